Background: an optimization exercise with open tools, aiming at small area. Do not read the settings as production practice. Function was checked by simulation only, so behaviour that the tests miss may differ from the original. The runs stand in the order in which they began. Some may have run side by side, so a run need not build on the results above it, and the first need not be the original design. Not every run is shown, and edits may drop behaviour that the tests do not exercise. The clock port is modelled as an ideal driver; clocking choices that lean on that would not hold on a real chip. Power is estimated from default activity; no workload was simulated.

File: design.v
`timescale 1ns / 1ps
module debounce(input pb_1,clk,reset,output pb_out);
	wire slow_clk_en;
	wire Q1,Q2,Q2_bar,Q0;
	clock_enable u1(clk,reset,slow_clk_en);
	my_dff_en d0(clk,reset,slow_clk_en,pb_1,Q0);
	my_dff_en d1(clk,reset,slow_clk_en,Q0,Q1);
	my_dff_en d2(clk,reset,slow_clk_en,Q1,Q2);
	assign Q2_bar = ~Q2;
	assign pb_out = Q1 & Q2_bar & slow_clk_en;
endmodule
module clock_enable(input Clk_100M,reset,output slow_clk_en);
    reg [26:0]counter;
		 always @(posedge Clk_100M)
		 begin
			 if (reset)
				 counter <= 0;
			 else
				 counter <= (counter>=249999)?0:counter+1;
		 end
    assign slow_clk_en = (counter == 249999)?1'b1:1'b0;
endmodule
module my_dff_en(input DFF_CLOCK, reset, clock_enable,D, output reg Q);
    always @ (posedge DFF_CLOCK) begin
			if (reset)
				Q <= 0;
			else if(clock_enable==1) 
				Q <= D;
    end
endmodule 
`timescale 1ns / 1ps
module division(input [3:0] sw, input clk, btn, reset, output reg [7:0] led);
  reg [7:0] dividend;
  reg [7:0] divisor;
  reg [7:0] quotient;
  reg [7:0] remainder;
  reg [3:0] btn_counter;
  localparam integer n = 8;
  integer counter;
  wire pb_out;
  debounce db (.pb_1(btn), .clk(clk), .reset(reset), .pb_out(pb_out));
	always @(posedge clk) begin
	if (reset) begin
		btn_counter <= 0;
		dividend <= 0;
		divisor <= 0;
	end
   if (pb_out) begin
      if (btn_counter == 0) begin
        dividend[7:4] <= sw[3:0];
      end else if (btn_counter == 1) begin
        dividend[3:0] <= sw[3:0];
      end else if (btn_counter == 2) begin
        divisor[7:4] <= sw[3:0];
      end else if (btn_counter == 3) begin
        divisor[3:0] <= sw[3:0];
      end
      btn_counter <= btn_counter + 1;
    end
  end
  always @(posedge clk) begin
  	if (reset) begin
		counter = 7;
		led <= 0;
		quotient = 0;
		remainder = 0;
	end
    if (btn_counter > 3) begin
      if (divisor > dividend) begin
        quotient = 8'b0;
        remainder = dividend;
      end
      else begin
        if ((counter >= 0) && (counter < n)) begin
          remainder = (remainder << 1) | ((dividend >> counter) & 1);
          quotient = quotient << 1;
          if (remainder >= divisor) begin
            remainder = remainder - divisor;
            quotient = quotient | 1;
          end
          counter = counter - 1;
        end
      end
      if (btn_counter == 4) begin
        led <= quotient;
      end
      else if (btn_counter > 4) begin
        led <= remainder;
      end
    end
  end
endmodule
File: run.sh
#!/bin/bash
# synth_recipe.tcl (not shown) runs the flow's synth.tcl, then flattens the netlist and writes it again
# the make line also repeats each setting of config.mk as NAME=value (left out here)
make -C /OpenROAD-flow-scripts/flow DESIGN_CONFIG=/design/flow/config.mk WORK_HOME=/design/flow/orfs CLKGATE_MAP_FILE= SYNTH_SCRIPT=/design/flow/synth_recipe.tcl finish
File: config.mk
export PLATFORM = sky130hd
export DESIGN_NAME = division
export DESIGN_NICKNAME = division
export VERILOG_FILES = /design/flow/design.v
export SDC_FILE = /design/flow/constraint.sdc
export NUM_CORES = 4
export LEC_CHECK = 0
export CAP_MARGIN = 20
export CORE_MARGIN = 2
export CORE_UTILIZATION = 40
export SLEW_MARGIN = 20
File: constraint.sdc
create_clock -name core_clock -period 10.0 [get_ports {clk}]
set_input_delay 2.0000 -clock core_clock [delete_from_list [all_inputs] [get_ports {clk}]]
set_output_delay 2.0000 -clock core_clock [all_outputs]
set_load 0.01 [all_outputs]
==> results.sh, run 1 <==
export IMPL_clk_pin_slew_ns=0.07
export IMPL_coreArea_mm2=0.0121
export IMPL_die_area_mm2=0.0133
export IMPL_cts_htree_levels=3
export IMPL_finClkSkew_ns=0.00633
export IMPL_root_buffer="clkbuf_16"
export IMPL_cp_top_family="compound AO/OA/AOI/OAI gates"
export IMPL_critPathArrivalTime_ns=6.04
export IMPL_start_util_pct=41.2
export IMPL_fin_tns_setup_ns=0
export IMPL_critical_path_buf_inv_count=4
export IMPL_synth_top_area_share_pct=41.1
export IMPL_placed_area_mm2=0.00528
export IMPL_cp_max_fo=66
export IMPL_first_pass_iters=4
export IMPL_ios=15
export IMPL_end_kind="register"
export IMPL_die_w_um=115
export IMPL_avgSynthCellArea_um2=8.59
export IMPL_finalCritPeriodShare_pct=58.2
export IMPL_reg2reg_depth=14
export IMPL_hold_end="db.u1.counter[0]$_SDFF_PP0_"
export IMPL_drt_total_wl_um=11000
export IMPL_synth_edff_count=4
export IMPL_fin_cells=766
export IMPL_cts_sinks=106
export IMPL_top_layer_used="met4"
export IMPL_grt_usage_pct=17.6
export IMPL_gr_total_overflow=0
export IMPL_cts_tree="built"
export IMPL_holdCritStartpoint="db.u1.counter[0]$_SDFF_PP0_"
export IMPL_io_buffers=14
export IMPL_synthArstFlopShare_pct=0
export IMPL_yosysUniqueCellTypes=62
export IMPL_m1WireLength_um=5260
export IMPL_synthTopCellsByCount="102 x dfxtp_1, 65 x nor2_1, 57 x inv_1, 51 x o21ai_0, 44 x nand2_1"
export IMPL_regToRegSetupSlack_ns=6.10
export IMPL_max_slew_margin_rel_pct=38.2
export IMPL_min_period_ns=5.82
export IMPL_post_cts_resized=0
export IMPL_r2r_end="led[0]$_DFF_P_"
export IMPL_syn_area_mm2=0.00496
export IMPL_synth_xor_area_share_pct=4.23
export IMPL_r2r_start="counter[0]$_DFF_P_"
export IMPL_vdd_ir_drop_worst_mv=0.110
export IMPL_p_total_mw=1.13
export IMPL_synthFlopType="dfxtp_1"
export IMPL_crit_slowest_cell="buf_4"
export IMPL_die_y_um=115
export IMPL_fin_nets=623
export IMPL_crit_path_start_kind="input port"
export IMPL_yosysSeqAreaShare_pct=43.6
export IMPL_syn_inst=578
export IMPL_slowest_delay_ns=0.50
export IMPL_power_leakage_nw=2.15
export IMPL_worstMarginPinSlew_ns=0.919
export IMPL_route_met3_wl_um=399
export IMPL_worstPathCellList="buf_2, buf_4, nor2_1, a211o_1, a32o_1, a22oi_1, ha_1, inv_1, fa_1, a211oi_1, o21ai_0, a311oi_1, buf_4, nor2_1, o21bai_1, a222oi_1, o21ai_0"
export IMPL_p_per_area_mw_per_mm2=203
export IMPL_setup_viol=0
export IMPL_gp_congestion=0.863
export IMPL_tritoncts_num_buffers=9
export IMPL_ys_warn_count=3
export IMPL_clk_latency_ns=0.34
export IMPL_outcome="finished clean"
export IMPL_setup_slack_ns=4.18
export IMPL_synthSimpleGateAreaFrac_pct=19.3
export IMPL_dp_slack_ns=3.87
export IMPL_wl_per_cell_um=14.3
export IMPL_hold_viol_final=0
export IMPL_vias=3991
export IMPL_required_ns=10.22
export IMPL_ys_ff_latch=106
export IMPL_hpwl_um=7870
export IMPL_synth_area_top_cells="dfxtp_1 41%, ha_1 5.5%, o21ai_0 5.1%"
export IMPL_drive_gt1_share_pct=6.02
export IMPL_vias_per_cell=5.21
export IMPL_whs_path_depth=1
export IMPL_dp_cells=749
export IMPL_fin_area_mm2=0.00558
export IMPL_grt_pass1_wl_um=18500
export IMPL_wl_met2_um=5180
export IMPL_hold_buffers=0
export IMPL_post_cts_repair_setup_buffers=0
export IMPL_synthAdderAreaFrac_pct=5.95
export IMPL_rows=40
export IMPL_post_synth_top_count_cell="dfxtp_1"
export IMPL_clock_fmax_mhz=172
export IMPL_drv_cap=0
export IMPL_grt_max_degree=67
export IMPL_antenna_found_initial=0
export IMPL_grt_pass1_vias=3853
export IMPL_synth_compound_area_share_pct=17.5
export IMPL_post_route_util_pct=46.3
export IMPL_yosys_area_top_type="dfxtp_1"
export IMPL_hold_class="reg -> reg"
export IMPL_drc=0
export IMPL_antenna_cells=0
export IMPL_ant_nets=0
export IMPL_rsz0062_at_grt="no"
export IMPL_critical_path_class="in -> reg"
export IMPL_hold_worst_slack_ns=0.451
export IMPL_synth_top_family_by_area="simple AND/OR/NAND/NOR gates"
export IMPL_areaGrowthSynthToFinish_pct=12.5
export IMPL_dr_first_iter_drc_count=275
export IMPL_cts_buffer_depth=2
export IMPL_yosys_mux_area_fraction_pct=2.95
export IMPL_slew_viol_final=0
worst register-to-register path, stage by stage (launching register included):
cell	delay [ns]
dfxtp_1	0.42
mux4_2	0.52
a32o_1	0.23
a22oi_1	0.28
ha_1	0.23
inv_1	0.05
fa_1	0.42
a211oi_1	0.29
o21ai_0	0.14
a311oi_1	0.28
buf_4	0.23
nor2_1	0.11
o21bai_1	0.20
a222oi_1	0.26
o21ai_0	0.13
final cells by class:
cell class              count  area [um^2]
clock buffers               9          225
inverters                  57          214
well taps                 168          210
repair buffers             19          176
multi-input cells         400         2540
flip-flops and latches    106         2160
clock inverters             7         55.1
fillers                  1198         6480
layer usage:
layer	up-vias	GRT usage (%)
li1	2011	-
met1	1896	22.7
met2	70	29.3
met3	14	4.06
met4	0	5.14
met5	-	0
power by group:
group | switching (mW) | total [mW] | internal [mW] | leakage [nW]
logic | 0.169 | 0.304 | 0.135 | 1.15
registers | 0.0276 | 0.497 | 0.470 | 0.869
clock network | 0.160 | 0.330 | 0.171 | 0.127
total | 0.356 | 1.13 | 0.776 | 2.15
flip-flops by register name (all words and copies together), names as in the netlist:
register / flops
db.d1.Q: 1
divisor: 8
db.u1.counter: 27
dividend: 8
quotient: 8
btn_counter: 4
remainder: 8
db.d0.Q: 1
db.d2.Q: 1
counter: 32
led: 8
cells in the final DEF, fill, tap and decap left out, types with 7 or more instances in the layout:
master / Yosys / final
xnor2_1: 12 / 12
a21o_1: 13 / 13
clkbuf_16: 0 / 9
mux2i_1: 9 / 9
nand2b_1: 8 / 8
nand3_1: 18 / 18
dfxtp_1: 102 / 102
nand2_1: 44 / 44
a21oi_1: 22 / 22
conb_1: 1 / 9
nor2_1: 65 / 65
nor3_1: 15 / 15
inv_1: 57 / 57
xor2_1: 12 / 12
o211ai_1: 7 / 7
ha_1: 22 / 22
clkdlybuf4s50_1: 0 / 13
a22oi_1: 8 / 8
nor4_1: 9 / 9
o21ai_0: 51 / 51
how the worst max path moves through the flow:
stage	startpoint	endpoint	slack, ns	cells after the start
3_5_place_dp	reset	led[0]$_DFF_P_	3.87	17
5_1_grt	reset	led[0]$_DFF_P_	3.80	17
6_report	reset	led[0]$_DFF_P_	4.18	17
3_3_place_gp	reset	led[0]$_DFF_P_	3.97	17
4_1_cts	reset	led[0]$_DFF_P_	4.20	17
2_1_floorplan	reset	remainder[2]$_DFF_P_	4.66	15
cell families after synthesis:
| kind of cell | Yosys count |
|---|---|
| xor+xnor | 24 |
| mux | 13 |
| compound gates | 137 |
| buf+inv | 80 |
| other cells | 1 |
| fa+ha+maj | 23 |
| simple gates | 194 |
| flops | 106 |
==> inputs of run 2 (changes only) <==
==> design.v (replaced) <==
module debounce(input pb_1, clk, reset, output pb_out, output slow_clk_en);
  reg [17:0] cnt;
  reg q0, q1, q2;
  assign slow_clk_en = (cnt[17:12] == 6'h00) && (cnt[10:0] == 11'h321);
  wire clr = reset | slow_clk_en;
  always @(posedge clk) begin
    if (clr)
      cnt <= 18'd0;
    else
      cnt <= {~cnt[16:0], cnt[17] ^ cnt[6]};
  end
  always @(posedge clk) begin
    if (reset) begin
      q0 <= 1'b0;
      q1 <= 1'b0;
      q2 <= 1'b0;
    end else if (slow_clk_en) begin
      q0 <= pb_1;
      q1 <= q0;
      q2 <= q1;
    end
  end
  assign pb_out = q1 & ~q2 & slow_clk_en;
endmodule
module division(input [3:0] sw, input clk, btn, reset, output [7:0] led);
  reg [7:0] dividend;
  reg [7:0] divisor;
  reg [7:0] quotient;
  reg [7:0] remainder;
  reg [3:0] btn_counter;
  reg [3:0] k;         
  reg       show_q;
  wire pb_out, strobe;
  debounce db (.pb_1(btn), .clk(clk), .reset(reset), .pb_out(pb_out), .slow_clk_en(strobe));
  always @(posedge clk) begin
    if (reset) begin
      btn_counter <= 4'd0;
      dividend <= 8'd0;
      divisor <= 8'd0;
    end
    if (pb_out) begin
      case (btn_counter)
        4'd0: dividend[7:4] <= sw;
        4'd1: dividend[3:0] <= sw;
        4'd2: divisor[7:4] <= sw;
        4'd3: divisor[3:0] <= sw;
        default: ;
      endcase
      btn_counter <= btn_counter + 4'd1;
    end
  end
  wire       run = btn_counter[3] | btn_counter[2];
  wire [3:0] k0  = reset ? 4'd7 : k;
  wire [7:0] q0  = reset ? 8'd0 : quotient;
  wire [7:0] r0  = reset ? 8'd0 : remainder;
  wire [7:0] r2   = {r0[6:0], dividend[k0[2:0]]};
  wire [8:0] diff = {1'b0, r2} - {1'b0, divisor};
  wire       ge   = ~diff[8];
  always @(posedge clk) begin
    if (run) begin
      if (divisor > dividend) begin
        quotient <= 8'd0;
        remainder <= dividend;
        k <= k0;
      end else if (!k0[3]) begin
        quotient <= {q0[6:0], ge};
        remainder <= ge ? diff[7:0] : r2;
        k <= k0 - 4'd1;
      end else begin
        quotient <= q0;
        remainder <= r0;
        k <= k0;
      end
      show_q <= (btn_counter == 4'd4);
    end else begin
      quotient <= q0;
      remainder <= r0;
      k <= k0;
      if (reset)
        show_q <= 1'b0;
    end
  end
  assign led = show_q ? quotient : remainder;
endmodule
==> run 2 against run 1 <==
  * Fmax grew 18%
  * Highest routed layer unchanged
  * Still clean
  * Hold slack lost 0.061 ns
  * Via count shrank 42%
  * Clock skew grew 0.0035 ns
  * Sequential share of layout area shrank 3.7 points
  * Power shrank 43%
  * Routed wire length shrank 42%
  * Largest power group unchanged
  * Global-route usage shrank 1.3 points
  * Register-to-register slack gained 0.84 ns
  * Non-clock buffer count shrank 4
  * Final area shrank 34%
  * Critical path depth shrank 4
==> results.sh, run 2 <==
export IMPL_cts_tree="built"
export IMPL_drv_cap=0
export IMPL_hold_viol_final=0
export IMPL_slowest_delay_ns=0.45
export IMPL_yosys_area_top_type="dfxtp_1"
export IMPL_synth_area_top_cells="dfxtp_1 35%, ha_1 8.1%, mux2_4 7.4%"
export IMPL_outcome="finished clean"
export IMPL_worstMarginPinSlew_ns=0.808
export IMPL_areaGrowthSynthToFinish_pct=13.2
export IMPL_hold_buffers=0
export IMPL_yosysSeqAreaShare_pct=39.7
export IMPL_regToRegSetupSlack_ns=6.94
export IMPL_cts_buffer_depth=2
export IMPL_cts_htree_levels=3
export IMPL_rsz0062_at_grt="no"
export IMPL_die_w_um=94.2
export IMPL_grt_usage_pct=16.3
export IMPL_grt_max_degree=42
export IMPL_wl_per_cell_um=13.9
export IMPL_finalCritPeriodShare_pct=49.4
export IMPL_ant_nets=0
export IMPL_final_common_cell="nor2_1"
export IMPL_critical_path_class="in -> reg"
export IMPL_top_register="db.cnt"
export IMPL_die_area_mm2=0.00887
export IMPL_vdd_ir_drop_worst_mv=0.0775
export IMPL_max_slew_margin_rel_pct=46.1
export IMPL_p_clk_share_pct=36.7
export IMPL_vias_per_cell=5.08
export IMPL_switching_share_pct=28.9
export IMPL_coreArea_mm2=0.00781
export IMPL_ios=15
export IMPL_power_leakage_nw=1.53
export IMPL_fin_cells=457
export IMPL_ys_ff_latch=62
export IMPL_synth_top_area_share_pct=35.1
export IMPL_hpwl_um=4690
export IMPL_drc=0
export IMPL_die_y_um=94.2
export IMPL_synthFlopType="dfxtp_1"
export IMPL_fin_tns_setup_ns=0
export IMPL_cp_max_fo=41
export IMPL_antenna_found_initial=0
export IMPL_clock_fmax_mhz=202
export IMPL_vias=2321
export IMPL_p_int_mw=0.455
export IMPL_syn_area_mm2=0.00325
export IMPL_dr_first_iter_drc_count=104
export IMPL_gr_total_overflow=0
export IMPL_io_buffers=14
export IMPL_post_synth_top_count_cell="nor2_1"
export IMPL_pwr_share_comb_pct=19.1
export IMPL_root_buffer="clkbuf_8"
export IMPL_grt_pass1_vias=2208
export IMPL_critPathArrivalTime_ns=5.18
export IMPL_hold_class="reg -> reg"
export IMPL_post_cts_repair_setup_buffers=0
export IMPL_min_period_ns=4.94
export IMPL_drive_gt1_share_pct=16.6
export IMPL_share_seq_of_total_power_pct=44.2
export IMPL_grt_pass1_wl_um=10900
export IMPL_crit_path_start_kind="input port"
export IMPL_clk_pin_slew_ns=0.08
export IMPL_ys_warn_count=2
export IMPL_cts_sinks=62
export IMPL_synthTopCellsByCount="58 x nor2_1, 57 x dfxtp_1, 24 x inv_1, 22 x nand2_1, 21 x ha_1"
export IMPL_p_sw_mw=0.185
export IMPL_tritoncts_num_buffers=9
export IMPL_crit_slowest_cell="clkdlybuf4s50_1"
export IMPL_avgSynthCellArea_um2=9.68
export IMPL_synthArstFlopShare_pct=0
export IMPL_antenna_cells=0
export IMPL_finClkSkew_ns=0.00981
export IMPL_gp_congestion=0.803
export IMPL_largest_reg_flops=18
export IMPL_drt_total_wl_um=6340
export IMPL_fin_nets=379
export IMPL_worstPathCellList="clkdlybuf4s50_1, buf_4, a21oi_1, o32ai_1, o32ai_1, ha_1, fa_1, nand2b_1, a21oi_1, a21o_1, mux2i_1, nor2_1, a221o_1"
export IMPL_synth_edff_count=5
export IMPL_start_util_pct=41.7
export IMPL_syn_inst=336
export IMPL_setup_viol=0
export IMPL_yosysUniqueCellTypes=52
export IMPL_end_kind="register"
export IMPL_required_ns=10.24
export IMPL_first_pass_iters=4
export IMPL_final_cell_mix="58 x nor2_1, 57 x dfxtp_1, 24 x inv_1"
export IMPL_post_cts_resized=0
export IMPL_slew_viol_final=0
export IMPL_clk_latency_ns=0.36
export IMPL_dp_cells=441
export IMPL_rows=32
export IMPL_p_per_area_mw_per_mm2=174
==> run 2: critical path: cells and delay by family <==
family	cells	cell delay (ns)
multiplexers	1	0.24
adder cells (fa/ha/maj)	2	0.64
AND/OR/NAND/NOR	2	0.23
AO/OA/AOI/OAI	6	1.24
buffers and inverters	2	0.81
==> run 2: per-stage QoR <==
step	area, um^2	setup slack (ns)	hold WS, ns	power (mW)	util [%]
after floorplan	3250	5.72	0.368	0.378	-
after global placement	3470	4.74	0.374	0.410	44.4
after detailed placement	3470	4.68	0.382	0.411	44.4
after CTS	3680	5.03	0.393	0.648	47.2
after global routing	3680	4.78	0.409	0.674	47.2
final	3680	5.06	0.390	0.640	47.2
==> run 2: power groups by stage <==
stage | Combinational, mW | Sequential (mW) | Clock, mW
2_1_floorplan | 0.0956 | 0.283 | 0
3_3_place_gp | 0.121 | 0.288 | 0
3_5_place_dp | 0.122 | 0.288 | 0
4_1_cts | 0.123 | 0.283 | 0.242
5_1_grt | 0.137 | 0.285 | 0.252
6_report | 0.122 | 0.282 | 0.235
==> run 2: routing by layer <==
metal	routed length, um	global-route usage [%]	part of all wire [%]	vias up
li1	-	-	-	1191
met1	3240	22.1	51	1087
met2	2720	24.1	43	33
met3	243	3.61	3.8	10
met4	143	8.33	2.3	0
met5	0	0	0	-
==> run 2: cell type report <==
type / count / area [um^2]
clock buffers: 11 / 174
clock inverters: 5 / 42.5
fillers: 752 / 4130
inverters: 24 / 90.1
multi-input cells: 238 / 1810
flip-flops and latches: 62 / 1290
well taps: 102 / 128
repair buffers: 15 / 148
==> run 2: final timing paths <==
path                            cells after the start             startpoint               endpoint
worst max register to register                     11           k[0]$_DFF_P_   remainder[4]$_DFF_P_
worst min-delay path                                1  db.cnt[11]$_SDFF_PP0_  db.cnt[12]$_SDFF_PP0_
worst min register to register                      1  db.cnt[11]$_SDFF_PP0_  db.cnt[12]$_SDFF_PP0_
worst max-delay path                               13                  reset   remainder[4]$_DFF_P_
==> run 2: cells by family after synthesis <==
kind of cell,count (synthesis),synth area share (%)
muxes,36,14.3
xor gates and xnor gates,10,2.69
DFF,62,39.7
buffers and inverters,36,4.69
AOI/OAI and AO/OA,46,10.2
and+or+nand+nor,124,19.8
adders and majority gates,22,8.69
==> inputs of run 3 (changes only) <==
==> flow/run.sh (new file) <==
#!/bin/bash
# Own layout flow: the standard synthesis, then its combinational logic mapped
# again by ABC for area (registers, their names and cell types kept as the
# standard synthesis made them), then the standard layout steps, with clock
# tree synthesis run without dummy loads.
set -euo pipefail
W=$(pwd)
YOSYS=$FLOW_HOME/../tools/install/yosys/bin/yosys
[ -x "$YOSYS" ] || YOSYS=yosys
R=$W/orfs/results/$FLOW_PLATFORM/division/base

bash standard.sh synth > $W/log_synth.txt 2>&1
cp $R/1_2_yosys.v $W/synth_std.v

# cells the platform marks don't-use
DU=$(sed -n '/^export DONT_USE_CELLS/,/^$/p' $FLOW_HOME/platforms/$FLOW_PLATFORM/config.mk \
      | grep -o 'sky130_fd_sc_hd__[A-Za-z0-9_]*' | tr '\n' ' ')
export REMAP_DONT_USE="$DU"
export REMAP_IN=$W/synth_std.v
export REMAP_OUT=$W/synth_remap.v
export REMAP_LIB=$FLOW_HOME/platforms/$FLOW_PLATFORM/lib/sky130_fd_sc_hd__tt_025C_1v80.lib
export REMAP_SCRIPT=$W/flow/area.abc
regs() { grep -oE '^\s*sky130_fd_sc_hd__(e?dfx|df|sdf|dl)[a-z0-9_]* +\S+' "$1" | sed -E 's/_[0-9]+ +/ /' | sort; }
if $YOSYS -c $W/flow/remap.tcl > $W/log_remap.txt 2>&1 \
   && [ -n "$(regs $W/synth_std.v)" ] \
   && [ "$(regs $W/synth_std.v)" == "$(regs $W/synth_remap.v)" ]; then
  cp $W/synth_remap.v $R/1_2_yosys.v
  touch $R/1_2_yosys.v
  rm -f $R/1_synth.odb
fi

bash standard.sh \
  "CTS_ARGS=-sink_clustering_enable -repair_clock_nets -dont_use_dummy_load" \
  finish > $W/log_layout.txt 2>&1
==> flow/area.abc (new file) <==
strash
&get -n
&deepsyn -T 20
&put
dch -f
amap
==> flow/remap.tcl (new file) <==
# Map the standard synthesis's combinational logic again for area. Every
# sequential and tie cell stays as it is (blackboxed), so the registers keep
# their instance names and cell types.
yosys -import
set lib $::env(REMAP_LIB)
read_liberty -ignore_miss_func $lib
read_verilog $::env(REMAP_IN)
hierarchy -top division
blackbox sky130_fd_sc_hd__df* sky130_fd_sc_hd__edf* sky130_fd_sc_hd__sdf* sky130_fd_sc_hd__dl* sky130_fd_sc_hd__conb_1
flatten
hierarchy -top division
opt_clean
set du {}
foreach c $::env(REMAP_DONT_USE) { lappend du -dont_use $c }
abc -liberty $lib {*}$du -script $::env(REMAP_SCRIPT)
opt_clean -purge
hilomap -singleton -hicell sky130_fd_sc_hd__conb_1 HI -locell sky130_fd_sc_hd__conb_1 LO
insbuf -buf sky130_fd_sc_hd__buf_4 A X
opt_clean -purge
tee -o $::env(REMAP_OUT).stat stat -liberty $lib
write_verilog -noattr -nohex -nodec $::env(REMAP_OUT)
==> standard.sh (new file) <==
#!/bin/bash
# synth_recipe.tcl (not shown) runs the flow's synth.tcl, then flattens the netlist and writes it again
# the make line also repeats each setting of config.mk as NAME=value (left out here)
make -C /OpenROAD-flow-scripts/flow DESIGN_CONFIG=/design/flow/config.mk WORK_HOME=/design/flow/orfs CLKGATE_MAP_FILE= SYNTH_SCRIPT=/design/flow/synth_recipe.tcl "${@:-finish}"
removed: run.sh
==> run 3 against run 2 <==
  * Routed wire length down 11%
  * Still clean
  * Clock power down 32%
  * Synthesized cell count down 9.5%
==> results.sh, run 3 <==
export IMPL_coreArea_mm2=0.00596
export IMPL_critPathArrivalTime_ns=6.90
export IMPL_cts_sinks=62
export IMPL_die_w_um=82.9
export IMPL_root_buffer="clkbuf_8"
export IMPL_reg2reg_depth=23
export IMPL_ant_nets=0
export IMPL_crit_path_start_kind="input port"
export IMPL_drt_total_wl_um=5640
export IMPL_power_leakage_nw=0.984
export IMPL_end_kind="register"
export IMPL_areaGrowthSynthToFinish_pct=14.4
export IMPL_drc=0
export IMPL_ys_warn_count=2
export IMPL_cts_buffer_depth=2
export IMPL_vias_per_cell=5.44
export IMPL_fin_cells=402
export IMPL_grt_usage_pct=17.2
export IMPL_vdd_ir_drop_worst_mv=0.0901
export IMPL_post_cts_resized=0
export IMPL_antenna_found_initial=0
export IMPL_fin_nets=336
export IMPL_tritoncts_num_buffers=9
export IMPL_max_slew_margin_rel_pct=57.9
export IMPL_outcome="finished clean"
export IMPL_avgSynthCellArea_um2=8.19
export IMPL_ios=15
export IMPL_final_cell_mix="57 x dfxtp_1, 52 x clkinv_1, 47 x nor2_1"
export IMPL_top_register="db.cnt"
export IMPL_hpwl_um=4210
export IMPL_holdCritStartpoint="db.cnt[11]$_SDFF_PP0_"
export IMPL_rsz0062_at_grt="no"
export IMPL_hold_class="reg -> reg"
export IMPL_grt_pass1_vias=1976
export IMPL_rows=28
export IMPL_r2r_end="remainder[5]$_DFF_P_"
export IMPL_grt_pass1_wl_um=9360
export IMPL_min_period_ns=6.73
export IMPL_largest_reg_flops=18
export IMPL_wl_per_cell_um=14.0
export IMPL_first_pass_iters=4
export IMPL_vias=2186
export IMPL_cts_tree="built"
export IMPL_p_per_area_mw_per_mm2=161
export IMPL_final_common_cell="dfxtp_1"
export IMPL_required_ns=10.17
export IMPL_grt_max_degree=20
export IMPL_post_cts_repair_setup_buffers=0
export IMPL_slew_viol_final=0
export IMPL_syn_inst=304
export IMPL_finalCritPeriodShare_pct=67.3
export IMPL_hold_viol_final=0
export IMPL_gp_congestion=0.871
export IMPL_cp_max_fo=11
export IMPL_regToRegSetupSlack_ns=5.28
export IMPL_hold_buffers=0
export IMPL_syn_area_mm2=0.00249
export IMPL_clk_pin_slew_ns=0.07
export IMPL_die_y_um=82.9
export IMPL_clock_fmax_mhz=149
export IMPL_start_util_pct=41.8
export IMPL_finClkSkew_ns=0.0189
export IMPL_io_buffers=14
export IMPL_gr_total_overflow=0
export IMPL_post_route_util_pct=47.8
export IMPL_dp_cells=393
export IMPL_drive_gt1_share_pct=2.75
export IMPL_fin_tns_setup_ns=0
export IMPL_cp_startpoint="reset"
export IMPL_clk_latency_ns=0.34
export IMPL_cts_htree_levels=3
export IMPL_setup_viol=0
export IMPL_dr_first_iter_drc_count=96
export IMPL_r2r_start="k[0]$_DFF_P_"
export IMPL_die_area_mm2=0.00687
export IMPL_drv_cap=0
export IMPL_cp_endpoint="remainder[5]$_DFF_P_"
export IMPL_antenna_cells=0
export IMPL_worstMarginPinSlew_ns=0.630
export IMPL_critical_path_class="in -> reg"
[run 3: worst min path at each step]
stage                     cells past startpoint  slack, ns               endpoint
after floorplan                               1       0.37  db.cnt[12]$_SDFF_PP0_
after global placement                        1       0.37  db.cnt[12]$_SDFF_PP0_
after detailed placement                      1       0.37  db.cnt[12]$_SDFF_PP0_
after CTS                                     1       0.38  db.cnt[12]$_SDFF_PP0_
after global routing                          1       0.40  db.cnt[12]$_SDFF_PP0_
final                                         1       0.38  db.cnt[12]$_SDFF_PP0_
[run 3: worst max-delay path, stage by stage]
cell	delay (ns)
clkdlybuf4s50_1	0.74
nor2_1	0.14
nand3_1	0.11
nand2_1	0.05
o32ai_1	0.35
nor2b_1	0.26
nand2_1	0.07
a31oi_1	0.23
nor2b_1	0.21
o22ai_1	0.12
nor2_1	0.14
o21ai_0	0.14
nor2_1	0.17
o21ai_0	0.14
nor2_1	0.15
o21ai_0	0.11
nor2b_1	0.16
a221oi_1	0.34
nor2b_1	0.21
nor2_1	0.07
nor2_1	0.49
a211oi_1	0.15
o211ai_1	0.19
o221ai_1	0.13
[run 3: layout make-up]
| class | instances | area (um^2) |
|---|---|---|
| flip-flops and latches | 62 | 1290 |
| repair buffers | 14 | 140 |
| clock buffers | 9 | 124 |
| fillers | 609 | 3110 |
| inverters | 52 | 195 |
| well taps | 75 | 93.8 |
| multi-input cells | 190 | 1000 |
[run 3: layer usage]
| metal | up-vias | routed length [um] | track usage (%) |
|---|---|---|---|
| met2 | 52 | 2350 | 25.4 |
| met4 | 0 | 110 | 9.54 |
| met3 | 11 | 292 | 3.78 |
| met1 | 986 | 2890 | 23.3 |
| met5 | - | 0 | 0 |
| li1 | 1137 | - | - |
[run 3: power breakdown]
group	total (mW)	switching, mW	internal [mW]
sequential	0.267	0.00694	0.260
combinational	0.0313	0.0186	0.0128
clock	0.160	0.0806	0.0797
total	0.459	0.106	0.353
[run 3: metrics by stage]
stage          hold slack (ns)  setup slack (ns)  cell area [um^2]  power (mW)
6_report                 0.382              3.27              2850       0.459
5_1_grt                  0.398              2.80              2850       0.477
4_1_cts                  0.384              3.41              2850       0.463
3_5_place_dp             0.373              3.09              2720       0.304
3_3_place_gp             0.372              3.32              2720       0.303
2_1_floorplan            0.368              4.44              2490       0.290
==> inputs of run 4 (changes only) <==
--- a/flow/run.sh
+++ b/flow/run.sh
@@ -4,3 +4,4 @@
 # standard synthesis made them), then the standard layout steps, with clock
-# tree synthesis run without dummy loads.
+# tree synthesis run without dummy loads and with clkbuf_4 only, and the
+# port buffers made of buf_1.
 set -euo pipefail
@@ -32,3 +33,4 @@
 bash standard.sh \
-  "CTS_ARGS=-sink_clustering_enable -repair_clock_nets -dont_use_dummy_load" \
+  "CTS_ARGS=-sink_clustering_enable -repair_clock_nets -dont_use_dummy_load -buf_list sky130_fd_sc_hd__clkbuf_4" \
+  "BUFFER_PORTS_ARGS=-buffer_cell sky130_fd_sc_hd__buf_1" \
   finish > $W/log_layout.txt 2>&1
==> run 4 against run 3 <==
  * Sequential share of layout area increased by 2.4 points
  * Via count down 1.5%
  * Final cell count unchanged
  * Clock skew increased by 0.013 ns
  * Fmax rose by 5.5%
  * Sequential cell count is the same
  * Worst setup slack gained 0.35 ns
  * Critical endpoint is now remainder[4]$_DFF_P_
  * Highest routed layer unchanged
==> results.sh, run 4 <==
export IMPL_clk_latency_ns=0.40
export IMPL_hold_worst_slack_ns=0.391
export IMPL_die_y_um=82.9
export IMPL_ant_nets=0
export IMPL_p_total_mw=0.411
export IMPL_ios=15
export IMPL_final_common_cell="dfxtp_1"
export IMPL_crit_slowest_cell="nor2_1"
export IMPL_setup_slack_ns=3.62
export IMPL_coreArea_mm2=0.00596
export IMPL_cts_htree_levels=3
export IMPL_clock_fmax_mhz=157
export IMPL_rows=28
export IMPL_finalCritPeriodShare_pct=63.8
export IMPL_regArea_mm2=0.00129
export IMPL_cp_max_fo=11
export IMPL_vias=2153
export IMPL_antenna_cells=0
export IMPL_largest_reg_flops=18
export IMPL_cts_sinks=62
export IMPL_slowest_delay_ns=0.47
export IMPL_hold_viol_final=0
export IMPL_cts_buffer_depth=2
export IMPL_start_util_pct=41.8
export IMPL_grt_max_degree=20
export IMPL_finClkSkew_ns=0.0315
export IMPL_setup_viol=0
export IMPL_reg2reg_depth=25
export IMPL_areaGrowthSynthToFinish_pct=8.59
export IMPL_post_route_util_pct=45.4
export IMPL_ys_warn_count=2
export IMPL_gp_congestion=0.850
export IMPL_crit_path_start_kind="input port"
export IMPL_die_w_um=82.9
export IMPL_grt_use_met2_pct=24.9
export IMPL_hold_buffers=0
export IMPL_min_period_ns=6.38
export IMPL_regToRegSetupSlack_ns=5.27
export IMPL_post_cts_resized=0
export IMPL_grt_pass1_vias=1978
export IMPL_drive_gt1_share_pct=2.75
export IMPL_antenna_found_initial=0
export IMPL_post_cts_repair_setup_buffers=0
export IMPL_end_kind="register"
export IMPL_vdd_ir_drop_worst_mv=0.0810
export IMPL_worstMarginPinSlew_ns=0.614
export IMPL_critPathArrivalTime_ns=6.62
export IMPL_drc=0
export IMPL_top_register="db.cnt"
export IMPL_met1_usage_pct=23.6
export IMPL_num_fill_cells=626
export IMPL_fin_tns_setup_ns=0
export IMPL_wl_per_cell_um=13.7
export IMPL_grt_usage_pct=17.2
export IMPL_power_leakage_nw=0.926
export IMPL_hpwl_um=4170
export IMPL_max_slew_margin_rel_pct=58.9
export IMPL_clk_pin_slew_ns=0.09
export IMPL_cp_common_cell="nor2_1"
export IMPL_hold_class="reg -> reg"
export IMPL_slew_viol_final=0
export IMPL_grt_use_met3_pct=4.57
export IMPL_root_buffer="clkbuf_4"
export IMPL_grt_pass1_wl_um=9380
export IMPL_whs_path_depth=1
export IMPL_rsz0062_at_grt="no"
export IMPL_critical_path_class="in -> reg"
export IMPL_first_pass_iters=4
export IMPL_dp_slack_ns=3.33
export IMPL_dr_first_iter_drc_count=149
export IMPL_vias_per_cell=5.36
export IMPL_die_area_mm2=0.00687
export IMPL_io_buffers=14
export IMPL_final_cell_mix="57 x dfxtp_1, 52 x clkinv_1, 47 x nor2_1"
export IMPL_syn_area_mm2=0.00249
export IMPL_avgSynthCellArea_um2=8.19
export IMPL_p_per_area_mw_per_mm2=152
export IMPL_drt_total_wl_um=5510
export IMPL_tritoncts_num_buffers=9
export IMPL_required_ns=10.24
export IMPL_gr_total_overflow=0
export IMPL_syn_inst=304
export IMPL_cts_tree="built"
export IMPL_fin_nets=336
export IMPL_multiInputGateArea_mm2=0.00100
export IMPL_grt_busiest_layer="met2"
export IMPL_outcome="finished clean"
export IMPL_drv_cap=0
## run 4: critical path, delay by kind of cell
family                 cells  cell delay [ns]
AOI/OAI and AO/OA         11             1.88
and+or+nand+nor           14             2.28
buffers and inverters      1             0.42
## run 4: metrics by stage
stage	instance area (um^2)	instances
floorplan	2490	304
global placement	2640	393
detailed placement	2640	393
CTS	2700	402
global route	2700	402
finish	2700	402
## run 4: layer usage
layer	vias up	part of all wire [%]
met5	-	0
met3	13	5.3
met4	0	2.7
met1	966	50
met2	47	42
li1	1127	-
## run 4: path summary, 6_finish.rpt
kind / from / endpoint
hold / removal: db.cnt[11]$_SDFF_PP0_ / db.cnt[12]$_SDFF_PP0_
setup reg to reg: k[0]$_DFF_P_ / remainder[4]$_DFF_P_
setup / recovery: reset / remainder[4]$_DFF_P_
hold reg to reg: db.cnt[11]$_SDFF_PP0_ / db.cnt[12]$_SDFF_PP0_
## run 4: power by group
group	total, mW	leakage (nW)	internal (mW)	switching, mW
sequential	0.267	0.520	0.260	0.00717
combinational	0.0272	0.365	0.00906	0.0182
clock	0.117	0.0414	0.0417	0.0754
total	0.411	0.926	0.310	0.101
## run 4: area by class of cell
cell class                      instances  share of cell area (%)
Clock buffer                            9                    2.50
Sequential cell                        62                    47.8
Timing Repair Buffer                   14                    1.94
Tap cell                               75                    3.47
Inverter                               52                    7.22
Multi-Input combinational cell        190                    37.1
==> inputs of run 5 (changes only) <==
--- a/design.v
+++ b/design.v
@@ -36,3 +36,2 @@
     if (reset) begin
-      btn_counter <= 4'd0;
       dividend <= 8'd0;
@@ -48,4 +47,4 @@
       endcase
-      btn_counter <= btn_counter + 4'd1;
     end
+    btn_counter <= (btn_counter & {4{~reset | pb_out}}) + {3'd0, pb_out};
   end
==> flow/area.abc (replaced) <==
strash
&get -n
&deepsyn -J 50 -T 60
&put
dch -f
amap
==> run 5 against run 4 <==
  * Still clean on timing, DRC and antenna
  * Fmax grew 7.7%
  * First-iteration DRC count shrank 18%
  * Final area shrank 1.2%
  * Routed wire length grew 1.2%
  * Power shrank 0.88%
  * Hold slack lost 0.020 ns
  * Die area shrank 1.3%
  * Non-clock buffer count is the same
  * Clock power is essentially flat
  * Via count grew 0.46%
  * Core utilization shrank 0.30 points
  * Worst setup slack gained 0.46 ns
==> results.sh, run 5 <==
export IMPL_vdd_ir_drop_worst_mv=0.0948
export IMPL_tritoncts_num_buffers=9
export IMPL_clock_fmax_mhz=169
export IMPL_drv_cap=0
export IMPL_max_slew_margin_rel_pct=61.8
export IMPL_worstMarginPinSlew_ns=0.567
export IMPL_avgSynthCellArea_um2=8.16
export IMPL_post_cts_repair_setup_buffers=0
export IMPL_top_register="db.cnt"
export IMPL_fin_nets=333
export IMPL_gr_total_overflow=0
export IMPL_cp_common_cell="nor2_1"
export IMPL_cts_sinks=62
export IMPL_grt_pass1_wl_um=9230
export IMPL_finalCritPeriodShare_pct=59.2
export IMPL_antenna_found_initial=0
export IMPL_rows=28
export IMPL_vias=2163
export IMPL_ys_warn_count=2
export IMPL_ant_nets=0
export IMPL_power_leakage_nw=0.889
export IMPL_setup_viol=0
export IMPL_wl_per_cell_um=14.0
export IMPL_cts_htree_levels=3
export IMPL_p_per_area_mw_per_mm2=153
export IMPL_cts_buffer_depth=2
export IMPL_coreArea_mm2=0.00592
export IMPL_grt_use_met2_pct=25.9
export IMPL_grt_busiest_layer="met2"
export IMPL_clk_pin_slew_ns=0.11
export IMPL_drt_total_wl_um=5570
export IMPL_worstPathCellList="buf_1, nor2_1, nor3_1, o32ai_1, nor2_1, nand2_1, a31oi_1, nand2_1, a31oi_1, nor2b_1, nor2_1, o22ai_1, nand2_1, a31oi_1, nor2b_1, o22ai_1, nor2_1, nor2_1, nor2_1, nor3_1, a21oi_1, nor2_1, a21oi_1, o22ai_1"
export IMPL_grt_pass1_vias=1980
export IMPL_drc=0
export IMPL_drive_gt1_share_pct=2.78
export IMPL_min_period_ns=5.92
export IMPL_largest_reg_flops=18
export IMPL_cp_max_fo=11
export IMPL_final_common_cell="dfxtp_1"
export IMPL_end_kind="register"
export IMPL_die_w_um=82.4
export IMPL_rsz0062_at_grt="no"
export IMPL_hold_viol_final=0
export IMPL_grt_use_met3_pct=5.54
export IMPL_critical_path_class="in -> reg"
export IMPL_root_buffer="clkbuf_4"
export IMPL_post_route_util_pct=45.1
export IMPL_start_util_pct=41.5
export IMPL_die_y_um=82.4
export IMPL_slowest_delay_ns=0.44
export IMPL_areaGrowthSynthToFinish_pct=8.71
export IMPL_ios=15
export IMPL_outcome="finished clean"
export IMPL_critPathArrivalTime_ns=6.18
export IMPL_dp_cells=390
export IMPL_syn_inst=301
export IMPL_grt_max_degree=19
export IMPL_post_cts_resized=0
export IMPL_gp_congestion=0.806
export IMPL_slew_viol_final=0
export IMPL_dr_first_iter_drc_count=122
export IMPL_syn_area_mm2=0.00246
export IMPL_final_cell_mix="61 x dfxtp_1, 54 x clkinv_1, 48 x nor2_1"
export IMPL_hold_buffers=0
export IMPL_hpwl_um=4150
export IMPL_first_pass_iters=4
export IMPL_cts_tree="built"
export IMPL_crit_path_start_kind="input port"
export IMPL_vias_per_cell=5.42
export IMPL_grt_usage_pct=18.4
export IMPL_crit_slowest_cell="buf_1"
export IMPL_io_buffers=14
export IMPL_clk_latency_ns=0.41
export IMPL_fin_cells=399
export IMPL_required_ns=10.26
export IMPL_antenna_cells=0
export IMPL_die_area_mm2=0.00678
export IMPL_met1_usage_pct=25.6
export IMPL_hold_class="reg -> reg"
export IMPL_finClkSkew_ns=0.0351
export IMPL_num_fill_cells=612
export IMPL_fin_tns_setup_ns=0
## run 5: stage by stage
stage          hold slack, ns  cell area (um^2)  setup WS [ns]  total power, mW
2_1_floorplan           0.368              2460           4.75            0.285
3_3_place_gp            0.378              2600           3.96            0.294
3_5_place_dp            0.378              2600           3.76            0.295
4_1_cts                 0.365              2670           4.14            0.411
5_1_grt                 0.385              2670           3.58            0.426
6_report                0.371              2670           4.08            0.408
## run 5: where the power goes
| part | internal, mW | total (mW) | switching (mW) |
|---|---|---|---|
| registers | 0.256 | 0.263 | 0.00635 |
| clock network | 0.0418 | 0.119 | 0.0769 |
| logic | 0.00836 | 0.0263 | 0.0180 |
| total | 0.306 | 0.408 | 0.101 |
## run 5: worst max-delay path, delay by kind of cell
family / cells / cell delay [ns]
and+or+nand+nor: 14 / 2.18
AOI/OAI and AO/OA: 9 / 1.55
buffers and inverters: 1 / 0.44
## run 5: worst paths after layout
path	startpoint	end	slack, ns	depth (start not counted)
max	reset	remainder[6]$_DFF_P_	4.08	24
min	db.cnt[11]$_SDFF_PP0_	db.cnt[12]$_SDFF_PP0_	0.37	1
max reg2reg	k[1]$_DFF_P_	remainder[6]$_DFF_P_	5.73	23
min reg2reg	db.cnt[11]$_SDFF_PP0_	db.cnt[12]$_SDFF_PP0_	0.37	1
## run 5: per-layer routing
metal | up-vias | share of wire [%]
met3 | 15 | 5.3
met1 | 959 | 52
li1 | 1130 | -
met2 | 59 | 40
met5 | - | 0
met4 | 0 | 2.9
## run 5: area by class of cell
| type | instances | area [um^2] | area share [%] |
|---|---|---|---|
| flip-flops and latches | 62 | 1250 | 46.9 |
| multi-input cells | 185 | 1000 | 37.5 |
| inverters | 54 | 203 | 7.59 |
| well taps | 75 | 93.8 | 3.51 |
| clock buffers | 9 | 67.6 | 2.53 |
| repair buffers | 14 | 52.6 | 1.97 |
==> inputs of run 6 (changes only) <==
--- a/flow/run.sh
+++ b/flow/run.sh
@@ -2,3 +2,3 @@
 # Own layout flow: the standard synthesis, then its combinational logic mapped
-# again by ABC for area (registers, their names and cell types kept as the
+# again by ABC for area, best of several runs (registers, their names and cell types kept as the
 # standard synthesis made them), then the standard layout steps, with clock
@@ -20,10 +20,28 @@
 export REMAP_IN=$W/synth_std.v
-export REMAP_OUT=$W/synth_remap.v
 export REMAP_LIB=$FLOW_HOME/platforms/$FLOW_PLATFORM/lib/sky130_fd_sc_hd__tt_025C_1v80.lib
-export REMAP_SCRIPT=$W/flow/area.abc
 regs() { grep -oE '^\s*sky130_fd_sc_hd__(e?dfx|df|sdf|dl)[a-z0-9_]* +\S+' "$1" | sed -E 's/_[0-9]+ +/ /' | sort; }
-if $YOSYS -c $W/flow/remap.tcl > $W/log_remap.txt 2>&1 \
-   && [ -n "$(regs $W/synth_std.v)" ] \
-   && [ "$(regs $W/synth_std.v)" == "$(regs $W/synth_remap.v)" ]; then
-  cp $W/synth_remap.v $R/1_2_yosys.v
+# several ABC runs (one per deepsyn seed); the smallest netlist that
+# keeps the standard synthesis's registers is used
+remap() {  # remap NAME SCRIPT-TEXT
+  printf "$2" > $W/remap_$1.abc
+  REMAP_OUT=$W/remap_$1.v REMAP_SCRIPT=$W/remap_$1.abc \
+    timeout 600 $YOSYS -c $W/flow/remap.tcl > $W/log_remap_$1.txt 2>&1 || true
+}
+i=0
+for S in 0 1 2 3 4 5 6 7; do
+  remap s$S "strash\n&get -n\n&deepsyn -J 100 -T 120 -S $S\n&put\ndch -f\namap\n" &
+  i=$((i+1)); if [ $((i % 4)) -eq 0 ]; then wait; fi
+done
+wait
+best=""; besta=""
+for f in $W/remap_s*.v; do
+  [ -f "$f.stat" ] || continue
+  a=$(awk '/Chip area/ {print $NF}' "$f.stat")
+  [ -n "$a" ] || continue
+  [ -n "$(regs $W/synth_std.v)" ] && [ "$(regs $W/synth_std.v)" == "$(regs $f)" ] || continue
+  if [ -z "$besta" ] || awk -v a=$a -v b=$besta 'BEGIN{exit !(a<b)}'; then best=$f; besta=$a; fi
+done
+echo "remap picked: $best $besta" > $W/log_remap_pick.txt
+if [ -n "$best" ]; then
+  cp $best $R/1_2_yosys.v
   touch $R/1_2_yosys.v
--- a/flow/remap.tcl
+++ b/flow/remap.tcl
@@ -5,8 +5,9 @@
 set lib $::env(REMAP_LIB)
+set top [expr {[info exists ::env(FLOW_TOP)] ? $::env(FLOW_TOP) : "division"}]
 read_liberty -ignore_miss_func $lib
 read_verilog $::env(REMAP_IN)
-hierarchy -top division
+hierarchy -top $top
 blackbox sky130_fd_sc_hd__df* sky130_fd_sc_hd__edf* sky130_fd_sc_hd__sdf* sky130_fd_sc_hd__dl* sky130_fd_sc_hd__conb_1
 flatten
-hierarchy -top division
+hierarchy -top $top
 opt_clean
removed: flow/area.abc
==> run 6 against run 5 <==
  * Still clean
  * Power fell by 0.52%
  * Register-to-register slack lost 0.36 ns
  * Die area decreased by 0.58%
  * Sequential share of layout area grew 0.18 points
  * Worst setup slack lost 0.34 ns
  * Critical path type unchanged
  * Largest power group unchanged
==> results.sh, run 6 <==
export IMPL_outcome="finished clean"
export IMPL_min_period_ns=6.26
export IMPL_ys_warn_count=2
export IMPL_regToRegSetupSlack_ns=5.37
export IMPL_grt_max_degree=20
export IMPL_required_ns=10.32
export IMPL_hold_viol_final=0
export IMPL_die_area_mm2=0.00674
export IMPL_reg2reg_depth=20
export IMPL_post_cts_resized=0
export IMPL_num_fill_cells=600
export IMPL_cts_htree_levels=3
export IMPL_coreArea_mm2=0.00592
export IMPL_tritoncts_num_buffers=9
export IMPL_syn_area_mm2=0.00244
export IMPL_die_y_um=82.1
export IMPL_final_cell_mix="61 x dfxtp_1, 52 x clkinv_1, 39 x o22ai_1"
export IMPL_finalCritPeriodShare_pct=62.6
export IMPL_cp_startpoint="reset"
export IMPL_drc=0
export IMPL_final_common_cell="dfxtp_1"
export IMPL_vias=2192
export IMPL_die_w_um=82.1
export IMPL_setup_slack_ns=3.74
export IMPL_vdd_ir_drop_worst_mv=0.0808
export IMPL_vias_per_cell=5.59
export IMPL_gp_congestion=0.895
export IMPL_hpwl_um=4130
export IMPL_grt_pass1_wl_um=9180
export IMPL_r2r_end="remainder[4]$_DFF_P_"
export IMPL_antenna_found_initial=0
export IMPL_antenna_cells=0
export IMPL_r2r_start="dividend[7]$_DFF_P_"
export IMPL_cts_buffer_depth=2
export IMPL_rsz0062_at_grt="no"
export IMPL_crit_path_start_kind="input port"
export IMPL_whs_path_depth=1
export IMPL_areaGrowthSynthToFinish_pct=8.97
export IMPL_fin_tns_setup_ns=0
export IMPL_dr_first_iter_drc_count=157
export IMPL_fin_nets=326
export IMPL_largest_reg_flops=18
export IMPL_clk_latency_ns=0.41
export IMPL_drive_gt1_share_pct=3.15
export IMPL_ios=15
export IMPL_clock_fmax_mhz=160
export IMPL_hold_buffers=0
export IMPL_first_pass_iters=5
export IMPL_cts_tree="built"
export IMPL_placed_area_mm2=0.00259
export IMPL_slew_viol_final=0
export IMPL_max_slew_margin_rel_pct=46.2
export IMPL_dp_slack_ns=3.40
export IMPL_top_register="db.cnt"
export IMPL_fin_area_mm2=0.00266
export IMPL_hold_class="reg -> reg"
export IMPL_rows=28
export IMPL_wl_per_cell_um=14.1
export IMPL_worstMarginPinSlew_ns=0.801
export IMPL_cp_max_fo=12
export IMPL_drv_cap=0
export IMPL_grt_usage_pct=18.4
export IMPL_holdCritStartpoint="db.cnt[11]$_SDFF_PP0_"
export IMPL_drt_total_wl_um=5530
export IMPL_end_kind="register"
export IMPL_grt_pass1_vias=1894
export IMPL_cts_sinks=62
export IMPL_power_leakage_nw=0.889
export IMPL_io_buffers=14
export IMPL_finClkSkew_ns=0.0214
export IMPL_start_util_pct=41.2
export IMPL_ant_nets=0
export IMPL_avgSynthCellArea_um2=8.33
export IMPL_clk_pin_slew_ns=0.08
export IMPL_syn_inst=293
export IMPL_critical_path_class="in -> reg"
export IMPL_setup_viol=0
export IMPL_root_buffer="clkbuf_4"
export IMPL_gr_total_overflow=0
export IMPL_p_total_mw=0.405
export IMPL_post_cts_repair_setup_buffers=0
export IMPL_critPathArrivalTime_ns=6.57
export IMPL_hold_end="db.cnt[12]$_SDFF_PP0_"
export IMPL_p_per_area_mw_per_mm2=152
-- run 6: report_power, final --
group	internal, mW	switching, mW
Clock	0.0417	0.0771
Combinational	0.00761	0.0167
Sequential	0.256	0.00641
-- run 6: worst max-delay path, stage by stage --
cell,delay [ns]
buf_1,0.40
nor2_1,0.15
o41ai_1,0.67
nor2_1,0.12
o22ai_1,0.26
nor2_1,0.08
o21ai_0,0.26
nor2_1,0.09
o21ai_0,0.30
nor2_1,0.10
o21ai_0,0.30
nor2_1,0.09
o21ai_0,0.27
nor2_1,0.09
o21ai_0,0.22
nor2_1,0.09
o22a_1,0.32
a211oi_1,0.30
o21ai_0,0.14
o311a_1,0.15
o22ai_1,0.16
-- run 6: cell type report --
class                           instances  area [um^2]  share of cell area, %
Tap cell                               75         93.8                   3.53
Timing Repair Buffer                   15         57.6                   2.16
Inverter                               52          195                   7.34
Multi-Input combinational cell        179          995                   37.4
Clock buffer                            9         67.6                   2.54
Sequential cell                        62         1250                   47.0
-- run 6: routing by layer --
metal  vias up  track usage [%]  part of all wire [%]
met4         0             9.50                   1.9
met1       995             26.6                    52
li1       1127                -                     -
met2        60             25.4                    40
met3        10             4.24                   6.0
met5         -                0                     0
-- run 6: worst max-delay path by stage --
stage | to | slack [ns]
final | remainder[4]$_DFF_P_ | 3.74
after detailed placement | remainder[3]$_DFF_P_ | 3.40
after global routing | remainder[4]$_DFF_P_ | 3.14
after floorplan | remainder[5]$_DFF_P_ | 4.51
after global placement | remainder[2]$_DFF_P_ | 3.63
after CTS | remainder[4]$_DFF_P_ | 3.83
-- run 6: through the flow --
step	util, %	cells	hold WS [ns]
3_3_place_gp	43.7	382	0.371
2_1_floorplan	-	293	0.368
6_report	44.9	392	0.392
5_1_grt	44.9	392	0.408
3_5_place_dp	43.7	382	0.382
4_1_cts	44.8	391	0.390
==> inputs of run 7 (changes only) <==
--- a/design.v
+++ b/design.v
@@ -29,3 +29,3 @@
   reg [7:0] remainder;
-  reg [3:0] btn_counter;
+  reg [3:0] btn_counter;   
   reg [3:0] k;         
@@ -33,2 +33,4 @@
   wire pb_out, strobe;
+  wire [3:0] pc_next = {btn_counter[2:0],
+                        btn_counter[3] ^ btn_counter[2] ^ (btn_counter[2:0] == 3'b000)};
   debounce db (.pb_1(btn), .clk(clk), .reset(reset), .pb_out(pb_out), .slow_clk_en(strobe));
@@ -41,6 +43,6 @@
       case (btn_counter)
-        4'd0: dividend[7:4] <= sw;
-        4'd1: dividend[3:0] <= sw;
-        4'd2: divisor[7:4] <= sw;
-        4'd3: divisor[3:0] <= sw;
+        4'b0000: dividend[7:4] <= sw;
+        4'b0001: dividend[3:0] <= sw;
+        4'b0010: divisor[7:4] <= sw;
+        4'b0100: divisor[3:0] <= sw;
         default: ;
@@ -48,5 +50,6 @@
     end
-    btn_counter <= (btn_counter & {4{~reset | pb_out}}) + {3'd0, pb_out};
+    btn_counter <= ({4{pb_out}} & pc_next) | ({4{~pb_out & ~reset}} & btn_counter);
   end
-  wire       run = btn_counter[3] | btn_counter[2];
+  wire       run = !(btn_counter == 4'b0000 || btn_counter == 4'b0001 ||
+                     btn_counter == 4'b0010 || btn_counter == 4'b0100);
   wire [3:0] k0  = reset ? 4'd7 : k;
@@ -72,3 +75,3 @@
       end
-      show_q <= (btn_counter == 4'd4);
+      show_q <= (btn_counter == 4'b1001);
     end else begin
==> run 7 against run 6 <==
  * Synthesized cell count up 2.0%
  * Sequential share of layout area is essentially flat
  * Clock power about the same
  * Area after synthesis is 0.21% lower
  * Sequential power fell by 2%
  * Power is 5.1% lower
  * Via count is 1.4% lower
  * Highest routed layer unchanged
==> results.sh, run 7 <==
export IMPL_antenna_cells=0
export IMPL_drive_gt1_share_pct=3.10
export IMPL_io_buffers=14
export IMPL_avgSynthCellArea_um2=8.15
export IMPL_die_w_um=82.0
export IMPL_worstMarginPinSlew_ns=0.590
export IMPL_num_fill_cells=620
export IMPL_cp_common_cell="o21ai_0"
export IMPL_root_buffer="clkbuf_4"
export IMPL_cp_top_family="compound AO/OA/AOI/OAI gates"
export IMPL_power_leakage_nw=0.932
export IMPL_dp_cells=389
export IMPL_grt_pass1_wl_um=8930
export IMPL_dr_first_iter_drc_count=140
export IMPL_top_register="db.cnt"
export IMPL_drt_total_wl_um=5390
export IMPL_vdd_ir_drop_worst_mv=0.105
export IMPL_syn_area_mm2=0.00244
export IMPL_r2r_start="dividend[7]$_DFF_P_"
export IMPL_crit_slowest_cell="o21ai_0"
export IMPL_vias_per_cell=5.43
export IMPL_p_per_area_mw_per_mm2=145
export IMPL_setup_slack_ns=4.18
export IMPL_cts_tree="built"
export IMPL_outcome="finished clean"
export IMPL_drc=0
export IMPL_gr_total_overflow=0
export IMPL_die_y_um=82.0
export IMPL_critical_path_buf_inv_count=2
export IMPL_crit_path_start_kind="input port"
export IMPL_clock_fmax_mhz=172
export IMPL_share_seq_of_total_power_pct=66.5
export IMPL_fin_tns_setup_ns=0
export IMPL_p_clk_share_pct=30.6
export IMPL_antenna_found_initial=0
export IMPL_areaGrowthSynthToFinish_pct=9.09
export IMPL_post_cts_resized=0
export IMPL_hold_viol_final=0
export IMPL_final_cell_mix="61 x dfxtp_1, 57 x clkinv_1, 42 x o22ai_1"
export IMPL_p_total_mw=0.385
export IMPL_largest_reg_flops=18
export IMPL_syn_inst=299
export IMPL_rows=28
export IMPL_slowest_delay_ns=0.48
export IMPL_cp_max_fo=8
export IMPL_hold_class="reg -> reg"
export IMPL_die_area_mm2=0.00673
export IMPL_coreArea_mm2=0.00592
export IMPL_dp_slack_ns=3.92
export IMPL_cts_htree_levels=3
export IMPL_cp_startpoint="reset"
export IMPL_hold_worst_slack_ns=0.390
export IMPL_grt_usage_pct=18.3
export IMPL_ys_warn_count=2
export IMPL_drv_cap=0
export IMPL_finClkSkew_ns=0.0255
export IMPL_pwr_share_comb_pct=2.9
export IMPL_vias=2162
export IMPL_fin_cells=398
export IMPL_first_pass_iters=4
export IMPL_gp_congestion=0.806
export IMPL_required_ns=10.27
export IMPL_critical_path_class="in -> reg"
export IMPL_setup_viol=0
export IMPL_grt_max_degree=19
export IMPL_start_util_pct=41.1
export IMPL_clk_latency_ns=0.40
export IMPL_cts_sinks=62
export IMPL_max_slew_margin_rel_pct=60.6
export IMPL_cts_buffer_depth=2
export IMPL_hold_buffers=0
export IMPL_holdCritStartpoint="db.cnt[11]$_SDFF_PP0_"
export IMPL_post_cts_repair_setup_buffers=0
export IMPL_switching_share_pct=22.5
export IMPL_p_int_mw=0.298
export IMPL_critPathArrivalTime_ns=6.08
export IMPL_finalCritPeriodShare_pct=58.2
export IMPL_ios=15
export IMPL_rsz0062_at_grt="no"
export IMPL_worstPathCellList="buf_1, nor2_1, nand3_1, nand2_1, o32ai_1, clkinv_1, o21ai_0, o21ai_0, nor2_1, o21ai_0, nor2_1, o21ai_0, nor2_1, o21ai_0, nor2_1, o21ai_0, nor2_1, o21ai_0, o21ai_0, o21bai_1, or2_0, a211oi_1, nand2_1, o21ai_0"
export IMPL_grt_pass1_vias=1904
export IMPL_clk_pin_slew_ns=0.10
export IMPL_final_common_cell="dfxtp_1"
export IMPL_post_route_util_pct=44.9
export IMPL_p_sw_mw=0.0867
export IMPL_placed_area_mm2=0.00259
export IMPL_fin_area_mm2=0.00266
export IMPL_ant_nets=0
export IMPL_hpwl_um=4000
export IMPL_fin_nets=332
export IMPL_wl_per_cell_um=13.5
export IMPL_tritoncts_num_buffers=9
export IMPL_min_period_ns=5.82
export IMPL_slew_viol_final=0
export IMPL_end_kind="register"
## run 7: cell types whose count changed in the layout (fill, tap and decap cells not counted), moves of 4 or more
cell / change
clkinv_1: +5
a211oi_1: -5
nand3_1: +5
a21oi_1: -5
nand2_1: +4
## run 7: layer usage
metal  wire length, um  GRT usage, %  share of wire, %  vias up
li1                  -             -                 -     1117
met1              2720          23.3                50      982
met2              2310          27.6                43       59
met3               315          7.91               5.8        4
met4                43          6.33              0.80        0
met5                 0             0                 0        -
## run 7: area by class of cell
type	instances	area [um^2]	share of cell area, %
Multi-Input combinational cell	180	971	36.5
Sequential cell	62	1250	47.1
Tap cell	75	93.8	3.53
Clock buffer	9	67.6	2.54
Timing Repair Buffer	15	60.1	2.26
Inverter	57	214	8.05
## run 7: power groups by stage
| stage | clock [mW] | combinational [mW] | sequential, mW |
|---|---|---|---|
| after floorplan | 0 | 0.00729 | 0.261 |
| after global placement | 0 | 0.0112 | 0.262 |
| after detailed placement | 0 | 0.0114 | 0.262 |
| after CTS | 0.123 | 0.0114 | 0.256 |
| after global routing | 0.135 | 0.0127 | 0.257 |
| final | 0.118 | 0.0113 | 0.256 |
## run 7: path summary, 6_finish.rpt
| check | cells after the start | slack (ns) | end |
|---|---|---|---|
| max reg2reg | 23 | 5.68 | remainder[6]$_DFF_P_ |
| min reg2reg | 1 | 0.39 | db.cnt[12]$_SDFF_PP0_ |
| max | 24 | 4.18 | remainder[6]$_DFF_P_ |
| min | 1 | 0.39 | db.cnt[12]$_SDFF_PP0_ |
==> inputs of run 8 (changes only) <==
--- a/flow/run.sh
+++ b/flow/run.sh
@@ -1,7 +1,2 @@
 #!/bin/bash
-# Own layout flow: the standard synthesis, then its combinational logic mapped
-# again by ABC for area, best of several runs (registers, their names and cell types kept as the
-# standard synthesis made them), then the standard layout steps, with clock
-# tree synthesis run without dummy loads and with clkbuf_4 only, and the
-# port buffers made of buf_1.
 set -euo pipefail
@@ -30,3 +25,3 @@
 i=0
-for S in 0 1 2 3 4 5 6 7; do
+for S in 0 1 2 3 4 5 6 7 8 9 10 11 12 13 14 15; do
   remap s$S "strash\n&get -n\n&deepsyn -J 100 -T 120 -S $S\n&put\ndch -f\namap\n" &
@@ -50,5 +45,17 @@
 
-bash standard.sh \
-  "CTS_ARGS=-sink_clustering_enable -repair_clock_nets -dont_use_dummy_load -buf_list sky130_fd_sc_hd__clkbuf_4" \
-  "BUFFER_PORTS_ARGS=-buffer_cell sky130_fd_sc_hd__buf_1" \
-  finish > $W/log_layout.txt 2>&1
+layout() {  # layout CLOCK-BUFFER LOG
+  bash standard.sh \
+    "CTS_ARGS=-sink_clustering_enable -repair_clock_nets -dont_use_dummy_load -buf_list $1" \
+    "BUFFER_PORTS_ARGS=-buffer_cell sky130_fd_sc_hd__buf_1" \
+    finish > $2 2>&1
+}
+layout sky130_fd_sc_hd__clkbuf_4 $W/log_layout.txt
+
+RESULTS=$R openroad -no_init -exit $W/flow/clkslew.tcl > $W/log_clkslew.txt 2>&1 || true
+slew=$(awk '/^CLKSLEW_PS/ {print $2}' $W/log_clkslew.txt)
+if [ -z "$slew" ] || awk -v s="$slew" 'BEGIN{exit !(s > 118)}'; then
+  mkdir -p $W/first_layout
+  cp $R/6_final.odb $W/first_layout/ 2>/dev/null || true
+  rm -f $R/4_* $R/5_* $R/6_* $W/out/final.def
+  layout sky130_fd_sc_hd__clkbuf_8 $W/log_layout2.txt
+fi
==> flow/clkslew.tcl (new file) <==
# Prints the largest slew (ps) at a flip-flop clock pin of the final layout,
# with its extracted parasitics.
set R $::env(RESULTS)
read_liberty $::env(REMAP_LIB)
read_db $R/6_final.odb
read_sdc $R/6_final.sdc
read_spef $R/6_final.spef
set worst 0.0
foreach pin [get_pins -hierarchical */CLK] {
  foreach a {min max} {
    foreach e {rise fall} {
      set s [get_property $pin slew_${a}_$e]
      if {[string is double -strict $s]} {
        set ps [expr {[sta::time_ui_sta $s] * 1e12}]
        if {$ps > $worst} { set worst $ps }
      }
    }
  }
}
puts "CLKSLEW_PS $worst"
==> run 8 against run 7 <==
  * Highest routed layer unchanged
  * Fmax did not move
  * Count of clock-buffer cells in the layout is the same
  * Still clean
  * Power unchanged
  * Combinational power is essentially flat
  * Largest cell class unchanged
  * Die area stayed put
==> results.sh, run 8 <==
export IMPL_grt_max_degree=19
export IMPL_dp_cells=389
export IMPL_critPathArrivalTime_ns=6.08
export IMPL_fin_nets=332
export IMPL_end_kind="register"
export IMPL_ant_nets=0
export IMPL_avgSynthCellArea_um2=8.15
export IMPL_cts_tree="built"
export IMPL_fin_tns_setup_ns=0
export IMPL_post_cts_repair_setup_buffers=0
export IMPL_finalCritPeriodShare_pct=58.2
export IMPL_post_cts_resized=0
export IMPL_tritoncts_num_buffers=9
export IMPL_vdd_ir_drop_worst_mv=0.105
export IMPL_vias=2162
export IMPL_grt_usage_pct=18.3
export IMPL_vias_per_cell=5.43
export IMPL_slowest_delay_ns=0.48
export IMPL_regToRegSetupSlack_ns=5.68
export IMPL_root_buffer="clkbuf_4"
export IMPL_min_period_ns=5.82
export IMPL_cts_buffer_depth=2
export IMPL_cts_htree_levels=3
export IMPL_required_ns=10.27
export IMPL_clk_pin_slew_ns=0.10
export IMPL_ys_warn_count=2
export IMPL_p_per_area_mw_per_mm2=145
export IMPL_clock_fmax_mhz=172
export IMPL_drc=0
export IMPL_cp_max_fo=8
export IMPL_gp_congestion=0.806
export IMPL_grt_pass1_vias=1904
export IMPL_crit_slowest_cell="o21ai_0"
export IMPL_final_common_cell="dfxtp_1"
export IMPL_syn_area_mm2=0.00244
export IMPL_worstMarginPinSlew_ns=0.590
export IMPL_antenna_cells=0
export IMPL_syn_inst=299
export IMPL_drv_cap=0
export IMPL_areaGrowthSynthToFinish_pct=9.09
export IMPL_multiInputGateArea_um2=971
export IMPL_setup_viol=0
export IMPL_num_fill_cells=620
export IMPL_drt_total_wl_um=5390
export IMPL_rsz0062_at_grt="no"
export IMPL_gr_total_overflow=0
export IMPL_rows=28
export IMPL_grt_pass1_wl_um=8930
export IMPL_top_register="db.cnt"
export IMPL_max_slew_margin_rel_pct=60.6
export IMPL_hold_viol_final=0
export IMPL_coreArea_mm2=0.00592
export IMPL_die_y_um=82.0
export IMPL_antenna_found_initial=0
export IMPL_start_util_pct=41.1
export IMPL_dr_first_iter_drc_count=140
export IMPL_regArea_mm2=0.00125
export IMPL_clk_latency_ns=0.40
export IMPL_crit_path_start_kind="input port"
export IMPL_finClkSkew_ns=0.0255
export IMPL_critical_path_class="in -> reg"
export IMPL_hold_buffers=0
export IMPL_final_cell_mix="61 x dfxtp_1, 57 x clkinv_1, 42 x o22ai_1"
export IMPL_hold_class="reg -> reg"
export IMPL_drive_gt1_share_pct=3.10
export IMPL_cp_common_cell="o21ai_0"
export IMPL_ios=15
export IMPL_p_total_mw=0.385
export IMPL_io_buffers=14
export IMPL_worstPathCellList="buf_1, nor2_1, nand3_1, nand2_1, o32ai_1, clkinv_1, o21ai_0, o21ai_0, nor2_1, o21ai_0, nor2_1, o21ai_0, nor2_1, o21ai_0, nor2_1, o21ai_0, nor2_1, o21ai_0, o21ai_0, o21bai_1, or2_0, a211oi_1, nand2_1, o21ai_0"
export IMPL_hpwl_um=4000
export IMPL_wl_per_cell_um=13.5
export IMPL_cts_sinks=62
export IMPL_largest_reg_flops=18
export IMPL_slew_viol_final=0
export IMPL_first_pass_iters=4
export IMPL_power_leakage_nw=0.932
export IMPL_die_w_um=82.0
export IMPL_die_area_mm2=0.00673
export IMPL_fin_cells=398
export IMPL_outcome="finished clean"
## run 8: cell counts in the layout (fill, tap and decap cells not counted)
Identical to the previous run, type by type.
## run 8: per-layer routing
metal,vias to the layer above,routed length (um),global-route usage (%),part of all wire [%]
li1,1117,-,-,-
met3,4,315,7.91,5.8
met4,0,43,6.33,0.80
met1,982,2720,23.3,50
met2,59,2310,27.6,43
met5,-,0,0,0
## run 8: cell type report
cell class              count  share of cell area (%)
inverters                  57                    8.05
flip-flops and latches     62                    47.1
repair buffers             15                    2.26
clock buffers               9                    2.54
well taps                  75                    3.53
multi-input cells         180                    36.5
## run 8: critical path: cells and delay by family
family / cells / cell delay, ns
AO/OA/AOI/OAI: 12 / 2.32
AND/OR/NAND/NOR: 10 / 1.32
buffers and inverters: 2 / 0.43
## run 8: worst paths after layout
| path | from | to | depth (start not counted) |
|---|---|---|---|
| worst max-delay path | reset | remainder[6]$_DFF_P_ | 24 |
| worst min-delay path | db.cnt[11]$_SDFF_PP0_ | db.cnt[12]$_SDFF_PP0_ | 1 |
| worst max register to register | dividend[7]$_DFF_P_ | remainder[6]$_DFF_P_ | 23 |
| worst min register to register | db.cnt[11]$_SDFF_PP0_ | db.cnt[12]$_SDFF_PP0_ | 1 |
## run 8: through the flow
stage,hold slack (ns),util (%),worst slack (ns),instance area [um^2]
finish,0.390,44.9,4.18,2660
global route,0.412,44.9,3.55,2660
CTS,0.394,44.9,4.31,2660
global placement,0.369,43.7,4.09,2590
floorplan,0.368,-,4.70,2440
detailed placement,0.378,43.7,3.92,2590
## run 8: power by group
part | leakage [nW] | internal, mW | total (mW) | switching, mW
Clock | 0.0414 | 0.0417 | 0.118 | 0.0758
Sequential | 0.508 | 0.253 | 0.256 | 0.00299
Combinational | 0.383 | 0.00348 | 0.0113 | 0.00784
==> inputs of run 9 (changes only) <==
--- a/config.mk
+++ b/config.mk
@@ -9,3 +9,3 @@
 export CORE_MARGIN = 2
-export CORE_UTILIZATION = 40
+export CORE_UTILIZATION = 60
 export SLEW_MARGIN = 20
==> run 9 against run 8 <==
  * Critical path depth unchanged
  * Critical path type unchanged
  * Global-route usage rose by 7.3 points
  * Clock skew shrank 0.0041 ns
  * Still clean
  * Critical endpoint is now remainder[3]$_DFF_P_
==> results.sh, run 9 <==
export IMPL_outcome="finished clean"
export IMPL_antenna_found_initial=0
export IMPL_setup_viol=0
export IMPL_power_leakage_nw=0.932
export IMPL_final_cell_mix="61 x dfxtp_1, 57 x clkinv_1, 42 x o22ai_1"
export IMPL_post_cts_resized=0
export IMPL_antenna_cells=0
export IMPL_coreArea_mm2=0.00394
export IMPL_tritoncts_num_buffers=9
export IMPL_critical_path_buf_inv_count=2
export IMPL_wl_per_cell_um=14.0
export IMPL_cp_max_fo=8
export IMPL_whs_path_depth=1
export IMPL_finClkSkew_ns=0.0214
export IMPL_start_util_pct=61.8
export IMPL_critPathArrivalTime_ns=6.05
export IMPL_r2r_end="remainder[3]$_DFF_P_"
export IMPL_first_pass_iters=4
export IMPL_r2r_start="k[0]$_DFF_P_"
export IMPL_ant_nets=0
export IMPL_hold_buffers=0
export IMPL_crit_path_start_kind="input port"
export IMPL_gr_total_overflow=0
export IMPL_vias=2108
export IMPL_cts_buffer_depth=2
export IMPL_drt_total_wl_um=5220
export IMPL_finalCritPeriodShare_pct=57.9
export IMPL_vias_per_cell=5.65
export IMPL_slowest_delay_ns=0.50
export IMPL_dp_slack_ns=3.91
export IMPL_cp_top_family="compound AO/OA/AOI/OAI gates"
export IMPL_setup_slack_ns=4.21
export IMPL_clk_latency_ns=0.39
export IMPL_dr_first_iter_drc_count=142
export IMPL_regToRegSetupSlack_ns=5.69
export IMPL_hold_end="db.cnt[12]$_SDFF_PP0_"
export IMPL_num_fill_cells=336
export IMPL_areaGrowthSynthToFinish_pct=7.81
export IMPL_regArea_mm2=0.00125
export IMPL_multiInputGateArea_um2=971
export IMPL_cts_tree="built"
export IMPL_critical_path_class="in -> reg"
export IMPL_end_kind="register"
export IMPL_grt_pass1_wl_um=8390
export IMPL_min_period_ns=5.79
export IMPL_root_buffer="clkbuf_4"
export IMPL_grt_pass1_vias=1843
export IMPL_die_area_mm2=0.00459
export IMPL_reg2reg_depth=24
export IMPL_crit_slowest_cell="o21ai_0"
export IMPL_cp_startpoint="reset"
export IMPL_rsz0062_at_grt="no"
export IMPL_drive_gt1_share_pct=3.10
export IMPL_dp_cells=364
export IMPL_cp_common_cell="o21ai_0"
export IMPL_placed_area_mm2=0.00256
export IMPL_post_route_util_pct=66.6
export IMPL_hold_viol_final=0
export IMPL_die_w_um=67.7
export IMPL_io_buffers=14
export IMPL_fin_tns_setup_ns=0
export IMPL_syn_area_mm2=0.00244
export IMPL_clk_pin_slew_ns=0.09
export IMPL_final_common_cell="dfxtp_1"
export IMPL_largest_reg_flops=18
export IMPL_worstMarginPinSlew_ns=0.654
export IMPL_hold_class="reg -> reg"
export IMPL_clock_fmax_mhz=173
export IMPL_grt_usage_pct=25.6
export IMPL_fin_cells=373
export IMPL_die_y_um=67.7
export IMPL_ys_warn_count=2
export IMPL_post_cts_repair_setup_buffers=0
export IMPL_grt_max_degree=19
export IMPL_ios=15
export IMPL_max_slew_margin_rel_pct=56.2
export IMPL_rows=23
export IMPL_required_ns=10.26
export IMPL_holdCritStartpoint="db.cnt[11]$_SDFF_PP0_"
export IMPL_worstPathCellList="buf_1, nor2_1, nand3_1, nand2_1, o32ai_1, clkinv_1, o21ai_0, o21ai_0, nor2_1, o21ai_0, nor2_1, o21ai_0, nor2_1, o21ai_0, nor2_1, o21ai_0, nor2_1, o21ai_0, o21ai_0, o21bai_1, or2_0, a211oi_1, nand2_1, o21ai_0"
export IMPL_vdd_ir_drop_worst_mv=0.104
export IMPL_avgSynthCellArea_um2=8.15
export IMPL_p_per_area_mw_per_mm2=147
export IMPL_fin_area_mm2=0.00263
export IMPL_cts_htree_levels=3
export IMPL_syn_inst=299
export IMPL_gp_congestion=0.868
export IMPL_drv_cap=0
export IMPL_cts_sinks=62
export IMPL_drc=0
export IMPL_hpwl_um=3820
export IMPL_top_register="db.cnt"
export IMPL_slew_viol_final=0
export IMPL_fin_nets=332
==> run 9: cell counts in the layout (fill, tap and decap cells not counted) <==
Identical to the previous run, type by type.
==> run 9: through the flow <==
stage | power, mW | hold WS [ns]
finish | 0.385 | 0.386
global route | 0.399 | 0.394
detailed placement | 0.273 | 0.371
CTS | 0.387 | 0.386
floorplan | 0.268 | 0.368
global placement | 0.273 | 0.369
==> run 9: area by class of cell <==
| cell class | count | area share, % |
|---|---|---|
| clock buffer | 9 | 2.57 |
| inverter | 57 | 8.15 |
| multi-input combinational | 180 | 37.0 |
| sequential | 62 | 47.6 |
| tap | 50 | 2.38 |
| timing repair buffer | 15 | 2.29 |
==> run 9: worst max-delay path by stage <==
stage | slack, ns | end | depth (start not counted)
after floorplan | 4.70 | remainder[3]$_DFF_P_ | 24
after global placement | 4.08 | remainder[3]$_DFF_P_ | 24
after detailed placement | 3.91 | remainder[3]$_DFF_P_ | 24
after CTS | 4.32 | remainder[3]$_DFF_P_ | 24
after global routing | 3.66 | remainder[3]$_DFF_P_ | 26
final | 4.21 | remainder[3]$_DFF_P_ | 24
==> run 9: power by group <==
part | internal [mW] | leakage [nW] | switching (mW)
Clock | 0.0418 | 0.0414 | 0.0764
Combinational | 0.00348 | 0.383 | 0.00776
Sequential | 0.253 | 0.508 | 0.00301
==> run 9: routing by layer <==
metal,vias to the layer above,track usage (%),share of wire [%]
met4,0,13.8,2.4
met3,15,5.83,3.3
li1,1114,-,-
met1,945,31.9,48
met2,34,40.9,46
met5,-,0,0
==> inputs of run 10 (changes only) <==
--- a/flow/run.sh
+++ b/flow/run.sh
@@ -17,3 +17,4 @@
 regs() { grep -oE '^\s*sky130_fd_sc_hd__(e?dfx|df|sdf|dl)[a-z0-9_]* +\S+' "$1" | sed -E 's/_[0-9]+ +/ /' | sort; }
-# several ABC runs (one per deepsyn seed); the smallest netlist that
+# several ABC runs (deepsyn seeds, amap with and without choices); the
+# smallest netlist that
 # keeps the standard synthesis's registers is used
@@ -27,3 +28,4 @@
   remap s$S "strash\n&get -n\n&deepsyn -J 100 -T 120 -S $S\n&put\ndch -f\namap\n" &
-  i=$((i+1)); if [ $((i % 4)) -eq 0 ]; then wait; fi
+  remap sa$S "strash\n&get -n\n&deepsyn -J 100 -T 120 -S $S\n&put\namap\n" &
+  i=$((i+2)); if [ $((i % 4)) -eq 0 ]; then wait; fi
 done
--- a/config.mk
+++ b/config.mk
@@ -9,3 +9,3 @@
 export CORE_MARGIN = 2
-export CORE_UTILIZATION = 60
+export CORE_UTILIZATION = 40
 export SLEW_MARGIN = 20
==> run 10 against run 9 <==
  * Global-route usage shrank 7.6 points
  * Combinational power about the same
  * Worst setup slack lost 0.69 ns
  * Routed wire length increased by 3.9%
  * Highest routed layer unchanged
  * Register-to-register slack got worse by 0.55 ns
  * Largest cell class unchanged
  * Area after synthesis down 0.56%
  * Fmax shrank 11%
  * Non-clock buffer count is 1 lower
  * Hold slack got worse by 0.00060 ns
  * Sequential share of layout area is 1.2 points lower
  * Final area rose by 2.5%
==> results.sh, run 10 <==
export IMPL_outcome="finished clean"
export IMPL_rows=28
export IMPL_ios=15
export IMPL_setup_viol=0
export IMPL_grt_pass1_wl_um=8900
export IMPL_power_leakage_nw=0.925
export IMPL_min_period_ns=6.48
export IMPL_gp_congestion=0.863
export IMPL_max_slew_margin_rel_pct=63.4
export IMPL_root_buffer="clkbuf_8"
export IMPL_rsz0062_at_grt="no"
export IMPL_clock_fmax_mhz=154
export IMPL_cts_sinks=62
export IMPL_grt_pass1_vias=1852
export IMPL_io_buffers=14
export IMPL_dp_cells=382
export IMPL_final_common_cell="dfxtp_1"
export IMPL_post_route_util_pct=45.7
export IMPL_p_per_area_mw_per_mm2=159
export IMPL_critical_path_buf_inv_count=1
export IMPL_post_cts_resized=0
export IMPL_drt_total_wl_um=5420
export IMPL_clk_latency_ns=0.34
export IMPL_placed_area_mm2=0.00257
export IMPL_syn_inst=293
export IMPL_required_ns=10.19
export IMPL_slew_viol_final=0
export IMPL_cp_max_fo=8
export IMPL_coreArea_mm2=0.00589
export IMPL_areaGrowthSynthToFinish_pct=11.2
export IMPL_vdd_ir_drop_worst_mv=0.0914
export IMPL_first_pass_iters=4
export IMPL_avgSynthCellArea_um2=8.27
export IMPL_worstMarginPinSlew_ns=0.547
export IMPL_hold_class="reg -> reg"
export IMPL_die_y_um=81.8
export IMPL_regToRegSetupSlack_ns=5.14
export IMPL_drv_cap=0
export IMPL_hpwl_um=4020
export IMPL_antenna_cells=0
export IMPL_cts_tree="built"
export IMPL_cp_top_family="compound AO/OA/AOI/OAI gates"
export IMPL_setup_slack_ns=3.52
export IMPL_dr_first_iter_drc_count=197
export IMPL_fin_tns_setup_ns=0
export IMPL_largest_reg_flops=18
export IMPL_cts_htree_levels=3
export IMPL_crit_slowest_cell="o21ai_0"
export IMPL_fin_area_mm2=0.00269
export IMPL_vias_per_cell=5.45
export IMPL_wl_per_cell_um=13.9
export IMPL_end_kind="register"
export IMPL_die_area_mm2=0.00669
export IMPL_ant_nets=0
export IMPL_finalCritPeriodShare_pct=64.8
export IMPL_tritoncts_num_buffers=9
export IMPL_dp_slack_ns=3.23
export IMPL_gr_total_overflow=0
export IMPL_start_util_pct=41.2
export IMPL_die_w_um=81.8
export IMPL_fin_cells=391
export IMPL_drc=0
export IMPL_top_register="db.cnt"
export IMPL_cts_buffer_depth=2
export IMPL_ys_warn_count=2
export IMPL_critical_path_class="in -> reg"
export IMPL_syn_area_mm2=0.00242
export IMPL_cp_startpoint="reset"
export IMPL_critPathArrivalTime_ns=6.67
export IMPL_antenna_found_initial=0
export IMPL_hold_buffers=0
export IMPL_r2r_start="dividend[7]$_DFF_P_"
export IMPL_grt_max_degree=19
export IMPL_vias=2129
export IMPL_fin_nets=325
export IMPL_drive_gt1_share_pct=2.85
export IMPL_slowest_delay_ns=0.43
export IMPL_post_cts_repair_setup_buffers=0
export IMPL_p_total_mw=0.429
export IMPL_worstPathCellList="buf_1, nor2_1, or3_1, a31oi_1, nor3_1, o21ai_0, nor2_1, o21ai_0, nor2_1, o21ai_0, nor2_1, o21ai_0, nor2_1, o21ai_0, nor2_1, o21ai_0, nor2_1, o21ai_0, o21ai_0, or2_0, a211o_1, nor2_1, a21oi_1"
export IMPL_crit_path_start_kind="input port"
export IMPL_holdCritStartpoint="db.cnt[11]$_SDFF_PP0_"
export IMPL_clk_pin_slew_ns=0.08
export IMPL_grt_usage_pct=18.0
export IMPL_hold_worst_slack_ns=0.385
export IMPL_final_cell_mix="61 x dfxtp_1, 57 x clkinv_1, 40 x o22ai_1"
export IMPL_finClkSkew_ns=0.0257
export IMPL_hold_viol_final=0
[run 10: worst register-to-register path: cells and delay by family, from the launching register on]
kind,cells,cell delay (ns)
AND/OR/NAND/NOR,10,1.34
buffers and inverters,1,0.15
AO/OA/AOI/OAI,11,2.92
flip-flops,1,0.33
[run 10: layout make-up]
class,count,area [um^2]
Clock buffer,9,124
Inverter,57,214
Timing Repair Buffer,14,52.6
Tap cell,75,93.8
Multi-Input combinational cell,174,957
Fill cell,596,3190
Sequential cell,62,1250
[run 10: report_power, final]
group	total (mW)	switching (mW)	leakage (nW)	internal, mW
sequential	0.256	0.00308	0.508	0.253
clock	0.161	0.0815	0.0647	0.0799
combinational	0.0115	0.00804	0.353	0.00351
[run 10: final timing paths]
check | to | cells after the start
worst max register to register | remainder[6]$_DFF_P_ | 22
worst min register to register | db.cnt[12]$_SDFF_PP0_ | 1
worst max-delay path | remainder[6]$_DFF_P_ | 23
worst min-delay path | db.cnt[12]$_SDFF_PP0_ | 1
[run 10: routing by layer]
| layer | up-vias | GRT usage, % | wire length, um |
|---|---|---|---|
| met5 | - | 0 | 0 |
| met4 | 0 | 9.83 | 104 |
| met3 | 10 | 3.74 | 276 |
| met2 | 62 | 25.1 | 2310 |
| met1 | 963 | 25.6 | 2740 |
| li1 | 1094 | - | - |
==> inputs of run 11 (changes only) <==
--- a/flow/run.sh
+++ b/flow/run.sh
@@ -57,3 +57,3 @@
 slew=$(awk '/^CLKSLEW_PS/ {print $2}' $W/log_clkslew.txt)
-if [ -z "$slew" ] || awk -v s="$slew" 'BEGIN{exit !(s > 118)}'; then
+if [ -z "$slew" ] || awk -v s="$slew" 'BEGIN{exit !(s > 122)}'; then
   mkdir -p $W/first_layout
==> run 11 against run 10 <==
  * Power fell by 10%
  * Non-clock buffer count unchanged
  * Count of clock-buffer cells in the layout did not move
  * Via count up 0.80%
==> results.sh, run 11 <==
export IMPL_ios=15
export IMPL_hold_viol_final=0
export IMPL_outcome="finished clean"
export IMPL_fin_cells=391
export IMPL_critPathArrivalTime_ns=6.73
export IMPL_fin_tns_setup_ns=0
export IMPL_dp_slack_ns=3.23
export IMPL_first_pass_iters=6
export IMPL_slew_viol_final=0
export IMPL_finalCritPeriodShare_pct=64.7
export IMPL_grt_pass1_wl_um=8990
export IMPL_top_register="db.cnt"
export IMPL_antenna_found_initial=0
export IMPL_grt_usage_pct=18.2
export IMPL_coreArea_mm2=0.00589
export IMPL_max_slew_margin_rel_pct=62.5
export IMPL_tritoncts_num_buffers=9
export IMPL_drv_cap=0
export IMPL_cts_htree_levels=3
export IMPL_whs_path_depth=1
export IMPL_critical_path_class="in -> reg"
export IMPL_rsz0062_at_grt="no"
export IMPL_post_route_util_pct=44.8
export IMPL_hold_end="db.cnt[16]$_SDFF_PP0_"
export IMPL_antenna_cells=0
export IMPL_vias=2146
export IMPL_holdCritStartpoint="db.cnt[15]$_SDFF_PP0_"
export IMPL_vdd_ir_drop_worst_mv=0.0906
export IMPL_clk_latency_ns=0.42
export IMPL_drc=0
export IMPL_drt_total_wl_um=5450
export IMPL_reg2reg_depth=22
export IMPL_fin_nets=325
export IMPL_clk_pin_slew_ns=0.12
export IMPL_die_w_um=81.8
export IMPL_gr_total_overflow=0
export IMPL_ys_warn_count=2
export IMPL_dp_cells=382
export IMPL_cp_max_fo=8
export IMPL_syn_area_mm2=0.00242
export IMPL_crit_path_start_kind="input port"
export IMPL_p_per_area_mw_per_mm2=146
export IMPL_power_leakage_nw=0.902
export IMPL_hpwl_um=4020
export IMPL_post_cts_resized=0
export IMPL_cts_sinks=62
export IMPL_io_buffers=14
export IMPL_die_area_mm2=0.00669
export IMPL_cts_tree="built"
export IMPL_gp_congestion=0.863
export IMPL_largest_reg_flops=18
export IMPL_r2r_end="remainder[6]$_DFF_P_"
export IMPL_required_ns=10.26
export IMPL_setup_slack_ns=3.53
export IMPL_r2r_start="dividend[7]$_DFF_P_"
export IMPL_fin_area_mm2=0.00264
export IMPL_post_cts_repair_setup_buffers=0
export IMPL_finClkSkew_ns=0.0403
export IMPL_setup_viol=0
export IMPL_hold_class="reg -> reg"
export IMPL_grt_max_degree=19
export IMPL_dr_first_iter_drc_count=200
export IMPL_cts_buffer_depth=2
export IMPL_hold_buffers=0
export IMPL_syn_inst=293
export IMPL_vias_per_cell=5.49
export IMPL_regToRegSetupSlack_ns=5.06
export IMPL_grt_pass1_vias=1864
export IMPL_areaGrowthSynthToFinish_pct=8.83
export IMPL_clock_fmax_mhz=155
export IMPL_avgSynthCellArea_um2=8.27
export IMPL_final_cell_mix="61 x dfxtp_1, 57 x clkinv_1, 40 x o22ai_1"
export IMPL_die_y_um=81.8
export IMPL_min_period_ns=6.47
export IMPL_drive_gt1_share_pct=2.85
export IMPL_ant_nets=0
export IMPL_placed_area_mm2=0.00257
export IMPL_rows=28
export IMPL_end_kind="register"
export IMPL_wl_per_cell_um=13.9
export IMPL_final_common_cell="dfxtp_1"
export IMPL_root_buffer="clkbuf_4"
export IMPL_worstMarginPinSlew_ns=0.556
export IMPL_start_util_pct=41.2
==> run 11: worst max-delay path, cell delays in order <==
cell	delay, ns
buf_1	0.31
nor2_1	0.13
or3_1	0.35
a31oi_1	0.32
nor3_1	0.11
o21ai_0	0.30
nor2_1	0.07
o21ai_0	0.27
nor2_1	0.09
o21ai_0	0.27
nor2_1	0.07
o21ai_0	0.27
nor2_1	0.06
o21ai_0	0.29
nor2_1	0.09
o21ai_0	0.26
nor2_1	0.06
o21ai_0	0.46
o21ai_0	0.21
or2_0	0.31
a211o_1	0.26
nor2_1	0.10
a21oi_1	0.05
==> run 11: worst max-delay path by stage <==
stage,cells after the start,slack [ns],startpoint,end
floorplan,22,4.27,reset,remainder[3]$_DFF_P_
global placement,23,3.45,reset,remainder[6]$_DFF_P_
detailed placement,23,3.23,reset,remainder[6]$_DFF_P_
CTS,23,3.59,reset,remainder[6]$_DFF_P_
global route,23,2.82,reset,remainder[3]$_DFF_P_
finish,23,3.53,reset,remainder[6]$_DFF_P_
==> run 11: stage by stage <==
stage | total power [mW] | hold slack [ns]
floorplan | 0.268 | 0.368
global placement | 0.273 | 0.379
detailed placement | 0.273 | 0.374
CTS | 0.388 | 0.385
global route | 0.402 | 0.404
finish | 0.384 | 0.384
==> run 11: power by group <==
| part | total [mW] | switching, mW | internal (mW) |
|---|---|---|---|
| clock network | 0.117 | 0.0752 | 0.0417 |
| registers | 0.256 | 0.00308 | 0.253 |
| logic | 0.0115 | 0.00796 | 0.00351 |
==> run 11: final cells by class <==
type	count	area (um^2)
Sequential cell	62	1250
Clock buffer	9	67.6
Tap cell	75	93.8
Multi-Input combinational cell	174	957
Inverter	57	214
Timing Repair Buffer	14	52.6
Fill cell	604	3250
==> run 11: per-layer routing <==
layer | wire length (um) | vias up | global-route usage (%)
met5 | 0 | - | 0
met4 | 136 | 0 | 10.8
met3 | 283 | 13 | 3.74
met2 | 2320 | 63 | 25.5
met1 | 2700 | 970 | 25.6
li1 | - | 1100 | -
==> inputs of run 12 (changes only) <==
--- a/flow/run.sh
+++ b/flow/run.sh
@@ -51,2 +51,3 @@
     "BUFFER_PORTS_ARGS=-buffer_cell sky130_fd_sc_hd__buf_1" \
+    "POST_CTS_TCL=$W/flow/post_cts.tcl" \
     finish > $2 2>&1
@@ -57,3 +58,3 @@
 slew=$(awk '/^CLKSLEW_PS/ {print $2}' $W/log_clkslew.txt)
-if [ -z "$slew" ] || awk -v s="$slew" 'BEGIN{exit !(s > 122)}'; then
+if [ -z "$slew" ] || awk -v s="$slew" 'BEGIN{exit !(s > 118)}'; then
   mkdir -p $W/first_layout
==> flow/post_cts.tcl (new file) <==
set my_upsized 0
foreach inst [[ord::get_db_block] getInsts] {
  if {[[$inst getMaster] getName] ne "sky130_fd_sc_hd__clkbuf_4"} { continue }
  set out [$inst findITerm X]
  if {$out eq "NULL"} { continue }
  set net [$out getNet]
  if {$net eq "NULL"} { continue }
  if {[llength [$net getITerms]] - 1 >= 11} {
    puts "post_cts: [$inst getName] drives [expr {[llength [$net getITerms]] - 1}] pins, now clkbuf_8"
    replace_cell [get_cells [$inst getName]] sky130_fd_sc_hd__clkbuf_8
    incr my_upsized
  }
}
if {$my_upsized > 0} {
  detailed_placement
  check_placement -verbose
  estimate_parasitics -placement
}
==> run 12 against run 11 <==
  * Highest routed layer unchanged
  * Hold slack better by 0.00096 ns
  * Still clean on timing, DRC and antenna
  * Fmax is 0.20% higher
  * Largest cell class unchanged
  * Register-to-register slack hardly changed
  * Largest power group unchanged
==> results.sh, run 12 <==
export IMPL_io_buffers=14
export IMPL_critical_path_class="in -> reg"
export IMPL_final_common_cell="dfxtp_1"
export IMPL_cts_tree="built"
export IMPL_clk_latency_ns=0.40
export IMPL_fin_tns_setup_ns=0
export IMPL_dp_slack_ns=3.23
export IMPL_die_area_mm2=0.00669
export IMPL_power_leakage_nw=0.904
export IMPL_slowest_delay_ns=0.46
export IMPL_hold_viol_final=0
export IMPL_cp_max_fo=8
export IMPL_ys_warn_count=2
export IMPL_gp_congestion=0.863
export IMPL_cts_sinks=62
export IMPL_drv_cap=0
export IMPL_drc=0
export IMPL_start_util_pct=41.2
export IMPL_slew_viol_final=0
export IMPL_vias=2150
export IMPL_grt_usage_pct=18.2
export IMPL_syn_area_mm2=0.00242
export IMPL_ant_nets=0
export IMPL_worstMarginPinSlew_ns=0.556
export IMPL_critical_path_buf_inv_count=1
export IMPL_finalCritPeriodShare_pct=64.5
export IMPL_die_w_um=81.8
export IMPL_cp_top_family="compound AO/OA/AOI/OAI gates"
export IMPL_finClkSkew_ns=0.0170
export IMPL_rsz0062_at_grt="no"
export IMPL_num_fill_cells=603
export IMPL_post_route_util_pct=44.9
export IMPL_fin_cells=391
export IMPL_syn_inst=293
export IMPL_setup_slack_ns=3.55
export IMPL_grt_max_degree=19
export IMPL_dr_first_iter_drc_count=208
export IMPL_fin_nets=325
export IMPL_end_kind="register"
export IMPL_largest_reg_flops=18
export IMPL_clock_fmax_mhz=155
export IMPL_drt_total_wl_um=5450
export IMPL_vdd_ir_drop_worst_mv=0.0928
export IMPL_avgSynthCellArea_um2=8.27
export IMPL_dp_cells=382
export IMPL_grt_pass1_wl_um=9010
export IMPL_placed_area_mm2=0.00257
export IMPL_hpwl_um=4020
export IMPL_worstPathCellList="buf_1, nor2_1, or3_1, a31oi_1, nor3_1, o21ai_0, nor2_1, o21ai_0, nor2_1, o21ai_0, nor2_1, o21ai_0, nor2_1, o21ai_0, nor2_1, o21ai_0, nor2_1, o21ai_0, o21ai_0, or2_0, a211o_1, nor2_1, a21oi_1"
export IMPL_required_ns=10.26
export IMPL_p_total_mw=0.389
export IMPL_ios=15
export IMPL_crit_slowest_cell="o21ai_0"
export IMPL_outcome="finished clean"
export IMPL_die_y_um=81.8
export IMPL_min_period_ns=6.45
export IMPL_first_pass_iters=4
export IMPL_coreArea_mm2=0.00589
export IMPL_max_slew_margin_rel_pct=62.6
export IMPL_hold_class="reg -> reg"
export IMPL_p_per_area_mw_per_mm2=147
export IMPL_critPathArrivalTime_ns=6.72
export IMPL_gr_total_overflow=0
export IMPL_vias_per_cell=5.50
export IMPL_final_cell_mix="61 x dfxtp_1, 57 x clkinv_1, 40 x o22ai_1"
export IMPL_drive_gt1_share_pct=2.85
export IMPL_antenna_cells=0
export IMPL_rows=28
export IMPL_hold_worst_slack_ns=0.385
export IMPL_fin_area_mm2=0.00264
export IMPL_clk_pin_slew_ns=0.09
export IMPL_top_register="db.cnt"
export IMPL_wl_per_cell_um=13.9
export IMPL_antenna_found_initial=0
export IMPL_setup_viol=0
export IMPL_areaGrowthSynthToFinish_pct=9.09
export IMPL_grt_pass1_vias=1867
export IMPL_crit_path_start_kind="input port"
[run 12: changes by cell type in the layout (fill, tap and decap cells not counted)]
cell	previous run	this run
clkbuf_4	9	8
clkbuf_8	0	1
[run 12: final timing paths]
kind | slack [ns] | to | start | cells past startpoint
setup reg to reg | 5.06 | remainder[6]$_DFF_P_ | dividend[7]$_DFF_P_ | 22
hold / removal | 0.38 | db.cnt[6]$_SDFF_PP0_ | db.cnt[5]$_SDFF_PP0_ | 1
hold reg to reg | 0.38 | db.cnt[6]$_SDFF_PP0_ | db.cnt[5]$_SDFF_PP0_ | 1
setup / recovery | 3.55 | remainder[6]$_DFF_P_ | reset | 23
[run 12: power by group]
group	leakage (nW)	internal, mW	switching, mW
logic	0.353	0.00351	0.00801
clock network	0.0440	0.0459	0.0759
registers	0.508	0.253	0.00316
total	0.904	0.302	0.0871
[run 12: cell type report]
class	instances	area [um^2]	share of cell area, %
clock buffer	9	73.8	2.79
inverter	57	214	8.10
multi-input combinational	174	957	36.2
sequential	62	1250	47.3
tap	75	93.8	3.55
timing repair buffer	14	52.6	1.99
[run 12: layer usage]
layer / routed length, um / up-vias / GRT usage [%]
met5: 0 / - / 0
met4: 185 / 0 / 10.8
met3: 285 / 17 / 3.74
met2: 2290 / 66 / 25.7
met1: 2690 / 970 / 25.6
li1: - / 1097 / -

[re-timing with driven ports]
The flow's constraints put no driver on any port. The routed layouts listed below were extracted and timed again, unchanged, in two steps. Step 1 (the two cells are an assumption about what drives the block):
set clk [get_ports {clk}]
set_driving_cell -lib_cell sky130_fd_sc_hd__clkbuf_16 $clk
set_driving_cell -lib_cell sky130_fd_sc_hd__buf_2 [delete_from_list [all_inputs] $clk]
Step 2 adds t to the input delays and takes it off the output delays; t is the mean of the earliest and latest rising clock arrival at the registers after step 1. Input paths then give back, and output paths get back, about the clock's delay inside the block. a / b / c = ideal / step 1 / step 2; a / b = the first two.
run | t, ns | setup WS [ns] | pins driven straight from the clock port
run 1 | 0.378 | 4.178 / 4.193 / 3.815 | 1
run 2 | 0.384 | 5.060 / 5.071 / 4.687 | 1
run 3 | 0.355 | 3.272 / 3.272 / 2.917 | 1
run 4 | 0.413 | 3.624 / 3.627 / 3.214 | 1
run 5 | 0.416 | 4.079 / 4.083 / 3.666 | 1
run 6 | 0.424 | 3.741 / 3.746 / 3.322 | 1
run 7 | 0.418 | 4.185 / 4.185 / 3.767 | 1
run 8 | 0.418 | 4.185 / 4.185 / 3.767 | 1
run 9 | 0.404 | 4.213 / 4.213 / 3.808 | 1
run 10 | 0.355 | 3.518 / 3.524 / 3.169 | 1
run 11 | 0.421 | 3.533 / 3.536 / 3.115 | 1
run 12 | 0.415 | 3.546 / 3.549 / 3.134 | 1
After both steps setup and hold are still met in every run listed. For run 6, which loses most, drivers alone change the setup slack by +0.005 ns; drivers and shift together by -0.419 ns.
